From an optimization exercise on the open Yosys and OpenROAD flow, aimed at small area; shortcuts taken in it are not production practice.
The RTL was checked by simulation tests, not by an equivalence proof against the original design.
The runs stand in the order in which they began. Some may have run side by side, so a run need not build on the results above it, and the first need not be the original design.
The series may have gaps, and a smaller design here may also do less where the tests do not look.
No driver is modelled on the clock port, so clocking that relies on it looks cheaper here than on a real chip.
Power is estimated from default activity; no workload was simulated.

==> config.mk <==
export PLATFORM = sky130hd
export DESIGN_NAME = TIA
export DESIGN_NICKNAME = TIA
export VERILOG_FILES = /design/flow/design.v
export SDC_FILE = /design/flow/constraint.sdc
export NUM_CORES = 4
export LEC_CHECK = 0
export CAP_MARGIN = 20
export CORE_MARGIN = 2
export CORE_UTILIZATION = 40
export PLACE_DENSITY = 0.6
export SLEW_MARGIN = 20
==> constraint.sdc <==
create_clock -name core_clock -period 12.0 [get_ports {MASTERCLK}]
set_input_delay 2.4000 -clock core_clock [delete_from_list [all_inputs] [get_ports {MASTERCLK}]]
set_output_delay 2.4000 -clock core_clock [all_outputs]
set_load 0.01 [all_outputs]
==> design.v <==
 `timescale 1ns / 1ps
module TIA(A,  
			Din,  
			Dout,  
			CS_n,  
			CS,  
			R_W_n,  
			RDY,  
			MASTERCLK,  
			BUS_EN,  
			idump_in,  
			Ilatch,  
			HSYNC,  
			HBLANK,  
			VSYNC,  
			VBLANK,  
			COLOROUT,  
			RES_n,  
			audv0,  
			audv1);  
   input [5:0] A;
   input [7:0] Din;
   output [7:0] Dout;
   input [2:0] 	CS_n;
   input 	CS;
   input 	R_W_n;
   output 	RDY;
   input 	MASTERCLK;
   input 	BUS_EN;
   input [1:0] 	Ilatch; 			 
   input [3:0] 	idump_in; 		 
   output 	HSYNC, HBLANK;
   output 	VSYNC, VBLANK;
   output [7:0] COLOROUT;
   input wire	RES_n;
   output reg [3:0] audv0, audv1;
   reg [7:0] 	Dout;
   wire 	HSYNC;
   reg 		VSYNC, VBLANK;
   reg [7:0] 	hCount;
   reg [3:0] 	hCountReset;
   reg clk_30;
   reg [7:0] clk_30_count;
   wire [3:0] Idump;
   wire [1:0] latchedInputsValue;
   reg 	      inputLatchEnabled, inputLatchReset;
   reg [1:0]  latchedInputs;
   always @(posedge MASTERCLK  )  
   begin
		if (~RES_n) begin
			hCount <= 8'd0;
			hCountReset[3:1] <= 3'd0;
			clk_30 <= 0;
			clk_30_count <= 0;
			latchedInputs <= 2'b11;
		end
		else begin
			if (inputLatchReset)
				 latchedInputs <= 2'b11;
			 else
				 latchedInputs <= latchedInputs & Ilatch;
			if (clk_30_count == 57) begin
				 clk_30 <= ~clk_30;
				 clk_30_count <= 0;
			 end else begin
				 clk_30_count <= clk_30_count + 1;
			 end
	 		 if ((hCountReset[3]) ||(hCount == 8'd227))			 
			    hCount <= 8'd0;
			 else
				 hCount <= hCount + 8'd1;
			 hCountReset[3:1] <= hCountReset[2:0];
		end
   end  
   assign HSYNC = (hCount >= 8'd20) && (hCount <  8'd36);
   assign HBLANK = (hCount < 8'd68);
   reg [7:0] player0Pos, r_player0Pos, player1Pos, r_player1Pos, missile0Pos, missile1Pos, ballPos;
   reg [4:0] player0Size, player1Size;
   reg [7:0] player0Color, player1Color, ballColor, pfColor, bgColor;
   reg [3:0] player0Motion, player1Motion, missile0Motion, missile1Motion,
				 ballMotion;
   reg 	     missile0Enable, missile1Enable, ballEnable, R_ballEnable;
   reg [1:0] ballSize;
   reg [19:0] pfGraphic, r_pfGraphic;
   reg [7:0]  player0Graphic, player1Graphic;
   reg [7:0]  R_player0Graphic, R_player1Graphic;
   reg 	      pfReflect, player0Reflect, player1Reflect;
   reg 	      prioCtrl;
   reg 	      pfColorCtrl;
   reg [14:0] collisionLatch;
   reg 	      missile0Lock, missile1Lock;
   reg 	      player0VertDelay, player1VertDelay, ballVertDelay;
   reg [3:0]  audc0, audc1;
   reg [4:0]  audf0, audf1;
   wire [7:0] pixelNum;
	assign pixelNum = (hCount >= 8'd68) ? (hCount - 8'd68) : 8'd227;
   wire [5:0] pfPixelNum;
   wire       pfPixelOn, pfLeftPixelVal, pfRightPixelVal;
   assign pfPixelNum = pixelNum[7:2];							 
   wire [63:0] pfGraphicExt = {44'd0, pfGraphic};	 
   assign pfLeftPixelVal  = pfGraphicExt[pfPixelNum];
   assign pfRightPixelVal = (pfReflect == 1'b0) ? pfGraphicExt[pfPixelNum - 6'd20]:
										pfGraphicExt[6'd39 - pfPixelNum];
   assign pfPixelOn = (pfPixelNum < 6'd20)? pfLeftPixelVal : pfRightPixelVal;
   wire       pl0PixelOn;
   wire [7:0] pl0Mask, pl0MaskDel;
	reg  [7:0] player0Gfx_2clk;							 
	reg        HBLANKdelay;
	assign pl0MaskDel = (player0VertDelay)? R_player0Graphic : player0Gfx_2clk;
   assign pl0Mask = (!player0Reflect)? pl0MaskDel : {pl0MaskDel[0], pl0MaskDel[1],
																	  pl0MaskDel[2], pl0MaskDel[3],
																	  pl0MaskDel[4], pl0MaskDel[5],
																	  pl0MaskDel[6], pl0MaskDel[7]};
	reg [7:0] r1_player0Pos, r2_player0Pos, r3_player0Pos;
	reg [7:0] r1_player1Pos, r2_player1Pos, r3_player1Pos;
	reg pl0Reset, pl1Reset;
	always @ (posedge MASTERCLK)
	if (~RES_n) begin
		r1_player0Pos <= 0; r2_player0Pos <= 0; r3_player0Pos <= 0; r_player0Pos <= 0;
		r1_player1Pos <= 0; r2_player1Pos <= 0; r3_player1Pos <= 0; r_player1Pos <= 0;
		pfGraphic <= 0; player0Gfx_2clk <= 0;
	end
	else if (BUS_EN)
	begin
		r1_player0Pos <= player0Pos;
		r2_player0Pos <= r1_player0Pos;
		r3_player0Pos <= r2_player0Pos;
		r_player0Pos  <= r3_player0Pos;
		r1_player1Pos <= player1Pos;
		r2_player1Pos <= r1_player1Pos;
		r3_player1Pos <= r2_player1Pos;
		r_player1Pos  <= r3_player1Pos;
		pfGraphic     	 <= r_pfGraphic;
		player0Gfx_2clk <= player0Graphic;
	end
	objPlayersPixelOn objpl0 (pixelNum, r_player0Pos, player0Size[2:0], pl0Mask, pl0Reset, pl0PixelOn);
   wire       pl1PixelOn;
   wire [7:0] pl1Mask, pl1MaskDel;
   assign pl1MaskDel = (player1VertDelay)? R_player1Graphic : player1Graphic;
   assign pl1Mask = (!player1Reflect)? pl1MaskDel : {pl1MaskDel[0], pl1MaskDel[1],
																	  pl1MaskDel[2], pl1MaskDel[3],
																	  pl1MaskDel[4], pl1MaskDel[5],
																	  pl1MaskDel[6], pl1MaskDel[7]};
   objPlayersPixelOn objpl1 (pixelNum, r_player1Pos, player1Size[2:0], pl1Mask, pl1Reset, pl1PixelOn);
   wire       mis0PixelOn, mis0PixelOut;
   wire [7:0] mis0ActualPos;
   reg  [7:0] mis0Mask;
   always @*
   begin
		case(player0Size[4:3])
		  2'd0: mis0Mask <= 8'h01;
		  2'd1: mis0Mask <= 8'h03;
		  2'd2: mis0Mask <= 8'h0F;
		  2'd3: mis0Mask <= 8'hFF;
		endcase
   end  
   assign mis0ActualPos = (missile0Lock)? player0Pos : missile0Pos;
   objPixelOn objpix1 (pixelNum, mis0ActualPos, player0Size[2:0], mis0Mask, mis0PixelOut);
   assign mis0PixelOn = mis0PixelOut && missile0Enable;
   wire mis1PixelOn, mis1PixelOut;
   wire [7:0] mis1ActualPos;
   reg [7:0]  mis1Mask;
	always @*
   begin
		case(player1Size[4:3])
		  2'd0: mis1Mask <= 8'h01;
		  2'd1: mis1Mask <= 8'h03;
		  2'd2: mis1Mask <= 8'h0F;
		  2'd3: mis1Mask <= 8'hFF;
		endcase
   end   
   assign mis1ActualPos = (missile1Lock) ? player1Pos : missile1Pos;
   objPixelOn objpix4 (pixelNum, mis1ActualPos, player1Size[2:0], mis1Mask, mis1PixelOut);
   assign mis1PixelOn = mis1PixelOut  & missile1Enable;			 
   wire ballPixelOut, ballPixelOn, ballEnableDel;
   reg [7:0] ballMask  ;
   always @*
   begin
		case(ballSize)
		  2'd0: ballMask <= 8'h01;
		  2'd1: ballMask <= 8'h03;
		  2'd2: ballMask <= 8'h0F;
		  2'd3: ballMask <= 8'hFF;
		endcase
   end  
   objPixelOn objball (pixelNum, ballPos, 3'd0, ballMask, ballPixelOut);
   assign ballEnableDel = ((ballVertDelay)? R_ballEnable : ballEnable);
   assign ballPixelOn = ballPixelOut && ballEnableDel;
   reg [7:0] pfActualColor;
   always @*
   begin
		if (pfColorCtrl)
		begin
	     if (pfPixelNum < 6'd20)
	       pfActualColor <= player0Color;
	     else
	       pfActualColor <= player1Color;
		end
		else
			pfActualColor <= pfColor;
   end  
   reg [7:0] pixelColor;
   assign COLOROUT = (HBLANK || HBLANKdelay) ? 8'b0 : pixelColor;				 
   always @*
   begin
		if (!prioCtrl)
		begin
		  if (pl0PixelOn || mis0PixelOn)
				 pixelColor <= player0Color;
		  else if( ballPixelOn)		 
				 pixelColor <=  pfColor  ;			 
		  else if (pl1PixelOn || mis1PixelOn)
				 pixelColor <= player1Color;
		  else if (pfPixelOn)
				 pixelColor <= pfActualColor;
		  else
				 pixelColor <= bgColor;
		end
		else begin
			if (pfPixelOn)
			  pixelColor <= pfActualColor;
		   else if( ballPixelOn)
				 pixelColor <=  pfColor;
			else if (pl0PixelOn || mis0PixelOn)
			  pixelColor <= player0Color;
		   else if (pl1PixelOn || mis1PixelOn)
			  pixelColor <= player1Color;
		   else if( ballPixelOn)
				 pixelColor <=  pfColor;
			else
			  pixelColor <= bgColor;
		end
   end  
   wire [14:0] collisions;
   reg 	      collisionLatchReset;
   assign collisions = {pl0PixelOn && pl1PixelOn, mis0PixelOn && mis1PixelOn,
								ballPixelOn && pfPixelOn,
								mis1PixelOn && pfPixelOn, mis1PixelOn && ballPixelOn,
								mis0PixelOn && pfPixelOn, mis0PixelOn && ballPixelOn,
								pl1PixelOn && pfPixelOn, pl1PixelOn && ballPixelOn,
								pl0PixelOn && pfPixelOn, pl0PixelOn && ballPixelOn,
								mis1PixelOn && pl0PixelOn, mis1PixelOn && pl1PixelOn,
								mis0PixelOn && pl1PixelOn, mis0PixelOn && pl0PixelOn};
	always @(posedge MASTERCLK)
   begin
		if (~RES_n || collisionLatchReset)
		  collisionLatch <= 15'b000000000000000;
		else
		  collisionLatch <= collisionLatch | collisions;
   end  
   reg wSync, wSyncReset;
   always @(posedge MASTERCLK)
   begin
		if (~RES_n)
			wSync <= 1'b0;
		else if (hCount == 8'd3)
			wSync <= 1'b0;
		else if (wSyncReset && hCount > 8'd5)
			wSync <= 1'b1;
   end  
   assign RDY = ~wSync;
   assign latchedInputsValue = (inputLatchEnabled)? latchedInputs : Ilatch;
   reg inputDumpEnabled;
   assign Idump = (inputDumpEnabled)? 4'b0000 : idump_in;
   always @(posedge MASTERCLK)
   begin
		if (~RES_n) begin
			inputLatchEnabled <= 1'b0;
			inputDumpEnabled <= 1'b0;
			VSYNC <= 1'b0;
			player0Pos <= 8'd0; player1Pos <= 8'd0;
			missile0Pos <= 8'd0; missile1Pos <= 8'd0; ballPos <= 8'd0;
			player0Size <= 5'd0; player1Size <= 5'd0;
			player0Color <= 8'd0; player1Color <= 8'd0; pfColor <= 8'd0; bgColor <= 8'd0;
			pfReflect <= 1'b0; pfColorCtrl <= 1'b0; prioCtrl <= 1'b0; ballSize <= 2'd0;
			player0Reflect <= 1'b0; player1Reflect <= 1'b0;
			r_pfGraphic <= 20'd0;
			audc0 <= 4'd0; audc1 <= 4'd0; audf0 <= 5'd0; audf1 <= 5'd0;
			audv0 <= 4'd0; audv1 <= 4'd0;
			player0Graphic <= 8'd0; player1Graphic <= 8'd0;
			R_player0Graphic <= 8'd0; R_player1Graphic <= 8'd0;
			ballEnable <= 1'b0; R_ballEnable <= 1'b0;
			missile0Enable <= 1'b0; missile1Enable <= 1'b0;
			player0Motion <= 4'd0; player1Motion <= 4'd0; missile0Motion <= 4'd0;
			missile1Motion <= 4'd0; ballMotion <= 4'd0;
			player0VertDelay <= 1'b0; player1VertDelay <= 1'b0; ballVertDelay <= 1'b0;
			missile0Lock <= 1'b0; missile1Lock <= 1'b0;
			inputLatchReset <= 1'b0;
			collisionLatchReset <= 1'b0;
			hCountReset[0] <= 1'b0;
			wSyncReset <= 1'b0;
			Dout <= 8'b00000000;
			VBLANK <= 0;
			pl0Reset <= 0;
			pl1Reset <= 0;
			HBLANKdelay <= 0;
		end
		else if (!BUS_EN) begin
		end
		else if (CS && !CS_n) begin
			inputLatchReset <= ({R_W_n, A[5:0]} == 7'h01 && Din[6] && !inputLatchEnabled);
			collisionLatchReset <= ({R_W_n, A[5:0]} == 7'h2C);
			hCountReset[0] <= ({R_W_n, A[5:0]} == 7'h03);
			wSyncReset <= ({R_W_n, A[5:0]} == 7'h02) && !wSync;
			case({R_W_n, A[5:0]})
			  7'h70: 	Dout <= {collisionLatch[1:0],6'b000000};
			  7'h71: 	Dout <= {collisionLatch[3:2],6'b000000};
			  7'h72: 	Dout <= {collisionLatch[5:4],6'b000000};
			  7'h73: 	Dout <= {collisionLatch[7:6],6'b000000};
			  7'h74: 	Dout <= {collisionLatch[9:8],6'b000000};
			  7'h75: 	Dout <= {collisionLatch[11:10],6'b000000};
			  7'h76: 	Dout <= {collisionLatch[12],7'b0000000};
			  7'h77: 	Dout <= {collisionLatch[14:13],6'b000000};
			  7'h78: 	Dout <= {Idump[0], 7'b0000000};
			  7'h79: 	Dout <= {Idump[1], 7'b0000000};
			  7'h7A: 	Dout <= {Idump[2], 7'b0000000};
			  7'h7B: 	Dout <= {Idump[3], 7'b0000000};
			  7'h7C: 	Dout <= {latchedInputsValue[0], 7'b0000000};
			  7'h7D: 	Dout <= {latchedInputsValue[1], 7'b0000000};
			  7'h00: VSYNC <= Din[1];
			  7'h01: begin
					inputLatchEnabled <= Din[6];
					inputDumpEnabled <= Din[7];
					VBLANK <= Din[1];
			  end
			  7'h02:	begin
			  		pl0Reset <= 0;
					pl1Reset <= 0;
				end
			  7'h03:;
			  7'h04: player0Size <= {Din[5:4],Din[2:0]};
			  7'h05: player1Size <= {Din[5:4],Din[2:0]};
			  7'h06: player0Color <= Din;
			  7'h07: player1Color <= Din;
			  7'h08: pfColor <= Din;
			  7'h09: bgColor <= Din;
			  7'h0A: begin
					pfReflect <= Din[0];
					pfColorCtrl <= Din[1];
					prioCtrl <= Din[2];
					ballSize <= Din[5:4];
			  end
			  7'h0B: player0Reflect <= Din[3];
			  7'h0C: player1Reflect <= Din[3];
			  7'h0D: r_pfGraphic[3:0] <= Din[7:4];    
			  7'h0E: r_pfGraphic[11:4] <= {Din[0], Din[1], Din[2], Din[3], Din[4], Din[5], Din[6], Din[7]};  
			  7'h0F: r_pfGraphic[19:12] <= Din[7:0];   
			  7'h10:
			   begin
						player0Pos <= pixelNum + 2;   	 
						if( hCount <  8'd68)					 
						   player0Pos <= 0;
						pl0Reset <= 1;
			   end
			  7'h11:
			   begin
						player1Pos <= pixelNum + 2;		 
						if( hCount <  8'd68)					 
						   player1Pos <= 0;
						pl1Reset <= 1;
			   end
			  7'h12: missile0Pos <= pixelNum + 1;
			  7'h13: missile1Pos <= pixelNum + 1;
			  7'h14:
			   begin
					ballPos <= pixelNum   - 1 +  1;					 
					if( hCount <  8'd68)				 
						ballPos <= hCount - 8'd68 + 8'd2;
				end
			  7'h15: audc0 <= Din[3:0];
			  7'h16: audc1 <= Din[3:0];
			  7'h17: audf0 <= Din[4:0];
			  7'h18: audf1 <= Din[4:0];
			  7'h19: audv0 <= Din[3:0];
			  7'h1A: audv1 <= Din[3:0];
			  7'h1B: begin
					player0Graphic <= {Din[0], Din[1], Din[2], Din[3],
										  	 Din[4], Din[5], Din[6], Din[7]};
					R_player1Graphic <= player1Graphic;
			  end
			  7'h1C: begin
					player1Graphic <= {Din[0], Din[1], Din[2], Din[3],
											 Din[4], Din[5], Din[6], Din[7]};
					R_player0Graphic <= player0Graphic;
					R_ballEnable <= ballEnable;
			  end
			  7'h1D: missile0Enable <= Din[1];
			  7'h1E: missile1Enable <= Din[1];
			  7'h1F: ballEnable <= Din[1];
			  7'h20: player0Motion <= Din[7:4];
			  7'h21: player1Motion <= Din[7:4];
			  7'h22: missile0Motion <= Din[7:4];
			  7'h23: missile1Motion <= Din[7:4];
			  7'h24: ballMotion <= Din[7:4];
			  7'h25: player0VertDelay <= Din[0];
			  7'h26: player1VertDelay <= Din[0];
			  7'h27: ballVertDelay <= Din[0];
			  7'h28: missile0Lock <= Din[1];
			  7'h29: missile1Lock <= Din[1];
			  7'h2A: begin
					player0Pos <= player0Pos - {{4{player0Motion[3]}}, player0Motion[3:0]};
					player1Pos <= player1Pos - {{4{player1Motion[3]}},	player1Motion[3:0]};
					missile0Pos <= missile0Pos - {{4{missile0Motion[3]}},	missile0Motion[3:0]};
					missile1Pos <= missile1Pos - {{4{missile1Motion[3]}},	missile1Motion[3:0]};
					ballPos <= ballPos - {{4{ballMotion[3]}},ballMotion[3:0]};
					if( ballPos - {{4{ballMotion[3]}},ballMotion[3:0]} >= 8'd227)
						ballPos <= 0;
					if( HBLANK) begin
						HBLANKdelay <= 1;
					end
			  end
			  7'h2B: begin
					player0Motion <= 0;  
					player1Motion <= 0;  
					missile0Motion <= 0;  
					missile1Motion <= 0;  
					ballMotion <= 0;  
			  end
			  7'h2C:;
			  default: Dout <= 8'b00000000;
			endcase
		end  
		else begin
			inputLatchReset <= 1'b0;
			collisionLatchReset <= 1'b0;
			hCountReset[0] <= 1'b0;
			wSyncReset <= 1'b0;
			Dout <= 8'b00000000;
			if( HBLANK) begin
				pl0Reset <= 0;
				pl1Reset <= 0;
			end
			if( hCount >= (8'd68 + 8'd7)) HBLANKdelay <= 0;
		end
  end  
endmodule
module objPixelOn(pixelNum, objPos, objSize, objMask, pixelOn);
   input [7:0] pixelNum, objPos, objMask;
   input [2:0] objSize;
   output      pixelOn;
   wire [7:0]  objIndex;
   wire [8:0]  objByteIndex;
   wire        objMaskOn, objPosOn;
   reg 	       objSizeOn;
   reg [2:0]   objMaskSel;
	assign objIndex = pixelNum - objPos - 8'd1;
   assign objByteIndex = 9'b1 << (objIndex[7:3]);
   always @*
   begin
		case (objSize)
		  3'd0: objSizeOn <= (objByteIndex & 9'b00000001) != 0;
		  3'd1: objSizeOn <= (objByteIndex & 9'b00000101) != 0;		 
		  3'd2: objSizeOn <= (objByteIndex & 9'b00010001) != 0;
		  3'd3: objSizeOn <= (objByteIndex & 9'b00010101) != 0;
		  3'd4: objSizeOn <= (objByteIndex & 9'b10000001) != 0;
		  3'd5: objSizeOn <= (objByteIndex & 9'b00000011) != 0;
		  3'd6: objSizeOn <= (objByteIndex &  9'b100010001) != 0;		 
		  3'd7: objSizeOn <= (objByteIndex & 9'b00001111) != 0;
		endcase
   end  
   always @*
   begin
		case (objSize)
		  3'd5: objMaskSel <= objIndex[3:1];
		  3'd7: objMaskSel <= objIndex[4:2];
		  default: objMaskSel <= objIndex[2:0];
		endcase
   end  
   assign objMaskOn = objMask[objMaskSel];
   assign objPosOn = (pixelNum > objPos) && ({1'b0, pixelNum} <= {1'b0, objPos} + 9'd72);
   assign pixelOn = objSizeOn && objMaskOn && objPosOn;
endmodule
module objPlayersPixelOn(pixelNum, objPos, objSize, objMask, plReset, pixelOn);
   input [7:0] pixelNum, objPos, objMask;
   input [2:0] objSize;
	input  		plReset;
   output      pixelOn;
   wire [7:0]  objIndex;
   wire [8:0]  objByteIndex;
   wire        objMaskOn, objPosOn;
   reg 	       objSizeOn;
   reg [2:0]   objMaskSel;
	assign objIndex = pixelNum - objPos - 8'd1;
   assign objByteIndex = 9'b1 << (objIndex[7:3]);
   always @*
   begin
		case (objSize)
		  3'd0: objSizeOn <= (objByteIndex & 9'b00000001 & ~plReset) != 0;
		  3'd1: objSizeOn <= (plReset) ? ((objByteIndex & 9'b00000100) != 0) : ((objByteIndex & 9'b0000101) != 0);
		  3'd2: objSizeOn <= (plReset) ? ((objByteIndex & 9'b00010000) != 0) : ((objByteIndex & 9'b00010001) != 0);
		  3'd3: objSizeOn <= (plReset) ? ((objByteIndex & 9'b00010100) != 0) : ((objByteIndex & 9'b00010101) != 0);
		  3'd4: objSizeOn <= (objByteIndex & 9'b10000001 & ~plReset) != 0;
		  3'd5: objSizeOn <= (objByteIndex & 9'b00000011 & ~plReset) != 0;
		  3'd6: objSizeOn <= (plReset) ? ((objByteIndex &  9'b100010000) != 0) : ((objByteIndex &  9'b100010001) != 0);
		  3'd7: objSizeOn <= (objByteIndex & 9'b00001111 & ~plReset) != 0;
		endcase
   end  
   always @*
   begin
		case (objSize)
		  3'd5: objMaskSel <= objIndex[3:1];
		  3'd7: objMaskSel <= objIndex[4:2];
		  default: objMaskSel <= objIndex[2:0];
		endcase
   end  
   assign objMaskOn = objMask[objMaskSel];
   assign objPosOn = (pixelNum > objPos) && ({1'b0, pixelNum} <= {1'b0, objPos} + 9'd72);
   assign pixelOn = objSizeOn && objMaskOn && objPosOn;
endmodule
==> run.sh <==
#!/bin/bash
# synth_recipe.tcl (not shown) runs the flow's synth.tcl, then flattens the netlist and writes it again
# the make line also repeats each setting of config.mk as NAME=value (left out here)
make -C /OpenROAD-flow-scripts/flow DESIGN_CONFIG=/design/flow/config.mk WORK_HOME=/design/flow/orfs CLKGATE_MAP_FILE= SYNTH_SCRIPT=/design/flow/synth_recipe.tcl finish
==> metrics.cfg, run 1 <==
[power_and_ir_drop]
combPwrFrac_pct=5.4
p_per_area_nw_per_um2=96.9
p_int_mw=1.77
power_frac_seq_pct=44.7
switchingPower_uw=554
p_leak_nw=8.76
irDropWorstVdd_mv=0.118
pwr-share-clk_pct=49.9
swShare_pct=23.9

[layout]
largestRegisters=pfGraphic x20, r_pfGraphic x20, collisionLatch x15
diodes=0
final_cell_area_um2=24000
fillers=5344
layout.nets=2775
multi_input_area_um2=14400
fin_cells=3350
drive_gt1_share_pct=6.63
regArea_um2=6250
areaGrowthSynthToFinish_pct=10.3
post-route-util_pct=44.5

[yosys]
yosys.area.top_type_share_pct=28.7
synth_common_cells=nand2_1 (348), dfxtp_1 (312), nor2b_1 (169)
synth_most_common_cell=nand2_1
synth_seq_area_share_pct=28.7
yosys_warnings=3
synth_enable_flop_cells=0
yosysTopAreaCell=dfxtp_1
syn_area_per_cell_um2=8.19
synth_cell_types=115
synth_ff_type=dfxtp_1
ys_ff_latch=312
synth_area_um2=21700
synth_cells=2655
netlist_top_cells_area=dfxtp_1 (29%), mux2i_1 (7.4%), ha_1 (6.6%), nand2_1 (6.0%), nor2b_1 (4.9%)
ys_async_sr_fraction_pct=0

[global_route]
gr-total-overflow=0
met2_usage_pct=41.2
grt_pass1_wl_um=110000
grt_pass1_vias=18900
use_met3_pct=4.22
grtUsageTotal_pct=24.9
antenna_found_initial=2
met1_usage_pct=32.5
gr-max-usage-layer=met2
grt_max_degree=124

[flow_run]
maxCapViolCount=0

[critical_path]
path_buf_inv=5
crit_family=compound AO/OA/AOI/OAI gates
critPathKind=reg2out
crit_top_cell=ha_1
required_ps=9600
crit_chain=buf_4 > clkinv_1 > ha_1 > or3b_4 > a221oi_2 > buf_4 > nor2_1 > inv_1 > ha_1 > ha_1 > o21ai_0 > a31oi_1 > a221o_1 > nor3_2 > nand2_1 > o41ai_1 > nand4_1 > a211oi_4 > or2_1 > a32oi_1 > o211a_1 > o21ai_1 > clkdlybuf4s50_1
slowest_stage=or2_1
end_kind=output port
worstSetupStartpointType=flop
crit_path_max_incr_delay_ps=650
crit_arrival_ps=8300
worstPathMaxFanout=27

[clocking]
post_cts_buffers=0
clkSlewWorstSetupHoldPaths_ps=60
clockBufferDepth=3
post_cts_resized=0
worstSkewPairLatency_ps=580
cts_root_buffer=clkbuf_16
ctsHoldBuffers=0
cts_tree=yes
htreeDepth=2
cts_buffers=38
clock-sinks=312

[place]
gp_congestion=0.931
hpwl_um=52200
pre_cts_slack_ps=1880
port_buffers=50
placed_cell_area_um2=22700
dp_cells=3282

[routing]
antenna_left=0
drt_first_pass_iters=5
vias_per_cell=5.86
drc=0
drtIter0Drc=1854
wl_per_cell_um=21.2
vias=19600
wirelength_um=71100

[floorplanning]
boundaryPins=57
row_count=85
initial_utilization_pct=40.4
die_x_um=237
die_h_um=237
core-area_um2=53800
dieArea_um2=56200

[timing]
setup-tns-final_ps=0
slew_headroom_pct=25.0
layout_worst_path_cycle_share_pct=89.2
timing.final.ws_setup_ps=1300
hold_violations=0
rsz0062_at_grt=no
setup_viol=0
fin_skew_ps=27.4
drv_slew=0
worstMarginPinSlew_ps=1130
period_needed_ps=10700
fmax_mhz=93.4

[min_path]
hp-class=reg2reg

[run_status]
status=no timing/DRC/antenna violations

==> cells by family (layout without fill, tap and decap cells) <==
family	count (synthesis)	in the layout	share of synthesized area, %
compound gates	678	678	22.8
xor+xnor	108	108	4.52
fa+ha+maj	123	123	7.22
buf+inv	283	277	5.27
flops	312	312	28.7
mux	185	185	9.54
other cells	1	6	0.0173
simple gates	965	965	21.9
==> routing by layer <==
metal	up-vias	wire length, um
met5	-	0
met1	9449	31700
met2	597	32600
li1	9446	-
met3	136	4260
met4	0	2520
==> layout by cell type (no fill, tap or decap), types with 15 or more instances in the layout <==
master	synthesis	final
and3_1	19	19
clkdlybuf4s50_1	0	48
a31oi_1	36	36
dfxtp_1	312	312
o211a_1	38	38
clkbuf_16	0	39
a211oi_1	22	22
o211ai_1	21	21
inv_1	119	119
buf_4	7	34
nand2b_1	35	35
or3_1	16	16
nor2_1	149	149
nand2_1	348	348
nand3_1	83	83
a21oi_1	114	114
o21ai_1	15	15
o21ai_0	81	81
xnor2_1	82	82
xor2_1	22	22
a21o_1	41	41
nor3_1	40	39
mux2i_1	160	160
mux4_2	17	17
and2_1	18	18
a21boi_0	113	113
a22oi_1	22	22
ha_1	115	115
nor2b_1	169	169
nand4_1	28	28
==> final timing paths <==
kind             startpoint           endpoint  slack [ps]  depth (start not counted)
min reg2reg  hCountReset[1]     hCountReset[2]         430                          1
max               hCount[2]        COLOROUT[3]        1300                         23
min          hCountReset[1]     hCountReset[2]         430                          1
max reg2reg       hCount[2]  collisionLatch[1]        5560                         19
==> metrics by stage <==
step           total power [mW]  hold WS (ps)
2_1_floorplan              1.14           412
3_3_place_gp               1.18           414
3_5_place_dp               1.19           417
4_1_cts                    2.34           431
5_1_grt                    2.39           458
6_report                   2.32           430
==> power by group through the flow <==
stage / registers [mW] / logic [mW] / clock network, mW
6_report: 1.04 / 0.126 / 1.16
5_1_grt: 1.04 / 0.133 / 1.22
4_1_cts: 1.04 / 0.125 / 1.18
3_5_place_dp: 1.06 / 0.124 / 0
3_3_place_gp: 1.06 / 0.123 / 0
2_1_floorplan: 1.06 / 0.0801 / 0
==> layout make-up <==
| class | instances | area share (%) |
|---|---|---|
| clock inverters | 13 | 0.600 |
| clock buffers | 54 | 4.60 |
| flip-flops and latches | 312 | 26.1 |
| multi-input cells | 2065 | 60.0 |
| inverters | 125 | 1.96 |
| repair buffers | 85 | 3.18 |
| well taps | 696 | 3.63 |
==> worst register-to-register path: stages, from the launching register on <==
cell	delay, ps
dfxtp_1	300
buf_4	230
clkinv_1	270
ha_1	550
or3b_4	480
a221o_2	550
nand2_1	480
inv_2	260
ha_1	390
a31oi_1	170
o21ai_1	140
or3_1	440
xnor2_1	400
a221o_1	320
nor3b_1	90
a2111oi_2	390
o21ai_2	170
nor2_1	500
a21oi_1	150
nor2_1	110
==> inputs of run 2 (changes only) <==
==> design.v (replaced) <==
`timescale 1ns / 1ps
module TIA(A, Din, Dout, CS_n, CS, R_W_n, RDY, MASTERCLK, BUS_EN, idump_in,
           Ilatch, HSYNC, HBLANK, VSYNC, VBLANK, COLOROUT, RES_n, audv0, audv1);
   input [5:0]  A;
   input [7:0]  Din;
   output [7:0] Dout;
   input [2:0]  CS_n;
   input        CS;
   input        R_W_n;
   output       RDY;
   input        MASTERCLK;
   input        BUS_EN;
   input [1:0]  Ilatch;
   input [3:0]  idump_in;
   output       HSYNC, HBLANK;
   output       VSYNC, VBLANK;
   output [7:0] COLOROUT;
   input        RES_n;
   output [3:0] audv0, audv1;
   wire       sel  = CS & ~(|CS_n);
   wire [6:0] op   = {R_W_n, A};
   wire       bsel = RES_n & BUS_EN & sel;       
   wire       E1   = RES_n & BUS_EN;             
   wire       E0   = RES_n & ~BUS_EN;            
   wire       bns  = E1 & ~sel;                  
   wire w_vsync  = bsel & (op == 7'h00);
   wire w_vblank = bsel & (op == 7'h01);
   wire w_nusiz0 = bsel & (op == 7'h04);
   wire w_nusiz1 = bsel & (op == 7'h05);
   wire w_colup0 = bsel & (op == 7'h06);
   wire w_colup1 = bsel & (op == 7'h07);
   wire w_colupf = bsel & (op == 7'h08);
   wire w_colubk = bsel & (op == 7'h09);
   wire w_ctrlpf = bsel & (op == 7'h0A);
   wire w_refp0  = bsel & (op == 7'h0B);
   wire w_refp1  = bsel & (op == 7'h0C);
   wire w_pf0    = bsel & (op == 7'h0D);
   wire w_pf1    = bsel & (op == 7'h0E);
   wire w_pf2    = bsel & (op == 7'h0F);
   wire w_resp0  = bsel & (op == 7'h10);
   wire w_resp1  = bsel & (op == 7'h11);
   wire w_resm0  = bsel & (op == 7'h12);
   wire w_resm1  = bsel & (op == 7'h13);
   wire w_resbl  = bsel & (op == 7'h14);
   wire w_audv0  = bsel & (op == 7'h19);
   wire w_audv1  = bsel & (op == 7'h1A);
   wire w_grp0   = bsel & (op == 7'h1B);
   wire w_grp1   = bsel & (op == 7'h1C);
   wire w_enam0  = bsel & (op == 7'h1D);
   wire w_enam1  = bsel & (op == 7'h1E);
   wire w_enabl  = bsel & (op == 7'h1F);
   wire w_hmp0   = bsel & (op == 7'h20);
   wire w_hmp1   = bsel & (op == 7'h21);
   wire w_hmm0   = bsel & (op == 7'h22);
   wire w_hmm1   = bsel & (op == 7'h23);
   wire w_hmbl   = bsel & (op == 7'h24);
   wire w_vdelp0 = bsel & (op == 7'h25);
   wire w_vdelp1 = bsel & (op == 7'h26);
   wire w_vdelbl = bsel & (op == 7'h27);
   wire w_resmp0 = bsel & (op == 7'h28);
   wire w_resmp1 = bsel & (op == 7'h29);
   wire w_hmove  = bsel & (op == 7'h2A);
   wire w_hmclr  = bsel & (op == 7'h2B);
   wire w_wsync  = bsel & (op == 7'h02);
   wire w_pf     = w_pf0 | w_pf1 | w_pf2;
   wire h_vsync  = RES_n & ~w_vsync;
   wire h_vblank = RES_n & ~w_vblank;
   wire h_nusiz0 = RES_n & ~w_nusiz0;
   wire h_nusiz1 = RES_n & ~w_nusiz1;
   wire h_colup0 = RES_n & ~w_colup0;
   wire h_colup1 = RES_n & ~w_colup1;
   wire h_colupf = RES_n & ~w_colupf;
   wire h_colubk = RES_n & ~w_colubk;
   wire h_ctrlpf = RES_n & ~w_ctrlpf;
   wire h_refp0  = RES_n & ~w_refp0;
   wire h_refp1  = RES_n & ~w_refp1;
   wire h_audv0  = RES_n & ~w_audv0;
   wire h_audv1  = RES_n & ~w_audv1;
   wire h_grp0   = RES_n & ~w_grp0;
   wire h_grp1   = RES_n & ~w_grp1;
   wire h_enam0  = RES_n & ~w_enam0;
   wire h_enam1  = RES_n & ~w_enam1;
   wire h_enabl  = RES_n & ~w_enabl;
   wire h_hmp0   = RES_n & ~w_hmp0 & ~w_hmclr;
   wire h_hmp1   = RES_n & ~w_hmp1 & ~w_hmclr;
   wire h_hmm0   = RES_n & ~w_hmm0 & ~w_hmclr;
   wire h_hmm1   = RES_n & ~w_hmm1 & ~w_hmclr;
   wire h_hmbl   = RES_n & ~w_hmbl & ~w_hmclr;
   wire h_vdelp0 = RES_n & ~w_vdelp0;
   wire h_vdelp1 = RES_n & ~w_vdelp1;
   wire h_vdelbl = RES_n & ~w_vdelbl;
   wire h_resmp0 = RES_n & ~w_resmp0;
   wire h_resmp1 = RES_n & ~w_resmp1;
   wire h_pf     = RES_n & ~w_pf;
   reg [7:0] hc;
   reg [3:0] hCountReset;
   wire      hb = hc[7] & (hc[6] | hc[5]);       
   wire [7:0] hc1 = hc + 8'd1;
   wire [7:0] hc2 = {hc[7:1] + 7'd1, hc[0]};
   wire      hwrap = hCountReset[3] | (hc == 8'd159);
   always @(posedge MASTERCLK) begin
      hc <= (~RES_n | hwrap) ? 8'd188 : hc1;
      hCountReset[3:1] <= {3{RES_n}} & hCountReset[2:0];
   end
   assign HSYNC  = (hc[7:4] == 4'b1101);         
   assign HBLANK = hb;
   wire [7:0] pn = hb ? 8'd227 : hc;
   reg       VSYNC, VBLANK, inputLatchEnabled, inputDumpEnabled;
   reg [4:0] player0Size, player1Size;
   reg [7:0] player0Color, player1Color, pfColor, bgColor;
   reg       pfReflect, pfColorCtrl, prioCtrl;
   reg [1:0] ballSize;
   reg       player0Reflect, player1Reflect;
   reg [3:0] audv0, audv1;
   reg [7:0] player0Graphic, player1Graphic, R_player0Graphic, R_player1Graphic;
   reg       missile0Enable, missile1Enable, ballEnable, R_ballEnable;
   reg [3:0] player0Motion, player1Motion, missile0Motion, missile1Motion, ballMotion;
   reg       player0VertDelay, player1VertDelay, ballVertDelay;
   reg       missile0Lock, missile1Lock;
   wire [7:0] Dr = {Din[0], Din[1], Din[2], Din[3], Din[4], Din[5], Din[6], Din[7]};
   always @(posedge MASTERCLK) begin
      VSYNC            <= (w_vsync  & Din[1]) | (h_vsync  & VSYNC);
      VBLANK           <= (w_vblank & Din[1]) | (h_vblank & VBLANK);
      inputLatchEnabled<= (w_vblank & Din[6]) | (h_vblank & inputLatchEnabled);
      inputDumpEnabled <= (w_vblank & Din[7]) | (h_vblank & inputDumpEnabled);
      player0Size  <= ({5{w_nusiz0}} & {Din[5:4], Din[2:0]}) | ({5{h_nusiz0}} & player0Size);
      player1Size  <= ({5{w_nusiz1}} & {Din[5:4], Din[2:0]}) | ({5{h_nusiz1}} & player1Size);
      player0Color <= ({8{w_colup0}} & Din) | ({8{h_colup0}} & player0Color);
      player1Color <= ({8{w_colup1}} & Din) | ({8{h_colup1}} & player1Color);
      pfColor      <= ({8{w_colupf}} & Din) | ({8{h_colupf}} & pfColor);
      bgColor      <= ({8{w_colubk}} & Din) | ({8{h_colubk}} & bgColor);
      pfReflect    <= (w_ctrlpf & Din[0]) | (h_ctrlpf & pfReflect);
      pfColorCtrl  <= (w_ctrlpf & Din[1]) | (h_ctrlpf & pfColorCtrl);
      prioCtrl     <= (w_ctrlpf & Din[2]) | (h_ctrlpf & prioCtrl);
      ballSize     <= ({2{w_ctrlpf}} & Din[5:4]) | ({2{h_ctrlpf}} & ballSize);
      player0Reflect <= (w_refp0 & Din[3]) | (h_refp0 & player0Reflect);
      player1Reflect <= (w_refp1 & Din[3]) | (h_refp1 & player1Reflect);
      audv0 <= ({4{w_audv0}} & Din[3:0]) | ({4{h_audv0}} & audv0);
      audv1 <= ({4{w_audv1}} & Din[3:0]) | ({4{h_audv1}} & audv1);
      player0Graphic   <= ({8{w_grp0}} & Dr) | ({8{h_grp0}} & player0Graphic);
      player1Graphic   <= ({8{w_grp1}} & Dr) | ({8{h_grp1}} & player1Graphic);
      R_player1Graphic <= ({8{w_grp0}} & player1Graphic) | ({8{h_grp0}} & R_player1Graphic);
      R_player0Graphic <= ({8{w_grp1}} & player0Graphic) | ({8{h_grp1}} & R_player0Graphic);
      R_ballEnable     <= (w_grp1 & ballEnable) | (h_grp1 & R_ballEnable);
      missile0Enable <= (w_enam0 & Din[1]) | (h_enam0 & missile0Enable);
      missile1Enable <= (w_enam1 & Din[1]) | (h_enam1 & missile1Enable);
      ballEnable     <= (w_enabl & Din[1]) | (h_enabl & ballEnable);
      player0Motion  <= ({4{w_hmp0}} & Din[7:4]) | ({4{h_hmp0}} & player0Motion);
      player1Motion  <= ({4{w_hmp1}} & Din[7:4]) | ({4{h_hmp1}} & player1Motion);
      missile0Motion <= ({4{w_hmm0}} & Din[7:4]) | ({4{h_hmm0}} & missile0Motion);
      missile1Motion <= ({4{w_hmm1}} & Din[7:4]) | ({4{h_hmm1}} & missile1Motion);
      ballMotion     <= ({4{w_hmbl}} & Din[7:4]) | ({4{h_hmbl}} & ballMotion);
      player0VertDelay <= (w_vdelp0 & Din[0]) | (h_vdelp0 & player0VertDelay);
      player1VertDelay <= (w_vdelp1 & Din[0]) | (h_vdelp1 & player1VertDelay);
      ballVertDelay    <= (w_vdelbl & Din[0]) | (h_vdelbl & ballVertDelay);
      missile0Lock <= (w_resmp0 & Din[1]) | (h_resmp0 & missile0Lock);
      missile1Lock <= (w_resmp1 & Din[1]) | (h_resmp1 & missile1Lock);
   end
   reg [19:0] pfGraphic;
   reg [7:0]  pfPend;         
   reg [1:0]  pfWhich;        
   wire u_pf0 = E1 & (pfWhich == 2'd1);
   wire u_pf1 = E1 & (pfWhich == 2'd2);
   wire u_pf2 = E1 & (pfWhich == 2'd3);
   wire k_pf0 = RES_n & ~u_pf0;
   wire k_pf1 = RES_n & ~u_pf1;
   wire k_pf2 = RES_n & ~u_pf2;
   wire [7:0] pfPendR = {pfPend[0], pfPend[1], pfPend[2], pfPend[3],
                         pfPend[4], pfPend[5], pfPend[6], pfPend[7]};
   always @(posedge MASTERCLK) begin
      pfPend  <= ({8{w_pf}} & Din) | ({8{h_pf}} & pfPend);
      pfWhich <= ({2{E1}} & {w_pf1 | w_pf2, w_pf0 | w_pf2}) | ({2{E0}} & pfWhich);
      pfGraphic[3:0]   <= ({4{u_pf0}} & pfPend[7:4]) | ({4{k_pf0}} & pfGraphic[3:0]);
      pfGraphic[11:4]  <= ({8{u_pf1}} & pfPendR)     | ({8{k_pf1}} & pfGraphic[11:4]);
      pfGraphic[19:12] <= ({8{u_pf2}} & pfPend)      | ({8{k_pf2}} & pfGraphic[19:12]);
   end
   reg [7:0] player0Pos, player1Pos, missile0Pos, missile1Pos, ballPos;
   reg [7:0] r1_player0Pos, r2_player0Pos, r3_player0Pos, r_player0Pos;
   reg [7:0] r1_player1Pos, r2_player1Pos, r3_player1Pos, r_player1Pos;
   reg [7:0] player0Gfx_2clk;
   wire [7:0] p0m = player0Pos  - {{4{player0Motion[3]}},  player0Motion};
   wire [7:0] p1m = player1Pos  - {{4{player1Motion[3]}},  player1Motion};
   wire [7:0] m0m = missile0Pos - {{4{missile0Motion[3]}}, missile0Motion};
   wire [7:0] m1m = missile1Pos - {{4{missile1Motion[3]}}, missile1Motion};
   wire [7:0] blm = ballPos     - {{4{ballMotion[3]}},     ballMotion};
   wire       blwrap = (blm >= 8'd227);
   wire [7:0] resP  = hb ? 8'd0 : hc2;
   wire [7:0] resM  = hb ? 8'd228 : hc1;
   wire [7:0] resBL = hb ? hc2 : hc;
   wire h_p0 = RES_n & ~w_resp0 & ~w_hmove;
   wire h_p1 = RES_n & ~w_resp1 & ~w_hmove;
   wire h_m0 = RES_n & ~w_resm0 & ~w_hmove;
   wire h_m1 = RES_n & ~w_resm1 & ~w_hmove;
   wire h_bl = RES_n & ~w_resbl & ~w_hmove;
   wire w_hmbl_nw = w_hmove & ~blwrap;
   always @(posedge MASTERCLK) begin
      player0Pos  <= ({8{w_resp0}} & resP)  | ({8{w_hmove}} & p0m) | ({8{h_p0}} & player0Pos);
      player1Pos  <= ({8{w_resp1}} & resP)  | ({8{w_hmove}} & p1m) | ({8{h_p1}} & player1Pos);
      missile0Pos <= ({8{w_resm0}} & resM)  | ({8{w_hmove}} & m0m) | ({8{h_m0}} & missile0Pos);
      missile1Pos <= ({8{w_resm1}} & resM)  | ({8{w_hmove}} & m1m) | ({8{h_m1}} & missile1Pos);
      ballPos     <= ({8{w_resbl}} & resBL) | ({8{w_hmbl_nw}} & blm) | ({8{h_bl}} & ballPos);
      r1_player0Pos <= ({8{E1}} & player0Pos)    | ({8{E0}} & r1_player0Pos);
      r2_player0Pos <= ({8{E1}} & r1_player0Pos) | ({8{E0}} & r2_player0Pos);
      r3_player0Pos <= ({8{E1}} & r2_player0Pos) | ({8{E0}} & r3_player0Pos);
      r_player0Pos  <= ({8{E1}} & r3_player0Pos) | ({8{E0}} & r_player0Pos);
      r1_player1Pos <= ({8{E1}} & player1Pos)    | ({8{E0}} & r1_player1Pos);
      r2_player1Pos <= ({8{E1}} & r1_player1Pos) | ({8{E0}} & r2_player1Pos);
      r3_player1Pos <= ({8{E1}} & r2_player1Pos) | ({8{E0}} & r3_player1Pos);
      r_player1Pos  <= ({8{E1}} & r3_player1Pos) | ({8{E0}} & r_player1Pos);
      player0Gfx_2clk <= ({8{E1}} & player0Graphic) | ({8{E0}} & player0Gfx_2clk);
   end
   reg inputLatchReset, collisionLatchReset, wSyncReset, wSync;
   reg pl0Reset, pl1Reset, HBLANKdelay;
   reg [1:0] latchedInputs;
   reg [1:0] Dout_hi;
   always @(posedge MASTERCLK) begin
      inputLatchReset     <= (w_vblank & Din[6] & ~inputLatchEnabled) | (E0 & inputLatchReset);
      collisionLatchReset <= (bsel & (op == 7'h2C)) | (E0 & collisionLatchReset);
      hCountReset[0]      <= (bsel & (op == 7'h03)) | (E0 & hCountReset[0]);
      wSyncReset          <= (w_wsync & ~wSync) | (E0 & wSyncReset);
      if (~RES_n | (hc == 8'd191))                        
         wSync <= 1'b0;
      else if (wSyncReset & ~(hc >= 8'd188 && hc <= 8'd193))    
         wSync <= 1'b1;
      pl0Reset <= w_resp0 | (pl0Reset & RES_n & ~w_wsync & ~(bns & hb));
      pl1Reset <= w_resp1 | (pl1Reset & RES_n & ~w_wsync & ~(bns & hb));
      HBLANKdelay <= (w_hmove & hb) |
                     (HBLANKdelay & RES_n & ~(bns & ~hb & (hc >= 8'd7)));
      latchedInputs <= {2{~RES_n | inputLatchReset}} | (latchedInputs & Ilatch);
   end
   assign RDY = ~wSync;
   wire [5:0] pp = hc[7:2];                        
   wire       pfLeft = (pp < 6'd20);
   wire [4:0] pq = pfLeft ? pp[4:0] : (pp[4:0] - 5'd20);
   wire [4:0] pi = (~pfLeft & pfReflect) ? (5'd19 - pq) : pq;
   wire [31:0] pfExt = {12'd0, pfGraphic};
   wire       pfPixelOn = ~hb & pfExt[pi];
   wire pl0PixelOn, pl1PixelOn, mis0Out, mis1Out, ballOut;
   wire [7:0] pl0Gfx = player0VertDelay ? R_player0Graphic : player0Gfx_2clk;
   wire [7:0] pl1Gfx = player1VertDelay ? R_player1Graphic : player1Graphic;
   tia_obj #(.PLAYER(1)) objpl0 (.pn(pn), .pos(r_player0Pos), .size(player0Size[2:0]),
      .gfx(pl0Gfx), .refl(player0Reflect), .msz(2'd0), .plReset(pl0Reset), .on(pl0PixelOn));
   tia_obj #(.PLAYER(1)) objpl1 (.pn(pn), .pos(r_player1Pos), .size(player1Size[2:0]),
      .gfx(pl1Gfx), .refl(player1Reflect), .msz(2'd0), .plReset(pl1Reset), .on(pl1PixelOn));
   tia_obj #(.PLAYER(0)) objm0 (.pn(pn), .pos(missile0Lock ? player0Pos : missile0Pos),
      .size(player0Size[2:0]), .gfx(8'd0), .refl(1'b0), .msz(player0Size[4:3]),
      .plReset(1'b0), .on(mis0Out));
   tia_obj #(.PLAYER(0)) objm1 (.pn(pn), .pos(missile1Lock ? player1Pos : missile1Pos),
      .size(player1Size[2:0]), .gfx(8'd0), .refl(1'b0), .msz(player1Size[4:3]),
      .plReset(1'b0), .on(mis1Out));
   tia_obj #(.PLAYER(0)) objbl (.pn(pn), .pos(ballPos), .size(3'd0), .gfx(8'd0),
      .refl(1'b0), .msz(ballSize), .plReset(1'b0), .on(ballOut));
   wire mis0PixelOn = mis0Out & missile0Enable;
   wire mis1PixelOn = mis1Out & missile1Enable;
   wire ballPixelOn = ballOut & (ballVertDelay ? R_ballEnable : ballEnable);
   wire o0 = pl0PixelOn | mis0PixelOn;
   wire o1 = pl1PixelOn | mis1PixelOn;
   wire [7:0] pfActualColor = pfColorCtrl ? (pfLeft ? player0Color : player1Color) : pfColor;
   reg  [7:0] pixelColor;
   always @* begin
      if (!prioCtrl) begin
         if (o0)               pixelColor = player0Color;
         else if (ballPixelOn) pixelColor = pfColor;
         else if (o1)          pixelColor = player1Color;
         else if (pfPixelOn)   pixelColor = pfActualColor;
         else                  pixelColor = bgColor;
      end else begin
         if (pfPixelOn)        pixelColor = pfActualColor;
         else if (ballPixelOn) pixelColor = pfColor;
         else if (o0)          pixelColor = player0Color;
         else if (o1)          pixelColor = player1Color;
         else                  pixelColor = bgColor;
      end
   end
   assign COLOROUT = (hb | HBLANKdelay) ? 8'd0 : pixelColor;
   reg [14:0] collisionLatch;
   wire [14:0] collisions = {pl0PixelOn & pl1PixelOn, mis0PixelOn & mis1PixelOn,
                             ballPixelOn & pfPixelOn,
                             mis1PixelOn & pfPixelOn, mis1PixelOn & ballPixelOn,
                             mis0PixelOn & pfPixelOn, mis0PixelOn & ballPixelOn,
                             pl1PixelOn & pfPixelOn, pl1PixelOn & ballPixelOn,
                             pl0PixelOn & pfPixelOn, pl0PixelOn & ballPixelOn,
                             mis1PixelOn & pl0PixelOn, mis1PixelOn & pl1PixelOn,
                             mis0PixelOn & pl1PixelOn, mis0PixelOn & pl0PixelOn};
   wire cl_keep = RES_n & ~collisionLatchReset;
   always @(posedge MASTERCLK)
      collisionLatch <= {15{cl_keep}} & (collisionLatch | collisions);
   wire [3:0] Idump = inputDumpEnabled ? 4'b0000 : idump_in;
   wire [1:0] latchedInputsValue = inputLatchEnabled ? latchedInputs : Ilatch;
   reg  [1:0] rd;       
   reg        rd_hold;  
   always @* begin
      rd = 2'b00;
      case (op)
        7'h70:  rd = collisionLatch[1:0];
        7'h71:  rd = collisionLatch[3:2];
        7'h72: rd = collisionLatch[5:4];
        7'h73: rd = collisionLatch[7:6];
        7'h74: rd = collisionLatch[9:8];
        7'h75: rd = collisionLatch[11:10];
        7'h76: rd = {collisionLatch[12], 1'b0};
        7'h77: rd = collisionLatch[14:13];
        7'h78:  rd = {Idump[0], 1'b0};
        7'h79:  rd = {Idump[1], 1'b0};
        7'h7A:  rd = {Idump[2], 1'b0};
        7'h7B:  rd = {Idump[3], 1'b0};
        7'h7C:  rd = {latchedInputsValue[0], 1'b0};
        7'h7D:  rd = {latchedInputsValue[1], 1'b0};
        default: rd = 2'b00;
      endcase
      rd_hold = ~op[6] & (op[5:0] <= 6'h2C);
   end
   wire d_keep = E0 | (bsel & rd_hold);
   always @(posedge MASTERCLK)
      Dout_hi <= ({2{bsel}} & rd) | ({2{d_keep}} & Dout_hi);
   assign Dout = {Dout_hi, 6'd0};
endmodule
module tia_obj(pn, pos, size, gfx, refl, msz, plReset, on);
   parameter PLAYER = 1;
   input [7:0] pn, pos, gfx;
   input [2:0] size;
   input       refl;
   input [1:0] msz;
   input       plReset;
   output      on;
   wire [8:0] sum = {1'b0, pn} + {1'b0, ~pos};
   wire       after = sum[8];                    
   wire [7:0] idx = sum[7:0];
   wire [4:0] k = idx[7:3];
   reg [8:0] pat;
   always @* begin
      case (size)
        3'd0: pat = 9'b000000001;
        3'd1: pat = 9'b000000101;
        3'd2: pat = 9'b000010001;
        3'd3: pat = 9'b000010101;
        3'd4: pat = 9'b010000001;
        3'd5: pat = 9'b000000011;
        3'd6: pat = 9'b100010001;
        default: pat = 9'b000001111;
      endcase
      pat[0] = pat[0] & ~plReset;
   end
   wire [15:0] patExt = {7'd0, pat};
   wire copyOn = ~k[4] & patExt[k[3:0]];
   reg [2:0] s;
   always @* begin
      case (size)
        3'd5: s = idx[3:1];
        3'd7: s = idx[4:2];
        default: s = idx[2:0];
      endcase
   end
   wire maskOn;
   generate
      if (PLAYER) begin : g_pl
         assign maskOn = gfx[s ^ {3{refl}}];
      end else begin : g_ms
         assign maskOn = (msz == 2'd3) | ((msz == 2'd2) & ~s[2]) |
                         ((msz == 2'd1) & ~s[2] & ~s[1]) | (s == 3'd0);
      end
   endgenerate
   assign on = after & copyOn & maskOn;
endmodule
--- a/config.mk
+++ b/config.mk
@@ -6,4 +6,5 @@
 export NUM_CORES = 4
 export LEC_CHECK = 0
+export ABC_AREA = 1
 export CAP_MARGIN = 20
 export CORE_MARGIN = 2
==> run 2 against run 1 <==
  * Wire length is 24% lower
  * Critical path depth is 10 higher
  * Critical endpoint is now COLOROUT[0]
  * Synthesized cell count is 9.6% lower
  * Still clean
  * Via count is 18% lower
  * Largest cell class unchanged
  * Utilization is 1.1 points higher
==> metrics.cfg, run 2 <==
[run_status]
status=no timing/DRC/antenna violations

[layout]
layout.cells.most_common_list=nand2_1 (560), inv_1 (367), dfxtp_1 (302)
largestRegisters=pfGraphic x20, collisionLatch x15
drive_gt1_share_pct=5.83  ; -0.80 points
largest-register=pfGraphic
layout_commonest_cell=nand2_1
layout.nets=2534  ; -8.7%
areaGrowthSynthToFinish_pct=12.2
largest_reg_flops=20
diodes=0  ; unchanged
post-route-util_pct=45.7  ; +1.1 points

[power_and_ir_drop]
p_leak_nw=7.59  ; -13%
p_per_area_nw_per_um2=127  ; +31%
irDropWorstVdd_mv=0.0993  ; -16%

[min_path]
hold_depth=2  ; +1
hp-class=reg2reg
hp-start=hCountReset[1]
hold-path-endpoint=hCountReset[2]

[clocking]
clock-sinks=302  ; -3.2%
worstSkewPairLatency_ps=540  ; -40 ps
clkSlewWorstSetupHoldPaths_ps=60  ; about the same
cts_buffers=35  ; -7.9%
htreeDepth=2  ; unchanged
ctsHoldBuffers=0  ; unchanged
post_cts_buffers=0  ; unchanged
cts_tree=yes
cts_root_buffer=clkbuf_16
clockBufferDepth=3  ; unchanged
post_cts_resized=0  ; unchanged

[timing]
slew_headroom_pct=29.5  ; +4.5 points
fin_skew_ps=28.0  ; +0.530 ps
setup_viol=0  ; unchanged
hold_violations=0  ; unchanged
fmax_mhz=116  ; +24%
drv_slew=0  ; unchanged
setup-tns-final_ps=0  ; unchanged
layout_worst_path_cycle_share_pct=72.0  ; -17 points
rsz0062_at_grt=no
period_needed_ps=8640  ; -2060 ps
worstMarginPinSlew_ps=1060  ; -68.9 ps

[yosys]
synth_common_cells=nand2_1 (561), inv_1 (367), dfxtp_1 (302)
ys_async_sr_fraction_pct=0  ; unchanged
synth.area.mux_share_pct=0.135  ; -9.4 points
synth_area_um2=16700  ; -23%
ys_ff_latch=302  ; -3.2%
synth_seq_area_share_pct=36.3  ; +7.6 points
synth_cells=2401  ; -9.6%
synthXorXnorAreaFrac_pct=2.51  ; -2.0 points
synth_most_common_cell=nand2_1
synth_enable_flop_cells=0  ; unchanged
yosysTopAreaCell=dfxtp_1
yosys.area.top_type_share_pct=36.3  ; +7.6 points
synth_top_family_by_area=simple AND/OR/NAND/NOR gates
yosys_warnings=3  ; unchanged
netlist_top_cells_area=dfxtp_1 (36%), nand2_1 (13%), inv_1 (8.3%), nand3_1 (5.8%), ha_1 (5.7%)
syn_area_per_cell_um2=6.94  ; -15%
synth_ff_type=dfxtp_1
synth_cell_types=63  ; -45%
yosys.area_share.simple_pct=26.2  ; +4.3 points
synth-compound-area-share_pct=17.8  ; -5.0 points
synthAdderAreaFrac_pct=6.31  ; -0.91 points

[critical_path]
r2r-end=collisionLatch[4]
r2r_cells=15  ; -4
crit_top_cell=nand2_1
crit_arrival_ps=6240  ; -2060 ps
slowest_stage=dfxtp_1
r2r-start=hc[7]
crit_path_max_incr_delay_ps=760  ; +110 ps
worstPathMaxFanout=21  ; -22%
critPathKind=reg2out
r2r_slack_ps=7110  ; +1550 ps
required_ps=9600  ; about the same
worstSetupStartpointType=flop
end_kind=output port

[floorplanning]
dieArea_um2=43300  ; -23%
row_count=74  ; -13%
core-area_um2=40900  ; -24%
die_x_um=208  ; -12%
boundaryPins=57  ; unchanged
initial_utilization_pct=40.7  ; +0.31 points
die_h_um=208  ; -12%

[global_route]
grt_pass1_vias=15100  ; -20%
gr-total-overflow=0  ; unchanged
grtUsageTotal_pct=24.5  ; -0.41 points
grt_max_degree=73  ; -41%
grt_pass1_wl_um=84300  ; -23%
antenna_found_initial=0  ; -2

[routing]
vias_per_cell=5.38  ; -8.1%
vias=16100  ; -18%
drc=0  ; unchanged
antenna_left=0  ; unchanged
drt_first_pass_iters=5  ; unchanged
wl_per_cell_um=18.1  ; -15%
drtIter0Drc=1228  ; -34%
wirelength_um=54100  ; -24%

[place]
port_buffers=50  ; unchanged
gp_congestion=0.947  ; +1.8%
hpwl_um=39700  ; -24%

[flow_run]
maxCapViolCount=0  ; unchanged

-- run 2: cell types whose count changed after synthesis, moves of 108 or more --
| cell | previous run | this run |
|---|---|---|
| a21boi_0 | 113 | 1 |
| inv_1 | 119 | 367 |
| mux2i_1 | 160 | 0 |
| nand2_1 | 348 | 561 |
| nand3_1 | 83 | 192 |
| nor2b_1 | 169 | 0 |
| o21ai_0 | 81 | 189 |
| o22ai_1 | 12 | 131 |
-- run 2: layer usage --
layer	part of all wire (%)	global-route usage (%)	up-vias
met5	0	0	-
met3	5.9	2.94	80
met2	46	41.0	520
met4	2.6	7.65	0
met1	45	32.8	7492
li1	-	-	7970
-- run 2: layout make-up --
| cell class | instances | area, um2 |
|---|---|---|
| clock buffer | 47 | 1000 |
| clock inverter | 17 | 133 |
| fill | 4212 | 22200 |
| inverter | 381 | 1430 |
| multi-input combinational | 1646 | 8850 |
| sequential | 302 | 6050 |
| tap | 532 | 666 |
| timing repair buffer | 59 | 563 |
-- run 2: cells by family after synthesis --
group,after synthesis
simple gates,1013
compound gates,498
buf+inv,458
flops,302
fa+ha+maj,81
xor+xnor,46
mux,2
other cells,1
-- run 2: worst max path at each step --
stage	start	endpoint	slack, ps	cells past startpoint
global route	hc[7]	COLOROUT[7]	2820	33
floorplan	hc[7]	COLOROUT[6]	5760	33
global placement	hc[7]	COLOROUT[6]	4080	33
CTS	hc[7]	COLOROUT[0]	3370	33
detailed placement	hc[7]	COLOROUT[7]	3990	33
finish	hc[7]	COLOROUT[0]	3360	33
-- run 2: worst max-delay path: cells and delay by family, from the launching register on --
kind / cells / cell delay (ps)
buffers and inverters: 5 / 1250
adders and majority gates: 2 / 670
and+or+nand+nor: 25 / 2850
AOI/OAI and AO/OA: 1 / 160
DFF: 1 / 760
-- run 2: report_power, final --
part / internal (mW) / switching [mW]
Sequential: 1.01 / 0.00555
Clock: 0.612 / 0.445
Combinational: 0.0957 / 0.215
-- run 2: per-stage QoR --
stage	hold WS (ps)	std cells	area (um2)	setup WS [ps]	total power, mW
final	425	2984	18700	3360	2.38
after global routing	456	2984	18700	2820	2.48
after CTS	427	2984	18700	3370	2.39
after detailed placement	400	2920	17600	3990	1.34
after global placement	393	2920	17600	4080	1.34
after floorplan	390	2406	16700	5760	1.25
==> inputs of run 3 (changes only) <==
--- a/design.v
+++ b/design.v
@@ -93,9 +93,34 @@
    wire h_resmp1 = RES_n & ~w_resmp1;
    wire h_pf     = RES_n & ~w_pf;
+   function automatic [6:0] inc7(input [6:0] x);
+      integer i;
+      reg c;
+      begin
+         c = 1'b1;
+         for (i = 0; i < 7; i = i + 1) begin
+            inc7[i] = x[i] ^ c;
+            c = c & x[i];
+         end
+      end
+   endfunction
+   function automatic [7:0] hsub(input [7:0] p, input [3:0] m);
+      integer i;
+      reg c;
+      reg [7:0] b;
+      begin
+         b = ~{{4{m[3]}}, m};
+         c = 1'b1;
+         for (i = 0; i < 8; i = i + 1) begin
+            hsub[i] = p[i] ^ b[i] ^ c;
+            c = (p[i] & b[i]) | (c & (p[i] ^ b[i]));
+         end
+      end
+   endfunction
    reg [7:0] hc;
    reg [3:0] hCountReset;
    wire      hb = hc[7] & (hc[6] | hc[5]);       
-   wire [7:0] hc1 = hc + 8'd1;
-   wire [7:0] hc2 = {hc[7:1] + 7'd1, hc[0]};
+   wire [6:0] hcu = inc7(hc[7:1]);
+   wire [7:0] hc2 = {hcu, hc[0]};
+   wire [7:0] hc1 = hc[0] ? {hcu, 1'b0} : {hc[7:1], 1'b1};
    wire      hwrap = hCountReset[3] | (hc == 8'd159);
    always @(posedge MASTERCLK) begin
@@ -179,10 +204,11 @@
    reg [7:0] r1_player1Pos, r2_player1Pos, r3_player1Pos, r_player1Pos;
    reg [7:0] player0Gfx_2clk;
-   wire [7:0] p0m = player0Pos  - {{4{player0Motion[3]}},  player0Motion};
-   wire [7:0] p1m = player1Pos  - {{4{player1Motion[3]}},  player1Motion};
-   wire [7:0] m0m = missile0Pos - {{4{missile0Motion[3]}}, missile0Motion};
-   wire [7:0] m1m = missile1Pos - {{4{missile1Motion[3]}}, missile1Motion};
-   wire [7:0] blm = ballPos     - {{4{ballMotion[3]}},     ballMotion};
-   wire       blwrap = (blm >= 8'd227);
+   wire [7:0] p0m = hsub(player0Pos,  player0Motion);
+   wire [7:0] p1m = hsub(player1Pos,  player1Motion);
+   wire [7:0] m0m = hsub(missile0Pos, missile0Motion);
+   wire [7:0] m1m = hsub(missile1Pos, missile1Motion);
+   wire [7:0] blm = hsub(ballPos,     ballMotion);
+   wire       blwrap = blm[7] & blm[6] & blm[5] &
+                       (blm[4] | blm[3] | blm[2] | (blm[1] & blm[0]));    
    wire [7:0] resP  = hb ? 8'd0 : hc2;
    wire [7:0] resM  = hb ? 8'd228 : hc1;
@@ -221,17 +247,23 @@
       if (~RES_n | (hc == 8'd191))                        
          wSync <= 1'b0;
-      else if (wSyncReset & ~(hc >= 8'd188 && hc <= 8'd193))    
+      else if (wSyncReset & ~((hc[7:2] == 6'b101111) | (hc[7:1] == 7'b1100000)))    
          wSync <= 1'b1;
       pl0Reset <= w_resp0 | (pl0Reset & RES_n & ~w_wsync & ~(bns & hb));
       pl1Reset <= w_resp1 | (pl1Reset & RES_n & ~w_wsync & ~(bns & hb));
       HBLANKdelay <= (w_hmove & hb) |
-                     (HBLANKdelay & RES_n & ~(bns & ~hb & (hc >= 8'd7)));
+                     (HBLANKdelay & RES_n & ~(bns & ~hb & ((hc[7:3] != 5'd0) | (hc[2:0] == 3'd7))));
       latchedInputs <= {2{~RES_n | inputLatchReset}} | (latchedInputs & Ilatch);
    end
    assign RDY = ~wSync;
    wire [5:0] pp = hc[7:2];                        
-   wire       pfLeft = (pp < 6'd20);
-   wire [4:0] pq = pfLeft ? pp[4:0] : (pp[4:0] - 5'd20);
-   wire [4:0] pi = (~pfLeft & pfReflect) ? (5'd19 - pq) : pq;
+   wire       pfLeft = ~pp[5] & (~pp[4] | (~pp[3] & ~pp[2]));
+   reg  [4:0] pi;
+   integer j;
+   always @* begin
+      pi = 5'd0;
+      for (j = 0; j < 40; j = j + 1)
+         if (pp == j)
+            pi = (j < 20) ? j : (pfReflect ? (39 - j) : (j - 20));
+   end
    wire [31:0] pfExt = {12'd0, pfGraphic};
    wire       pfPixelOn = ~hb & pfExt[pi];
@@ -256,22 +288,15 @@
    wire o0 = pl0PixelOn | mis0PixelOn;
    wire o1 = pl1PixelOn | mis1PixelOn;
-   wire [7:0] pfActualColor = pfColorCtrl ? (pfLeft ? player0Color : player1Color) : pfColor;
-   reg  [7:0] pixelColor;
-   always @* begin
-      if (!prioCtrl) begin
-         if (o0)               pixelColor = player0Color;
-         else if (ballPixelOn) pixelColor = pfColor;
-         else if (o1)          pixelColor = player1Color;
-         else if (pfPixelOn)   pixelColor = pfActualColor;
-         else                  pixelColor = bgColor;
-      end else begin
-         if (pfPixelOn)        pixelColor = pfActualColor;
-         else if (ballPixelOn) pixelColor = pfColor;
-         else if (o0)          pixelColor = player0Color;
-         else if (o1)          pixelColor = player1Color;
-         else                  pixelColor = bgColor;
-      end
-   end
-   assign COLOROUT = (hb | HBLANKdelay) ? 8'd0 : pixelColor;
+   wire vis   = ~(hb | HBLANKdelay);
+   wire pfsel = prioCtrl ? pfPixelOn : (~o0 & ~ballPixelOn & ~o1 & pfPixelOn);
+   wire blsel = prioCtrl ? (~pfPixelOn & ballPixelOn) : (~o0 & ballPixelOn);
+   wire o0sel = prioCtrl ? (~pfPixelOn & ~ballPixelOn & o0) : o0;
+   wire o1sel = ~o0 & ~ballPixelOn & o1 & ~(prioCtrl & pfPixelOn);
+   wire s_c0  = vis & (o0sel | (pfsel & pfColorCtrl & pfLeft));
+   wire s_c1  = vis & (o1sel | (pfsel & pfColorCtrl & ~pfLeft));
+   wire s_pf  = vis & (blsel | (pfsel & ~pfColorCtrl));
+   wire s_bk  = vis & ~(o0 | o1 | pfPixelOn | ballPixelOn);
+   assign COLOROUT = ({8{s_c0}} & player0Color) | ({8{s_c1}} & player1Color) |
+                     ({8{s_pf}} & pfColor) | ({8{s_bk}} & bgColor);
    reg [14:0] collisionLatch;
    wire [14:0] collisions = {pl0PixelOn & pl1PixelOn, mis0PixelOn & mis1PixelOn,
@@ -288,30 +313,25 @@
    wire [3:0] Idump = inputDumpEnabled ? 4'b0000 : idump_in;
    wire [1:0] latchedInputsValue = inputLatchEnabled ? latchedInputs : Ilatch;
-   reg  [1:0] rd;       
-   reg        rd_hold;  
-   always @* begin
-      rd = 2'b00;
-      case (op)
-        7'h70:  rd = collisionLatch[1:0];
-        7'h71:  rd = collisionLatch[3:2];
-        7'h72: rd = collisionLatch[5:4];
-        7'h73: rd = collisionLatch[7:6];
-        7'h74: rd = collisionLatch[9:8];
-        7'h75: rd = collisionLatch[11:10];
-        7'h76: rd = {collisionLatch[12], 1'b0};
-        7'h77: rd = collisionLatch[14:13];
-        7'h78:  rd = {Idump[0], 1'b0};
-        7'h79:  rd = {Idump[1], 1'b0};
-        7'h7A:  rd = {Idump[2], 1'b0};
-        7'h7B:  rd = {Idump[3], 1'b0};
-        7'h7C:  rd = {latchedInputsValue[0], 1'b0};
-        7'h7D:  rd = {latchedInputsValue[1], 1'b0};
-        default: rd = 2'b00;
-      endcase
-      rd_hold = ~op[6] & (op[5:0] <= 6'h2C);
-   end
+   wire rdx = bsel & op[6] & op[5] & op[4];      
+   wire [15:0] ra;
+   genvar ga;
+   generate for (ga = 0; ga < 16; ga = ga + 1) begin : g_ra
+      assign ra[ga] = (op[3:0] == ga);
+   end endgenerate
+   wire [1:0] rd = {(ra[0] & collisionLatch[1]) | (ra[1] & collisionLatch[3]) |
+                    (ra[2] & collisionLatch[5]) | (ra[3] & collisionLatch[7]) |
+                    (ra[4] & collisionLatch[9]) | (ra[5] & collisionLatch[11]) |
+                    (ra[6] & collisionLatch[12]) | (ra[7] & collisionLatch[14]) |
+                    (ra[8] & Idump[0]) | (ra[9] & Idump[1]) | (ra[10] & Idump[2]) |
+                    (ra[11] & Idump[3]) | (ra[12] & latchedInputsValue[0]) |
+                    (ra[13] & latchedInputsValue[1]),
+                    (ra[0] & collisionLatch[0]) | (ra[1] & collisionLatch[2]) |
+                    (ra[2] & collisionLatch[4]) | (ra[3] & collisionLatch[6]) |
+                    (ra[4] & collisionLatch[8]) | (ra[5] & collisionLatch[10]) |
+                    (ra[7] & collisionLatch[13])};
+   wire rd_hold = ~op[6] & (~op[5] | ~op[4] & (~(op[3] & op[2]) | (op[1:0] == 2'b00)));
    wire d_keep = E0 | (bsel & rd_hold);
    always @(posedge MASTERCLK)
-      Dout_hi <= ({2{bsel}} & rd) | ({2{d_keep}} & Dout_hi);
+      Dout_hi <= ({2{rdx}} & rd) | ({2{d_keep}} & Dout_hi);
    assign Dout = {Dout_hi, 6'd0};
 endmodule
@@ -324,7 +344,14 @@
    input       plReset;
    output      on;
-   wire [8:0] sum = {1'b0, pn} + {1'b0, ~pos};
-   wire       after = sum[8];                    
-   wire [7:0] idx = sum[7:0];
+   reg [7:0] idx;
+   reg       after;
+   integer i;
+   always @* begin
+      after = 1'b0;
+      for (i = 0; i < 8; i = i + 1) begin
+         idx[i] = pn[i] ^ ~pos[i] ^ after;
+         after  = (pn[i] & ~pos[i]) | (after & (pn[i] ^ ~pos[i]));
+      end
+   end
    wire [4:0] k = idx[7:3];
    reg [8:0] pat;
==> flow/run.sh (new file) <==
#!/bin/bash
# Own layout flow:
#  1. the standard synthesis;
#  2. an area-oriented re-mapping of the combinational logic only: every flip-flop
#     instance of the standard synthesis is kept as it is (name and cell type), as
#     are the adder cells and tie cells;
set -euo pipefail
W=$(pwd)
PLAT=${FLOW_PLATFORM:-sky130hd}
R=$W/orfs/results/$PLAT/TIA/base
LIB=$FLOW_HOME/platforms/$PLAT/lib/sky130_fd_sc_hd__tt_025C_1v80.lib
YOSYS=$FLOW_HOME/../tools/install/yosys/bin/yosys
[[ -x $YOSYS ]] || YOSYS=yosys
OPENROAD=$FLOW_HOME/../tools/install/OpenROAD/bin/openroad
[[ -x $OPENROAD ]] || OPENROAD=openroad

# 1. standard synthesis
bash standard.sh synth > $W/log_1_standard_synth.txt 2>&1
cp $R/1_2_yosys.v $W/synth_standard.v

# 2. re-map combinational logic
{
  echo "read_liberty -ignore_miss_func -ignore_miss_dir $LIB"
  echo "read_verilog $W/synth_standard.v"
  echo "hierarchy -top $FLOW_TOP"
  for c in $(grep -oE "sky130_fd_sc_hd__[a-z0-9_]+" $W/synth_standard.v | sort -u | grep -E "df|dl|edf|sdf|conb|__fa_|__ha_"); do
    echo "blackbox $c"
  done
  echo "flatten"
  echo "opt_clean -purge"
  echo "opt -purge"
  echo "abc -script $W/flow/area.abc -liberty $LIB -dont_use sky130_fd_sc_hd__probe_p_8 -dont_use sky130_fd_sc_hd__probec_p_8 -dont_use sky130_fd_sc_hd__lpflow_* -dont_use sky130_fd_sc_hd__o22ai_* -dont_use sky130_fd_sc_hd__o21ai_*"
  echo "opt_clean -purge"
  echo "hilomap -singleton -hicell sky130_fd_sc_hd__conb_1 HI -locell sky130_fd_sc_hd__conb_1 LO"
  echo "opt_clean -purge"
  echo "stat -liberty $LIB"
  echo "write_verilog -noattr -nohex -nodec $W/synth_remap.v"
} > $W/remap.ys
$YOSYS -s $W/remap.ys > $W/log_2_remap.txt 2>&1
cp $W/synth_remap.v $R/1_2_yosys.v
rm -f $R/1_synth.odb $R/1_synth.sdc

# 3. standard floorplan and placement; ports get the smallest buffer
export BUFFER_PORTS_ARGS="-buffer_cell sky130_fd_sc_hd__buf_1"
bash standard.sh place > $W/log_3_standard_place.txt 2>&1

# 4. pick the clock tree: largest sink clusters whose clock pin slew (placement
#    parasitics) stays under 110 ps
CTS_BASE="-sink_clustering_enable -repair_clock_nets -dont_use_dummy_load -buf_list sky130_fd_sc_hd__clkbuf_8 -root_buf sky130_fd_sc_hd__clkbuf_8"
PICK=""
for cfg in "16 100" "16 60" "14 60" "12 50" "10 40"; do
  set -- $cfg
  ARGS="$CTS_BASE -sink_clustering_size $1 -sink_clustering_max_diameter $2"
  S=$(CTSA="$ARGS" P=$R LIB=$LIB $OPENROAD -no_init -exit $W/flow/cts_try.tcl 2>&1 | tee -a $W/log_4_cts_try.txt | sed -n 's/^CTS_SLEW //p')
  echo "cfg $cfg slew $S" >> $W/log_4_cts_try.txt
  if [[ -n "$S" ]] && python3 -c "import sys; sys.exit(0 if float('$S') <= 0.110 else 1)"; then
    PICK="$ARGS"; break
  fi
done
[[ -n "$PICK" ]] || PICK="-sink_clustering_enable -repair_clock_nets -dont_use_dummy_load"
echo "picked: $PICK" >> $W/log_4_cts_try.txt
export CTS_ARGS="$PICK"

# 5. standard CTS, routing and finish
bash standard.sh finish > $W/log_5_standard_finish.txt 2>&1
==> flow/area.abc (new file) <==
strash
dc2
dch -f
amap -m
==> flow/cts_try.tcl (new file) <==
# Trial clock tree on the placed design (not saved): prints the worst flip-flop clock pin slew.
set P $::env(P)
read_db $P/3_place.odb
read_liberty $::env(LIB)
read_sdc $P/3_place.sdc
source $::env(FLOW_HOME)/platforms/$::env(FLOW_PLATFORM)/setRC.tcl
clock_tree_synthesis {*}$::env(CTSA)
set_propagated_clock [all_clocks]
estimate_parasitics -placement
set worst 0
foreach p [get_pins -hierarchical */CLK] {
  foreach k {slew_max_rise slew_max_fall} {
    set s [get_property $p $k]
    if {$s > $worst} { set worst $s }
  }
}
puts "CTS_SLEW $worst"
==> standard.sh (new file) <==
#!/bin/bash
# synth_recipe.tcl (not shown) runs the flow's synth.tcl, then flattens the netlist and writes it again
# the make line also repeats each setting of config.mk as NAME=value (left out here)
make -C /OpenROAD-flow-scripts/flow DESIGN_CONFIG=/design/flow/config.mk WORK_HOME=/design/flow/orfs CLKGATE_MAP_FILE= SYNTH_SCRIPT=/design/flow/synth_recipe.tcl "${@:-finish}"
--- a/config.mk
+++ b/config.mk
@@ -10,4 +10,5 @@
 export CORE_MARGIN = 2
 export CORE_UTILIZATION = 40
+export GPL_TIMING_DRIVEN = 0
 export PLACE_DENSITY = 0.6
 export SLEW_MARGIN = 20
removed: run.sh
==> run 3 against run 2 <==
  * Wire length down 25%
  * Clock power fell by 51%
  * Combinational power is 54% lower
  * Critical path type unchanged
  * Highest routed layer unchanged
==> metrics.cfg, run 3 <==
[power_and_ir_drop]
pwr-share-clk_pct=31.3  ; -13 points
p_per_area_nw_per_um2=113  ; -11%
power_frac_seq_pct=60.2  ; +18 points
irDropWorstVdd_mv=0.0672  ; -32%
combPwrFrac_pct=8.5  ; -4.6 points
swShare_pct=26.4  ; -1.6 points
p_int_mw=1.23  ; -28%
p_total_mw=1.67  ; -30%
switchingPower_uw=442  ; -34%
p_leak_nw=5.16  ; -32%

[global_route]
grt_max_degree=45  ; -38%
antenna_found_initial=0  ; unchanged
gr-total-overflow=0  ; unchanged
grt_pass1_wl_um=63000  ; -25%
grtUsageTotal_pct=22.9  ; -1.6 points
grt_pass1_vias=10500  ; -31%

[critical_path]
r2r-end=collisionLatch[8]
endpoint=COLOROUT[3]
critPathKind=reg2out
required_ps=9600  ; about the same
crit_arrival_ps=9100  ; +2860 ps
r2r-start=hc[7]
r2r_cells=19  ; +4
worstSetupStartpointType=flop
end_kind=output port
slowest_stage=dfxtp_1
worstPathMaxFanout=14  ; -33%
startpoint=hc[7]
crit_path_max_incr_delay_ps=790  ; +30 ps
r2r_slack_ps=5120  ; -1990 ps

[run_status]
status=no timing/DRC/antenna violations

[yosys]
syn_area_per_cell_um2=9.99  ; +44%
yosys_warnings=3  ; unchanged
synth_area_um2=13500  ; -19%
synth_cells=1348  ; -44%

[routing]
vias_per_cell=5.92  ; +10%
drt_first_pass_iters=6  ; +1
wl_per_cell_um=21.6  ; +19%
drtIter0Drc=1016  ; -17%
vias=11200  ; -31%
wirelength_um=40700  ; -25%
drc=0  ; unchanged
antenna_left=0  ; unchanged

[floorplanning]
die_h_um=188  ; -9.9%
boundaryPins=57  ; unchanged
core-area_um2=33400  ; -18%
row_count=67  ; -9.5%
initial_utilization_pct=40.4  ; -0.33 points
die_x_um=188  ; -9.9%
dieArea_um2=35200  ; -19%

[clocking]
post_cts_buffers=0  ; unchanged
cts_buffers=26  ; -26%
ctsHoldBuffers=0  ; unchanged
clkSlewWorstSetupHoldPaths_ps=100  ; +40 ps
clock-sinks=302  ; unchanged
worstSkewPairLatency_ps=610  ; +70 ps
cts_tree=yes

[timing]
period_needed_ps=11500  ; +2860 ps
worstMarginPinSlew_ps=1180  ; +128 ps
slew_headroom_pct=20.8  ; -8.7 points
layout_worst_path_cycle_share_pct=95.8  ; +24 points
drv_slew=0  ; unchanged
timing.final.ws_setup_ps=501  ; -2860 ps
fmax_mhz=87.0  ; -25%
setup_viol=0  ; unchanged
hold_violations=0  ; unchanged
fin_skew_ps=67.5  ; +39.5 ps
rsz0062_at_grt=no

[layout]
layout.cells.most_common_list=dfxtp_1 (302), a22o_1 (213), clkinv_1 (178)
areaGrowthSynthToFinish_pct=9.93
diodes=0  ; unchanged
drive_gt1_share_pct=4.18  ; -1.7 points
largestRegisters=pfGraphic x20, collisionLatch x15
post-route-util_pct=44.4  ; -1.3 points
largest-register=pfGraphic
layout.nets=1549  ; -39%
fin_cells=1884  ; -37%
final_cell_area_um2=14800  ; -21%
layout_commonest_cell=dfxtp_1
largest_reg_flops=20  ; unchanged
fillers=3335  ; -21%

[flow_run]
maxCapViolCount=0  ; unchanged

[place]
gp_congestion=0.893  ; -5.7%
dp_cells=1857  ; -36%
placed_cell_area_um2=14400  ; -18%
port_buffers=50  ; unchanged
hpwl_um=28600  ; -28%
pre_cts_slack_ps=531  ; -3460 ps

[min_path]
hp-class=reg2reg

run 3: layer usage:
metal / track usage, % / vias to the layer above / routed length, um
li1: - / 5186 / -
met1: 32.9 / 5506 / 19000
met2: 35.6 / 384 / 18000
met3: 2.96 / 86 / 2310
met4: 7.84 / 0 / 1360
met5: 0 / - / 0
run 3: repair_timing:
action,CTS,global route
setup endpoints to repair,8,8
gates cloned,1,0
pin swaps,1,0
gates resized for setup,0,3
run 3: area by class of cell:
class	instances	area, um2	area share (%)
inverter	181	686	4.63
sequential	302	6050	40.8
multi-input combinational	871	6860	46.3
clock buffer	26	358	2.42
timing repair buffer	56	295	1.99
tap	448	561	3.79
run 3: stage by stage:
stage               hold slack, ps  setup TNS (ps)
floorplan                      398               0
global placement               413           -8490
detailed placement             419               0
CTS                            437               0
global route                   455               0
finish                         432               0
run 3: how the worst min path moves through the flow:
| stage | startpoint | endpoint | cells past startpoint | slack [ps] |
|---|---|---|---|---|
| after floorplan | hCountReset[0] | hCountReset[1] | 2 | 400 |
| after global placement | hCountReset[0] | hCountReset[1] | 2 | 410 |
| after detailed placement | hCountReset[0] | hCountReset[1] | 2 | 420 |
| after CTS | hCountReset[0] | hCountReset[1] | 2 | 440 |
| after global routing | hCountReset[0] | hCountReset[1] | 2 | 460 |
| final | hCountReset[0] | hCountReset[1] | 2 | 430 |
run 3: power by group through the flow:
stage / clock network [mW] / registers [mW] / logic, mW
final: 0.524 / 1.01 / 0.142
after global routing: 0.570 / 1.01 / 0.152
after CTS: 0.534 / 1.01 / 0.138
after detailed placement: 0 / 1.03 / 0.137
after global placement: 0 / 1.03 / 0.130
after floorplan: 0 / 1.03 / 0.0761
run 3: worst max-delay path, delay by kind of cell, from the launching register on:
kind,cells,cell delay (ps)
adder cells (fa/ha/maj),7,2020
flip-flops,1,790
AND/OR/NAND/NOR,9,2920
buffers and inverters,8,1640
AO/OA/AOI/OAI,4,1140
==> inputs of run 4 (changes only) <==
--- a/flow/run.sh
+++ b/flow/run.sh
@@ -24,5 +24,5 @@
   echo "read_verilog $W/synth_standard.v"
   echo "hierarchy -top $FLOW_TOP"
-  for c in $(grep -oE "sky130_fd_sc_hd__[a-z0-9_]+" $W/synth_standard.v | sort -u | grep -E "df|dl|edf|sdf|conb|__fa_|__ha_"); do
+  for c in $(grep -oE "sky130_fd_sc_hd__[a-z0-9_]+" $W/synth_standard.v | sort -u | grep -E "df|dl|edf|sdf|conb|__fa_"); do
     echo "blackbox $c"
   done
==> flow/area.abc (replaced) <==
strash
dc2
dc2
dch -f
amap -m -F 3 -A 10 -C 1000
==> run 4 against run 3 <==
  * Combinational power decreased by 22%
  * Register-to-register slack worse by 50 ps
  * Highest routed layer unchanged
  * Critical path type unchanged
  * Via count decreased by 2.6%
  * Total power is 1.3% lower
  * Critical path depth decreased by 5
  * Wire length decreased by 6.3%
  * Worst hold slack worse by 0.89 ps
  * Worst setup slack improved by 390 ps
  * Clock-buffer cell count increased by 2
  * Utilization grew 0.58 points
  * Clock skew down 25 ps
  * Sequential share of layout area up 0.39 points
==> metrics.cfg, run 4 <==
[yosys]
synth_cells=1337  ; -0.82%
yosys_warnings=3  ; unchanged
synth_area_um2=13300  ; -1.4%
syn_area_per_cell_um2=9.94  ; -0.55%

[power_and_ir_drop]
pwr-share-clk_pct=32.4  ; +1.1 points
swShare_pct=25.1  ; -1.3 points
switchingPower_uw=415  ; -6.3%
irDropWorstVdd_mv=0.0664  ; -1.2%
p_int_mw=1.24  ; +0.51%
p_per_area_nw_per_um2=113  ; -0.33%
power_frac_seq_pct=60.9  ; +0.7 points
p_leak_nw=5.10  ; -1.1%
combPwrFrac_pct=6.7  ; -1.8 points

[floorplanning]
dieArea_um2=34700  ; -1.3%
die_x_um=186  ; -0.67%
die_h_um=186  ; -0.67%
boundaryPins=57  ; unchanged
row_count=66  ; -1.5%
initial_utilization_pct=40.7  ; +0.36 points
core-area_um2=32600  ; -2.2%

[global_route]
grtUsageTotal_pct=22.1  ; -0.74 points
grt_max_degree=51  ; +13%
antenna_found_initial=0  ; unchanged
grt_pass1_wl_um=59300  ; -5.9%
grt_pass1_vias=10300  ; -1.7%
gr-total-overflow=0  ; unchanged

[routing]
vias_per_cell=5.82  ; -1.7%
drtIter0Drc=1058  ; +4.1%
wirelength_um=38100  ; -6.3%
drc=0  ; unchanged
antenna_left=0  ; unchanged
drt_first_pass_iters=9  ; +3
vias=10900  ; -2.6%
wl_per_cell_um=20.4  ; -5.5%

[layout]
layout_commonest_cell=dfxtp_1
fillers=3154  ; -5.4%
drive_gt1_share_pct=4.21  ; +0.029 points
fin_cells=1868  ; -0.85%
layout.cells.most_common_list=dfxtp_1 (302), a22o_1 (216), clkinv_1 (176)
largestRegisters=pfGraphic x20, collisionLatch x15
largest-register=pfGraphic
areaGrowthSynthToFinish_pct=10.4
largest_reg_flops=20  ; unchanged
diodes=0  ; unchanged
layout.nets=1521  ; -1.8%

[timing]
hold_violations=0  ; unchanged
fmax_mhz=90.1  ; +3.6%
setup_viol=0  ; unchanged
hold_slack_ps=431  ; -0.885 ps
layout_worst_path_cycle_share_pct=92.5  ; -3.3 points
drv_slew=0  ; unchanged
period_needed_ps=11100  ; -395 ps
slew_headroom_pct=30.7  ; +9.9 points
worstMarginPinSlew_ps=1030  ; -153 ps
rsz0062_at_grt=no
fin_skew_ps=42.0  ; -25.4 ps

[clocking]
post_cts_buffers=0  ; unchanged
clkSlewWorstSetupHoldPaths_ps=90  ; about the same
ctsHoldBuffers=0  ; unchanged
post_cts_resized=0  ; unchanged
cts_tree=yes
clock-sinks=302  ; unchanged
cts_buffers=28  ; +7.7%
worstSkewPairLatency_ps=600  ; about the same

[critical_path]
required_ps=9600  ; about the same
path_buf_inv=4  ; -4
crit_arrival_ps=8700  ; -400 ps
crit_chain=clkinv_1 > a21oi_4 > nor2_1 > fa_1 > fa_1 > fa_1 > clkinv_1 > fa_1 > clkinv_1 > fa_1 > nor2b_1 > a222oi_1 > a21oi_1 > or4b_1 > a311oi_2 > nor2_1 > nand3_1 > nand2_1 > nand2_1 > o32ai_2 > a222oi_1 > a21oi_1 > buf_1
r2r-end=collisionLatch[3]
r2r-start=hc[7]
r2r_slack_ps=5070  ; -50 ps
slowest_stage=dfxtp_1
end_kind=output port
critPathKind=reg2out
crit_path_max_incr_delay_ps=910  ; +120 ps
crit_family=compound AO/OA/AOI/OAI gates
worstPathMaxFanout=27  ; +13
crit_top_cell=fa_1
r2r_cells=17  ; -2
worstSetupStartpointType=flop

[min_path]
hp-class=reg2reg
hold_depth=1  ; -1
hp-start=r2_player0Pos[5]
hold-path-endpoint=r3_player0Pos[5]

[place]
gp_congestion=0.899  ; +0.64%
dp_cells=1840  ; -0.92%
port_buffers=50  ; unchanged
hpwl_um=27200  ; -4.8%

[flow_run]
maxCapViolCount=0  ; unchanged

[run_status]
status=no timing/DRC/antenna violations

-- run 4: layout make-up --
cell class                      count  area [um2]  area share, %
Inverter                          178         671           4.57
Multi-Input combinational cell    862        6700           45.7
Sequential cell                   302        6050           41.2
Clock buffer                       28         385           2.63
Timing Repair Buffer               56         309           2.11
Tap cell                          442         553           3.77
-- run 4: worst max path at each step --
stage,startpoint,endpoint,cells past startpoint
final,hc[7],COLOROUT[2],23
after global routing,hc[7],COLOROUT[2],26
after CTS,hc[7],COLOROUT[2],25
after detailed placement,hc[7],COLOROUT[2],25
after global placement,hc[7],COLOROUT[6],23
after floorplan,hc[7],COLOROUT[1],19
-- run 4: power groups by stage --
stage	registers (mW)	clock network, mW	logic, mW
CTS	1.01	0.552	0.110
detailed placement	1.03	0	0.109
finish	1.01	0.535	0.111
floorplan	1.03	0	0.0603
global placement	1.03	0	0.103
global route	1.01	0.589	0.120
-- run 4: layer usage --
metal | part of all wire (%) | wire [um] | GRT usage, %
met4 | 3.0 | 1130 | 6.68
met5 | 0 | 0 | 0
met3 | 6.2 | 2350 | 2.71
met1 | 46 | 17700 | 32.0
met2 | 44 | 17000 | 34.7
-- run 4: through the flow --
stage | utilization (%) | setup TNS (ps) | instance area, um2 | power [mW] | worst slack (ps)
floorplan | - | 0 | 13300 | 1.09 | 2400
global placement | 43.1 | -3730 | 14000 | 1.13 | -539
detailed placement | 43.7 | 0 | 14200 | 1.14 | 1180
CTS | 44.9 | 0 | 14600 | 1.67 | 493
global route | 45.0 | 0 | 14700 | 1.72 | 384
finish | 45.0 | 0 | 14700 | 1.65 | 896
==> inputs of run 5 (changes only) <==
--- a/flow/run.sh
+++ b/flow/run.sh
@@ -45,19 +45,20 @@
 bash standard.sh place > $W/log_3_standard_place.txt 2>&1
 
-# 4. pick the clock tree: largest sink clusters whose clock pin slew (placement
-#    parasitics) stays under 110 ps
+# 4. pick the clock tree: among trial trees on the placed design, the smallest one
+#    whose worst flip-flop clock pin slew (placement parasitics) is under 115 ps
 CTS_BASE="-sink_clustering_enable -repair_clock_nets -dont_use_dummy_load -buf_list sky130_fd_sc_hd__clkbuf_8 -root_buf sky130_fd_sc_hd__clkbuf_8"
-PICK=""
-for cfg in "16 100" "16 60" "14 60" "12 50" "10 40"; do
+PICK=""; BEST=""
+for cfg in "24 80" "20 80" "20 60" "18 70" "18 60" "16 80" "16 60" "14 60" "12 50" "10 40"; do
   set -- $cfg
   ARGS="$CTS_BASE -sink_clustering_size $1 -sink_clustering_max_diameter $2"
-  S=$(CTSA="$ARGS" P=$R LIB=$LIB $OPENROAD -no_init -exit $W/flow/cts_try.tcl 2>&1 | tee -a $W/log_4_cts_try.txt | sed -n 's/^CTS_SLEW //p')
-  echo "cfg $cfg slew $S" >> $W/log_4_cts_try.txt
-  if [[ -n "$S" ]] && python3 -c "import sys; sys.exit(0 if float('$S') <= 0.110 else 1)"; then
-    PICK="$ARGS"; break
+  OUT=$(CTSA="$ARGS" P=$R LIB=$LIB $OPENROAD -no_init -exit $W/flow/cts_try.tcl 2>&1 | tee -a $W/log_4_cts_try.txt)
+  S=$(echo "$OUT" | sed -n 's/^CTS_SLEW //p'); A=$(echo "$OUT" | sed -n 's/^CTS_AREA //p')
+  echo "cfg $cfg slew $S area $A" >> $W/log_4_cts_try.txt
+  if [[ -n "$S" && -n "$A" ]] && python3 -c "import sys; sys.exit(0 if float('$S') <= 0.115 and ('$BEST' == '' or float('$A') < float('${BEST:-0}')) else 1)"; then
+    PICK="$ARGS"; BEST="$A"
   fi
 done
 [[ -n "$PICK" ]] || PICK="-sink_clustering_enable -repair_clock_nets -dont_use_dummy_load"
-echo "picked: $PICK" >> $W/log_4_cts_try.txt
+echo "picked: $PICK (area $BEST)" >> $W/log_4_cts_try.txt
 export CTS_ARGS="$PICK"
 
--- a/flow/cts_try.tcl
+++ b/flow/cts_try.tcl
@@ -5,5 +5,15 @@
 read_sdc $P/3_place.sdc
 source $::env(FLOW_HOME)/platforms/$::env(FLOW_PLATFORM)/setRC.tcl
+proc cell_area {} {
+  set a 0
+  foreach inst [[ord::get_db_block] getInsts] {
+    set m [$inst getMaster]
+    set a [expr {$a + [$m getWidth] * [$m getHeight] / 1e6}]
+  }
+  return $a
+}
+set a0 [cell_area]
 clock_tree_synthesis {*}$::env(CTSA)
+set a1 [cell_area]
 set_propagated_clock [all_clocks]
 estimate_parasitics -placement
@@ -16,2 +26,3 @@
 }
 puts "CTS_SLEW $worst"
+puts "CTS_AREA [expr {$a1 - $a0}]"
--- a/config.mk
+++ b/config.mk
@@ -7,8 +7,8 @@
 export LEC_CHECK = 0
 export ABC_AREA = 1
-export CAP_MARGIN = 20
+export CAP_MARGIN = 10
 export CORE_MARGIN = 2
 export CORE_UTILIZATION = 40
 export GPL_TIMING_DRIVEN = 0
 export PLACE_DENSITY = 0.6
-export SLEW_MARGIN = 20
+export SLEW_MARGIN = 10
==> run 5 against run 4 <==
  * Worst setup slack lost 180 ps
  * First-iteration DRC count is 0.47% higher
  * Synthesized area stayed put
  * Global-route usage fell by 0.082 points
  * Cell count decreased by 0.21%
  * Fmax shrank 1.6%
  * Die area unchanged
  * Clock skew down 9.8 ps
  * Largest power group unchanged
==> metrics.cfg, run 5 <==
[min_path]
hp-class=reg2reg
hold_depth=1  ; unchanged

[timing]
slew_headroom_pct=6.98  ; -24 points
setup_viol=0  ; unchanged
hold_slack_ps=456  ; +25.1 ps
hold_violations=0  ; unchanged
timing.final.ws_setup_ps=714  ; -182 ps
fmax_mhz=88.6  ; -1.6%
drv_slew=0  ; unchanged
fin_skew_ps=32.2  ; -9.82 ps
worstMarginPinSlew_ps=1400  ; +363 ps
layout_worst_path_cycle_share_pct=94.1  ; +1.5 points
rsz0062_at_grt=no
period_needed_ps=11290  ; +182 ps

[place]
port_buffers=50  ; unchanged
pre_cts_slack_ps=1100  ; -75.1 ps
gp_congestion=0.899  ; unchanged
hpwl_um=27200  ; -0.19%

[layout]
areaGrowthSynthToFinish_pct=9.44
layout.nets=1517  ; -0.26%
diodes=0  ; unchanged
largestRegisters=pfGraphic x20, collisionLatch x15
layout.cells.most_common_list=dfxtp_1 (302), a22o_1 (216), clkinv_1 (177)
largest_reg_flops=20  ; unchanged
largest-register=pfGraphic
layout_commonest_cell=dfxtp_1
fillers=3125  ; -0.92%
drive_gt1_share_pct=3.16  ; -1.0 points

[floorplanning]
initial_utilization_pct=40.7  ; unchanged
dieArea_um2=34700  ; unchanged
die_h_um=186  ; unchanged
row_count=66  ; unchanged
die_x_um=186  ; unchanged
core-area_um2=32600  ; unchanged
boundaryPins=57  ; unchanged

[power_and_ir_drop]
p_total_mw=1.61  ; -2.8%
p_int_mw=1.20  ; -2.9%
irDropWorstVdd_mv=0.0675  ; +1.8%
combPwrFrac_pct=6.8  ; about the same
swShare_pct=25.2  ; +0.12 points
p_leak_nw=5.04  ; -1.3%
power_frac_seq_pct=62.7  ; +1.8 points
switchingPower_uw=405  ; -2.3%
p_per_area_nw_per_um2=110  ; -2.0%
pwr-share-clk_pct=30.5  ; -1.9 points

[yosys]
synth_cells=1337  ; unchanged
yosys_warnings=3  ; unchanged
syn_area_per_cell_um2=9.94  ; unchanged
synth_area_um2=13300  ; unchanged

[clocking]
cts_buffers=23  ; -18%
worstSkewPairLatency_ps=570  ; -30 ps
clock-sinks=302  ; unchanged
clkSlewWorstSetupHoldPaths_ps=100  ; about the same
post_cts_buffers=0  ; unchanged
cts_tree=yes
ctsHoldBuffers=0  ; unchanged
post_cts_resized=0  ; unchanged

[critical_path]
required_ps=9600  ; about the same
critPathKind=reg2out
crit_path_max_incr_delay_ps=960  ; +50 ps
crit_family=compound AO/OA/AOI/OAI gates
slowest_stage=nor2_1
path_buf_inv=5  ; +1
end_kind=output port
worstPathMaxFanout=16  ; -41%
crit_arrival_ps=8890  ; +190 ps
crit_cells=25  ; +8.7%
crit_top_cell=fa_1
worstSetupStartpointType=flop
r2r_cells=19  ; +2

[global_route]
grt_pass1_vias=10200  ; -0.48%
grt_pass1_wl_um=59300  ; about the same
gr-total-overflow=0  ; unchanged
antenna_found_initial=0  ; unchanged
grt_max_degree=51  ; unchanged
grtUsageTotal_pct=22.1  ; -0.082 points

[routing]
drtIter0Drc=1063  ; +0.47%
wirelength_um=37900  ; -0.61%
drt_first_pass_iters=7  ; -2
vias=10900  ; -0.0092%
drc=0  ; unchanged
vias_per_cell=5.83  ; +0.21%
wl_per_cell_um=20.3  ; -0.40%
antenna_left=0  ; unchanged

[flow_run]
maxCapViolCount=0  ; unchanged

[run_status]
status=no timing/DRC/antenna violations

## run 5: cell type report
| type | instances | area, um2 | share of cell area (%) |
|---|---|---|---|
| Inverter | 178 | 669 | 4.60 |
| Sequential cell | 302 | 6050 | 41.6 |
| Tap cell | 442 | 553 | 3.80 |
| Multi-Input combinational cell | 862 | 6650 | 45.8 |
| Clock buffer | 23 | 317 | 2.18 |
| Timing Repair Buffer | 57 | 303 | 2.08 |
## run 5: worst paths after layout
path	slack, ps	from	end
setup / recovery	710	hc[7]	COLOROUT[2]
hold / removal	460	hCountReset[2]	hCountReset[3]
setup reg to reg	4980	hc[7]	collisionLatch[3]
hold reg to reg	460	hCountReset[2]	hCountReset[3]
## run 5: metrics by stage
step                      instance area, um2  utilization (%)  TNS, ps  instances
after floorplan                        13300                -        0       1342
after global placement                 14000             43.1    -3730       1834
after detailed placement               14200             43.5        0       1841
after CTS                              14500             44.5        0       1864
after global routing                   14500             44.6        0       1864
final                                  14500             44.6        0       1864
## run 5: power by group through the flow
| stage | clock network, mW | registers, mW | logic (mW) |
|---|---|---|---|
| final | 0.490 | 1.01 | 0.110 |
| after global routing | 0.539 | 1.01 | 0.119 |
| after CTS | 0.506 | 1.01 | 0.108 |
| after detailed placement | 0 | 1.03 | 0.108 |
| after global placement | 0 | 1.03 | 0.103 |
| after floorplan | 0 | 1.03 | 0.0603 |
## run 5: worst register-to-register path, cell delays in order (launching register included)
cell	delay, ps
dfxtp_1	620
clkinv_1	400
a21oi_2	160
nor2_1	960
fa_1	350
clkinv_1	90
fa_1	420
fa_1	430
fa_1	400
clkinv_1	70
fa_1	180
clkinv_1	90
fa_1	550
nor2b_1	60
a222oi_1	320
a21oi_1	110
or4b_1	510
a311oi_1	950
a21oi_1	190
nor2_1	120
## run 5: per-layer routing
metal	share of wire, %	track usage, %	up-vias	routed length (um)
li1	-	-	5159	-
met1	47	32.0	5304	17700
met2	45	34.6	354	17000
met3	5.6	2.41	59	2130
met4	2.8	6.74	0	1060
met5	0	0	-	0
==> inputs of run 6 (changes only) <==
--- a/design.v
+++ b/design.v
@@ -117,4 +117,8 @@
       end
    endfunction
+   reg [7:0] r1_player0Pos, r2_player0Pos, r3_player0Pos, r_player0Pos;
+   reg [7:0] r1_player1Pos, r2_player1Pos, r3_player1Pos, r_player1Pos;
+   reg [7:0] player0Gfx_2clk;
+   wire [7:0] player0Graphic;
    reg [7:0] hc;
    reg [3:0] hCountReset;
@@ -138,5 +142,5 @@
    reg       player0Reflect, player1Reflect;
    reg [3:0] audv0, audv1;
-   reg [7:0] player0Graphic, player1Graphic, R_player0Graphic, R_player1Graphic;
+   reg [7:0] player1Graphic, R_player0Graphic, R_player1Graphic;
    reg       missile0Enable, missile1Enable, ballEnable, R_ballEnable;
    reg [3:0] player0Motion, player1Motion, missile0Motion, missile1Motion, ballMotion;
@@ -163,5 +167,4 @@
       audv0 <= ({4{w_audv0}} & Din[3:0]) | ({4{h_audv0}} & audv0);
       audv1 <= ({4{w_audv1}} & Din[3:0]) | ({4{h_audv1}} & audv1);
-      player0Graphic   <= ({8{w_grp0}} & Dr) | ({8{h_grp0}} & player0Graphic);
       player1Graphic   <= ({8{w_grp1}} & Dr) | ({8{h_grp1}} & player1Graphic);
       R_player1Graphic <= ({8{w_grp0}} & player1Graphic) | ({8{h_grp0}} & R_player1Graphic);
@@ -182,28 +185,39 @@
       missile1Lock <= (w_resmp1 & Din[1]) | (h_resmp1 & missile1Lock);
    end
+   localparam LO_NONE = 3'd0, LO_PF0 = 3'd1, LO_PF1 = 3'd2, LO_PF2 = 3'd3,
+              LO_GRP0 = 3'd4, LO_RESP0 = 3'd5, LO_RESP1 = 3'd6, LO_HMOVE = 3'd7;
+   reg [2:0]  lastOp;
+   reg [7:0]  pend;
    reg [19:0] pfGraphic;
-   reg [7:0]  pfPend;         
-   reg [1:0]  pfWhich;        
-   wire u_pf0 = E1 & (pfWhich == 2'd1);
-   wire u_pf1 = E1 & (pfWhich == 2'd2);
-   wire u_pf2 = E1 & (pfWhich == 2'd3);
+   wire lo_grp0  = (lastOp == LO_GRP0);
+   wire lo_resp0 = (lastOp == LO_RESP0);
+   wire lo_resp1 = (lastOp == LO_RESP1);
+   wire lo_hmove = (lastOp == LO_HMOVE);
+   wire u_pf0 = E1 & (lastOp == LO_PF0);
+   wire u_pf1 = E1 & (lastOp == LO_PF1);
+   wire u_pf2 = E1 & (lastOp == LO_PF2);
    wire k_pf0 = RES_n & ~u_pf0;
    wire k_pf1 = RES_n & ~u_pf1;
    wire k_pf2 = RES_n & ~u_pf2;
-   wire [7:0] pfPendR = {pfPend[0], pfPend[1], pfPend[2], pfPend[3],
-                         pfPend[4], pfPend[5], pfPend[6], pfPend[7]};
+   wire [7:0] pendR = {pend[0], pend[1], pend[2], pend[3],
+                       pend[4], pend[5], pend[6], pend[7]};
+   assign player0Graphic = lo_grp0 ? pendR : player0Gfx_2clk;
+   wire [7:0] resP  = hb ? 8'd0 : hc2;
+   wire       w_resp = w_resp0 | w_resp1;
+   wire [2:0] opCode = {w_grp0 | w_resp0 | w_resp1 | w_hmove,
+                        w_pf1 | w_pf2 | w_resp1 | w_hmove,
+                        w_pf0 | w_pf2 | w_resp0 | w_hmove};
    always @(posedge MASTERCLK) begin
-      pfPend  <= ({8{w_pf}} & Din) | ({8{h_pf}} & pfPend);
-      pfWhich <= ({2{E1}} & {w_pf1 | w_pf2, w_pf0 | w_pf2}) | ({2{E0}} & pfWhich);
-      pfGraphic[3:0]   <= ({4{u_pf0}} & pfPend[7:4]) | ({4{k_pf0}} & pfGraphic[3:0]);
-      pfGraphic[11:4]  <= ({8{u_pf1}} & pfPendR)     | ({8{k_pf1}} & pfGraphic[11:4]);
-      pfGraphic[19:12] <= ({8{u_pf2}} & pfPend)      | ({8{k_pf2}} & pfGraphic[19:12]);
+      lastOp <= ({3{E1}} & opCode) | ({3{E0}} & lastOp);
+      pend   <= ({8{E1}} & (w_resp ? resP : Din)) | ({8{E0}} & pend);
+      pfGraphic[3:0]   <= ({4{u_pf0}} & pend[7:4]) | ({4{k_pf0}} & pfGraphic[3:0]);
+      pfGraphic[11:4]  <= ({8{u_pf1}} & pendR)     | ({8{k_pf1}} & pfGraphic[11:4]);
+      pfGraphic[19:12] <= ({8{u_pf2}} & pend)      | ({8{k_pf2}} & pfGraphic[19:12]);
    end
-   reg [7:0] player0Pos, player1Pos, missile0Pos, missile1Pos, ballPos;
-   reg [7:0] r1_player0Pos, r2_player0Pos, r3_player0Pos, r_player0Pos;
-   reg [7:0] r1_player1Pos, r2_player1Pos, r3_player1Pos, r_player1Pos;
-   reg [7:0] player0Gfx_2clk;
-   wire [7:0] p0m = hsub(player0Pos,  player0Motion);
-   wire [7:0] p1m = hsub(player1Pos,  player1Motion);
+   reg [7:0] missile0Pos, missile1Pos, ballPos;
+   wire [7:0] p0m = hsub(r1_player0Pos, player0Motion);
+   wire [7:0] p1m = hsub(r1_player1Pos, player1Motion);
+   wire [7:0] player0Pos = lo_resp0 ? pend : lo_hmove ? p0m : r1_player0Pos;
+   wire [7:0] player1Pos = lo_resp1 ? pend : lo_hmove ? p1m : r1_player1Pos;
    wire [7:0] m0m = hsub(missile0Pos, missile0Motion);
    wire [7:0] m1m = hsub(missile1Pos, missile1Motion);
@@ -211,9 +225,6 @@
    wire       blwrap = blm[7] & blm[6] & blm[5] &
                        (blm[4] | blm[3] | blm[2] | (blm[1] & blm[0]));    
-   wire [7:0] resP  = hb ? 8'd0 : hc2;
    wire [7:0] resM  = hb ? 8'd228 : hc1;
    wire [7:0] resBL = hb ? hc2 : hc;
-   wire h_p0 = RES_n & ~w_resp0 & ~w_hmove;
-   wire h_p1 = RES_n & ~w_resp1 & ~w_hmove;
    wire h_m0 = RES_n & ~w_resm0 & ~w_hmove;
    wire h_m1 = RES_n & ~w_resm1 & ~w_hmove;
@@ -221,6 +232,4 @@
    wire w_hmbl_nw = w_hmove & ~blwrap;
    always @(posedge MASTERCLK) begin
-      player0Pos  <= ({8{w_resp0}} & resP)  | ({8{w_hmove}} & p0m) | ({8{h_p0}} & player0Pos);
-      player1Pos  <= ({8{w_resp1}} & resP)  | ({8{w_hmove}} & p1m) | ({8{h_p1}} & player1Pos);
       missile0Pos <= ({8{w_resm0}} & resM)  | ({8{w_hmove}} & m0m) | ({8{h_m0}} & missile0Pos);
       missile1Pos <= ({8{w_resm1}} & resM)  | ({8{w_hmove}} & m1m) | ({8{h_m1}} & missile1Pos);
--- a/flow/run.sh
+++ b/flow/run.sh
@@ -46,21 +46,34 @@
 
 # 4. pick the clock tree: among trial trees on the placed design, the smallest one
-#    whose worst flip-flop clock pin slew (placement parasitics) is under 115 ps
+#    whose worst flip-flop clock pin slew (placement parasitics) is under a limit
 CTS_BASE="-sink_clustering_enable -repair_clock_nets -dont_use_dummy_load -buf_list sky130_fd_sc_hd__clkbuf_8 -root_buf sky130_fd_sc_hd__clkbuf_8"
-PICK=""; BEST=""
-for cfg in "24 80" "20 80" "20 60" "18 70" "18 60" "16 80" "16 60" "14 60" "12 50" "10 40"; do
-  set -- $cfg
-  ARGS="$CTS_BASE -sink_clustering_size $1 -sink_clustering_max_diameter $2"
-  OUT=$(CTSA="$ARGS" P=$R LIB=$LIB $OPENROAD -no_init -exit $W/flow/cts_try.tcl 2>&1 | tee -a $W/log_4_cts_try.txt)
-  S=$(echo "$OUT" | sed -n 's/^CTS_SLEW //p'); A=$(echo "$OUT" | sed -n 's/^CTS_AREA //p')
-  echo "cfg $cfg slew $S area $A" >> $W/log_4_cts_try.txt
-  if [[ -n "$S" && -n "$A" ]] && python3 -c "import sys; sys.exit(0 if float('$S') <= 0.115 and ('$BEST' == '' or float('$A') < float('${BEST:-0}')) else 1)"; then
-    PICK="$ARGS"; BEST="$A"
-  fi
-done
-[[ -n "$PICK" ]] || PICK="-sink_clustering_enable -repair_clock_nets -dont_use_dummy_load"
-echo "picked: $PICK (area $BEST)" >> $W/log_4_cts_try.txt
+pick_cts() {
+  local LIMIT=$1 cfg ARGS OUT S A
+  PICK=""; BEST=""
+  for cfg in "24 80" "20 80" "20 60" "18 70" "18 60" "16 80" "16 60" "14 60" "12 50" "10 40" "8 30"; do
+    set -- $cfg
+    ARGS="$CTS_BASE -sink_clustering_size $1 -sink_clustering_max_diameter $2"
+    OUT=$(CTSA="$ARGS" P=$R LIB=$LIB $OPENROAD -no_init -exit $W/flow/cts_try.tcl 2>&1 | tee -a $W/log_4_cts_try.txt)
+    S=$(echo "$OUT" | sed -n 's/^CTS_SLEW //p'); A=$(echo "$OUT" | sed -n 's/^CTS_AREA //p')
+    echo "limit $LIMIT cfg $cfg slew $S area $A" >> $W/log_4_cts_try.txt
+    if [[ -n "$S" && -n "$A" ]] && python3 -c "import sys; sys.exit(0 if float('$S') <= $LIMIT and ('$BEST' == '' or float('$A') < float('${BEST:-0}')) else 1)"; then
+      PICK="$ARGS"; BEST="$A"
+    fi
+  done
+  [[ -n "$PICK" ]] || PICK="-sink_clustering_enable -repair_clock_nets -dont_use_dummy_load"
+  echo "picked (limit $LIMIT): $PICK (area $BEST)" >> $W/log_4_cts_try.txt
+}
+pick_cts 0.115
 export CTS_ARGS="$PICK"
 
 # 5. standard CTS, routing and finish
 bash standard.sh finish > $W/log_5_standard_finish.txt 2>&1
+
+FS=$(P=$R LIB=$LIB $OPENROAD -no_init -exit $W/flow/final_slew.tcl 2>&1 | tee $W/log_6_final_slew.txt | sed -n 's/^FINAL_SLEW //p')
+if [[ -z "$FS" ]] || python3 -c "import sys; sys.exit(0 if float('$FS') > 0.120 else 1)"; then
+  rm -f $R/4_* $R/5_* $R/6_* $W/out/final.def
+  pick_cts 0.095
+  export CTS_ARGS="$PICK"
+  bash standard.sh finish > $W/log_7_standard_finish_retry.txt 2>&1
+  P=$R LIB=$LIB $OPENROAD -no_init -exit $W/flow/final_slew.tcl > $W/log_8_final_slew_retry.txt 2>&1 || true
+fi
==> flow/final_slew.tcl (new file) <==
# Worst flip-flop clock pin slew of the routed layout, with its extracted parasitics.
set P $::env(P)
read_db $P/6_final.odb
read_liberty $::env(LIB)
read_sdc $P/6_final.sdc
read_spef $P/6_final.spef
set_propagated_clock [all_clocks]
set worst 0
foreach p [get_pins -hierarchical */CLK] {
  foreach k {slew_max_rise slew_max_fall} {
    set s [get_property $p $k]
    if {$s > $worst} { set worst $s }
  }
}
puts "FINAL_SLEW $worst"
==> run 6 against run 5 <==
  * Largest power group unchanged
  * Register-to-register slack improved by 100 ps
  * First-iteration DRC count fell by 23%
  * Sequential power fell by 7%
  * Still clean
  * Worst setup slack got worse by 210 ps
==> metrics.cfg, run 6 <==
[routing]
drt_first_pass_iters=6  ; -1
wl_per_cell_um=20.8  ; +2.4%
drtIter0Drc=817  ; -23%
wirelength_um=39500  ; +4.2%
highest_layer=met4
wl_met2_um=17600  ; +3.7%
met3WireLength_um=2200  ; +3.2%
antenna_left=0  ; unchanged
met1Wirelength_um=18500  ; +4.8%
drc=0  ; unchanged
vias=11100  ; +2.4%
vias_per_cell=5.87  ; +0.58%

[floorplanning]
core-area_um2=32300  ; -1.0%
die_h_um=184  ; -1.0%
die_x_um=184  ; -1.0%
row_count=66  ; unchanged
boundaryPins=57  ; unchanged
initial_utilization_pct=40.3  ; -0.43 points
dieArea_um2=34000  ; -2.0%

[timing]
rsz0062_at_grt=no
slew_headroom_pct=9.22  ; +2.2 points
setup_viol=0  ; unchanged
fmax_mhz=87.0  ; -1.8%
worstMarginPinSlew_ps=1360  ; -33.6 ps
fin_skew_ps=83.8  ; +51.6 ps
layout_worst_path_cycle_share_pct=95.8  ; +1.8 points
hold_slack_ps=448  ; -7.47 ps
drv_slew=0  ; unchanged
period_needed_ps=11500  ; +212 ps
hold_violations=0  ; unchanged

[clocking]
clkSlewWorstSetupHoldPaths_ps=80  ; -20 ps
post_cts_buffers=0  ; unchanged
ctsHoldBuffers=0  ; unchanged
cts_buffers=31  ; +35%
clock-sinks=279  ; -7.6%
cts_tree=yes
worstSkewPairLatency_ps=620  ; +50 ps

[power_and_ir_drop]
p_leak_nw=4.91  ; -2.5%
irDropWorstVdd_mv=0.0836  ; +24%
p_per_area_nw_per_um2=111  ; +0.83%

[critical_path]
slowest_stage=o32ai_1
end_kind=output port
path_buf_inv=7  ; +2
critPathKind=reg2out
worstSetupStartpointType=flop
crit_top_cell=fa_1
worstPathMaxFanout=10  ; -6
crit_arrival_ps=9100  ; +210 ps
required_ps=9600  ; about the same
r2r_slack_ps=5080  ; +100 ps
crit_path_max_incr_delay_ps=1070  ; +110 ps
crit_family=adder cells

[layout]
layout_commonest_cell=dfxtp_1
largest_reg_flops=20  ; unchanged
layout.cells.most_common_list=dfxtp_1 (279), a22o_1 (205), clkinv_1 (186)
fillers=3235  ; +3.5%
final_cell_area_um2=14400  ; -1.0%
layout.nets=1551  ; +2.2%
largestRegisters=pfGraphic x20, collisionLatch x15
areaGrowthSynthToFinish_pct=10.6
largest-register=pfGraphic
drive_gt1_share_pct=3.78  ; +0.61 points
diodes=0  ; unchanged

[yosys]
syn_area_per_cell_um2=9.55  ; -3.9%
synth_cells=1363  ; +1.9%
synth_area_um2=13000  ; -2.1%
yosys_warnings=3  ; unchanged

[global_route]
antenna_found_initial=0  ; unchanged
grt_max_degree=53  ; +3.9%
grt_pass1_wl_um=61200  ; +3.1%
gr-total-overflow=0  ; unchanged
grtUsageTotal_pct=23.2  ; +1.1 points
grt_pass1_vias=10500  ; +3.1%

[run_status]
status=no timing/DRC/antenna violations

[place]
gp_congestion=0.930  ; +3.4%
placed_cell_area_um2=13900  ; -1.9%
port_buffers=50  ; unchanged
hpwl_um=28500  ; +4.8%

[min_path]
hp-class=reg2reg

[flow_run]
maxCapViolCount=0  ; unchanged

==> run 6: report_power, final <==
group | switching (mW) | internal (mW)
sequential | 0.00654 | 0.929
combinational | 0.0927 | 0.0313
clock | 0.316 | 0.227
total | 0.416 | 1.19
==> run 6: worst paths after layout <==
path,startpoint,endpoint,cells past startpoint
worst max-delay path,lastOp[0],COLOROUT[6],26
worst min-delay path,hCountReset[2],hCountReset[3],1
worst max register to register,lastOp[0],collisionLatch[3],23
worst min register to register,hCountReset[2],hCountReset[3],1
==> run 6: metal layers <==
metal / up-vias / global-route usage (%)
met5: - / 0
met4: 0 / 6.34
met3: 67 / 2.94
met2: 321 / 36.7
met1: 5506 / 33.3
li1: 5245 / -
==> run 6: final cells by class <==
type | count | area, um2 | share of cell area [%]
timing repair inverter | 1 | 5.00 | 0.0348
sequential | 279 | 5590 | 38.8
tap | 442 | 553 | 3.84
clock buffer | 31 | 427 | 2.96
timing repair buffer | 56 | 297 | 2.06
inverter | 188 | 711 | 4.94
multi-input combinational | 901 | 6820 | 47.4
==> run 6: through the flow <==
stage | instances | utilization, % | total power, mW | setup WS, ps | setup TNS (ps)
6_report | 1898 | 44.6 | 1.60 | 502 | 0
3_3_place_gp | 1860 | 42.7 | 1.07 | -337 | -1850
4_1_cts | 1897 | 44.5 | 1.61 | 115 | 0
5_1_grt | 1898 | 44.6 | 1.66 | 82.7 | 0
2_1_floorplan | 1368 | - | 1.02 | 2330 | 0
3_5_place_dp | 1866 | 43.1 | 1.08 | -150 | -307
==> run 6: what timing repair did <==
| item | CTS | global route |
|---|---|---|
| gates cloned | 0 | 1 |
| resized for setup | 2 | 2 |
| setup endpoints to repair | 8 | 8 |
==> inputs of run 7 (changes only) <==
--- a/flow/run.sh
+++ b/flow/run.sh
@@ -70,10 +70,16 @@
 bash standard.sh finish > $W/log_5_standard_finish.txt 2>&1
 
-FS=$(P=$R LIB=$LIB $OPENROAD -no_init -exit $W/flow/final_slew.tcl 2>&1 | tee $W/log_6_final_slew.txt | sed -n 's/^FINAL_SLEW //p')
-if [[ -z "$FS" ]] || python3 -c "import sys; sys.exit(0 if float('$FS') > 0.120 else 1)"; then
+n=0
+for LIM in 0.105 0.090; do
+  FS=$(P=$R LIB=$LIB $OPENROAD -no_init -exit $W/flow/final_slew.tcl 2>&1 | tee -a $W/log_6_final_slew.txt | sed -n 's/^FINAL_SLEW //p')
+  echo "final slew $FS" >> $W/log_6_final_slew.txt
+  if [[ -n "$FS" ]] && python3 -c "import sys; sys.exit(0 if float('$FS') <= 0.120 else 1)"; then
+    break
+  fi
+  n=$((n + 1))
   rm -f $R/4_* $R/5_* $R/6_* $W/out/final.def
-  pick_cts 0.095
+  pick_cts $LIM
   export CTS_ARGS="$PICK"
-  bash standard.sh finish > $W/log_7_standard_finish_retry.txt 2>&1
-  P=$R LIB=$LIB $OPENROAD -no_init -exit $W/flow/final_slew.tcl > $W/log_8_final_slew_retry.txt 2>&1 || true
-fi
+  bash standard.sh finish > $W/log_7_standard_finish_retry$n.txt 2>&1
+done
+P=$R LIB=$LIB $OPENROAD -no_init -exit $W/flow/final_slew.tcl >> $W/log_6_final_slew.txt 2>&1 || true
==> run 7 against run 6 <==
  * First-iteration DRC count rose by 21%
  * Clock-buffer cell count shrank 6
  * Die area is the same
  * Largest cell class unchanged
  * Worst hold slack improved by 6.0 ps
  * Flip-flop and latch count is the same
  * Register-to-register slack about the same
==> metrics.cfg, run 7 <==
[global_route]
grt_pass1_wl_um=60900  ; -0.36%
grtUsageTotal_pct=23.2  ; about the same
antenna_found_initial=0  ; unchanged
gr-total-overflow=0  ; unchanged
grt_max_degree=53  ; unchanged
grt_pass1_vias=10500  ; -0.64%

[timing]
fmax_mhz=86.9  ; about the same
worstMarginPinSlew_ps=1370  ; +12.4 ps
setup-tns-final_ps=0  ; unchanged
layout_worst_path_cycle_share_pct=95.8  ; about the same
fin_skew_ps=72.7  ; -11.1 ps
slew_headroom_pct=8.39  ; -0.83 points
hold_violations=0  ; unchanged
hold_slack_ps=454  ; +5.97 ps
period_needed_ps=11500  ; +3.52 ps
setup_viol=0  ; unchanged
rsz0062_at_grt=no
drv_slew=0  ; unchanged

[yosys]
syn_area_per_cell_um2=9.55  ; unchanged
yosys_warnings=3  ; unchanged
synth_area_um2=13000  ; unchanged
synth_cells=1363  ; unchanged

[critical_path]
critPathKind=reg2out
required_ps=9600  ; about the same
end_kind=output port
r2r_slack_ps=5080  ; about the same
r2r-start=lastOp[0]
r2r-end=collisionLatch[2]
endpoint=COLOROUT[6]
r2r_cells=23  ; unchanged
worstSetupStartpointType=flop
worstPathMaxFanout=10  ; unchanged
startpoint=lastOp[0]
crit_arrival_ps=9100  ; about the same

[power_and_ir_drop]
irDropWorstVdd_mv=0.0687  ; -18%
power_frac_seq_pct=60.2  ; +1.9 points
swShare_pct=26.3  ; +0.35 points
switchingPower_uw=408  ; -1.7%
p_leak_nw=4.87  ; -0.88%
combPwrFrac_pct=8.0  ; +0.3 points
pwr-share-clk_pct=31.8  ; -2.1 points
p_per_area_nw_per_um2=109  ; -2.5%
p_int_mw=1.15  ; -3.5%

[routing]
vias_per_cell=5.87  ; +0.10%
wl_per_cell_um=20.9  ; +0.36%
vias=11100  ; -0.22%
drt_first_pass_iters=8  ; +2
drc=0  ; unchanged
wirelength_um=39500  ; about the same
antenna_left=0  ; unchanged
drtIter0Drc=991  ; +21%

[layout]
layout.nets=1545  ; -0.39%
diodes=0  ; unchanged
post-route-util_pct=44.3  ; -0.26 points
layout_commonest_cell=dfxtp_1
drive_gt1_share_pct=3.38  ; -0.40 points
largest_reg_flops=20  ; unchanged
layout.cells.most_common_list=dfxtp_1 (279), a22o_1 (205), clkinv_1 (186)
areaGrowthSynthToFinish_pct=9.96
largest-register=pfGraphic
largestRegisters=pfGraphic x20, collisionLatch x15

[floorplanning]
die_h_um=184  ; unchanged
row_count=66  ; unchanged
dieArea_um2=34000  ; unchanged
core-area_um2=32300  ; unchanged
initial_utilization_pct=40.3  ; unchanged
die_x_um=184  ; unchanged
boundaryPins=57  ; unchanged

[min_path]
hp-start=hCountReset[2]
hp-class=reg2reg

[flow_run]
maxCapViolCount=0  ; unchanged

[clocking]
clock-sinks=279  ; unchanged
worstSkewPairLatency_ps=600  ; -20 ps
post_cts_buffers=0  ; unchanged
clkSlewWorstSetupHoldPaths_ps=100  ; +20 ps
cts_tree=yes
cts_buffers=25  ; -19%

[run_status]
status=no timing/DRC/antenna violations

[place]
port_buffers=50  ; unchanged
hpwl_um=28500  ; unchanged
gp_congestion=0.930  ; unchanged

[run 7: metal layers]
layer  global-route usage, %  up-vias  wire [um]
li1                        -     5235          -
met4                    5.86        0       1040
met2                    37.0      301      17800
met1                    33.3     5515      18700
met3                    2.75       64       2020
met5                       0        -          0
[run 7: area by class of cell]
type / count / area (um2)
clock buffers: 25 / 344
fillers: 3228 / 18000
inverters: 188 / 711
repair inverters: 1 / 5.00
multi-input cells: 901 / 6820
well taps: 442 / 553
flip-flops and latches: 279 / 5590
repair buffers: 56 / 297
[run 7: worst max-delay path, cell delays in order (launching register included)]
cell and delay, ps:
dfxtp_1 420, clkinv_1 230, nor3_4 600, clkinvlp_4 440, nor2_1 210, o2bb2ai_1 80
mux2i_1 260, a22o_1 220, nor2_1 60, clkinv_1 100, fa_1 170, clkinv_1 90
fa_1 450, fa_1 460, fa_1 430, clkinv_1 70, fa_1 170, clkinv_1 90
fa_1 450, fa_1 500, nand3b_1 190, nor4_2 840, nor2_1 150, o32ai_1 1090
a222oi_1 210, a21oi_1 290, buf_1 180
[run 7: worst min path at each step]
stage                               end  cells after the start  slack, ps
floorplan                hCountReset[1]                      2        400
detailed placement       hCountReset[2]                      1        430
global placement    collisionLatchReset                      1        440
finish                   hCountReset[3]                      1        450
global route           r3_player1Pos[1]                      1        470
CTS                    latchedInputs[1]                      2        460
[run 7: through the flow]
step	power (mW)	setup slack (ps)	std cells	instance area, um2
2_1_floorplan	1.02	2330	1368	13000
3_3_place_gp	1.07	-337	1860	13800
3_5_place_dp	1.08	-150	1866	13900
4_1_cts	1.56	128	1891	14300
5_1_grt	1.61	96.8	1892	14300
6_report	1.55	499	1892	14300
[run 7: timing repair]
action	4_1_cts	5_1_grt
gates cloned	0	1
endpoints found under the setup margin	8	8
gates resized for setup	2	2
hold buffers	0	0
[run 7: power by group through the flow]
stage	logic [mW]	registers [mW]	clock network [mW]
floorplan	0.0696	0.954	0
global placement	0.117	0.957	0
detailed placement	0.121	0.957	0
CTS	0.122	0.935	0.506
global route	0.134	0.936	0.537
finish	0.124	0.935	0.495

-- re-timing with driven ports --
Ports are ideal in the flow. The routed layouts listed here were re-timed in OpenROAD. Step 1: set_driving_cell puts a clkbuf_16 on MASTERCLK and a buf_2 on each other input, an assumption about the parent block. Step 2 times the ports against the registers' clock, not the clock port: input delays grow and output delays shrink by t, the midpoint of the rising clock arrivals with the driver on. Slacks: ideal / step 1 / step 2; pairs: ideal / step 1.
| run | t, ns | slack for setup (ns) | clock arrival spread, ns | worst data-port slew with drivers (ns) |
|---|---|---|---|---|
| run 1 | 0.626 | 1.299 / 1.239 / 1.865 | 0.028 / 0.028 | 0.07 |
| run 2 | 0.587 | 3.362 / 3.306 / 3.893 | 0.029 / 0.029 | 0.04 |
| run 3 | 0.617 | 0.501 / 0.456 / 1.073 | 0.068 / 0.068 | 0.06 |
| run 4 | 0.627 | 0.896 / 0.849 / 1.475 | 0.051 / 0.051 | 0.03 |
| run 5 | 0.592 | 0.714 / 0.666 / 1.257 | 0.071 / 0.071 | 0.03 |
| run 6 | 0.631 | 0.502 / 0.450 / 1.081 | 0.084 / 0.084 | 0.05 |
| run 7 | 0.619 | 0.499 / 0.447 / 1.066 | 0.075 / 0.074 | 0.05 |
After both steps every run listed still meets setup and hold.
